What follows belongs to an exercise in optimizing a design on an open flow for small area, a short achievable clock period and few clock cycles per item; a production flow would make more cautious choices.
At most, simulation tests tie the RTL to the original design; equivalence was not proved.
Runs are listed by start time; runs that overlapped did not see each other's results, and the first one shown may already differ from the original design.
The series may have gaps, and a smaller design here may also do less where the tests do not look.
Only the layout flow was run in run 3; the RTL was not checked for function there.
Power and IR drop assume default switching activity.

==> design.v <==
module replace_last_packet_with_sha
(
    input logic clock,
    input logic reset,
    input logic [511:0] inp_data,
    input logic inp_valid,
    output logic inp_ready,
    input logic [63:0] inp_keep,
    input logic [5:0] inp_id,
    input logic inp_last,
    input logic [511:0] chk_data,
    input logic chk_valid,
    output logic chk_ready,
    input logic [63:0] chk_keep,
    input logic [5:0] chk_id,
    input logic chk_last,
    output logic [511:0] out,
    output logic out_valid,
    input logic out_ready,
    output logic [63:0] out_keep,
    output logic [5:0] out_id,
    output logic out_last
);
localparam [0:0]
    S0 = 1'b0,
    S1 = 1'b1;
reg [0:0] current_state, next_state;
always @(posedge clock)
    begin
        if(reset == 1'b0) 
            begin
                current_state <= S0;
            end
        else
            begin
                current_state <= next_state;
            end
    end
always @(*)
	begin
		next_state = current_state;
        case (current_state)
            S0: begin
                    if (inp_valid && inp_last)
                        next_state = S1;
                end
            S1: begin
                    if (chk_valid && inp_valid)
                        next_state = S0;
                end
        endcase
	end
always @*
    begin
        out = 0;
        out_valid = 0;
        inp_ready = 0;
        chk_ready = 0;
        out_keep = 0;
        out_id = 0;
        out_last = 0;
        case (current_state)
            S0: begin
                    if (inp_valid && !inp_last) 
                        begin
                            inp_ready = 1;
                            out = inp_data;
                            out_valid = inp_valid;
                            out_keep = inp_keep;
                            out_id = inp_id;
                            out_last = 0;  
                        end
                end
            S1: begin
                    if (chk_valid && inp_valid && inp_last) 
                        begin
                            chk_ready = 1;
                            inp_ready = 1;
                            out = chk_data;
                            out_valid = 1;
                            out_keep = chk_keep;
                            out_id = chk_id;
                            out_last = 1;
                        end
                end
        endcase
    end
endmodule
module sha512_signer (
    input  wire         clk,
    input  wire         rst_n,
    input  wire [511:0] s_tdata,
    input  wire [63:0]  s_tkeep,
    input  wire [5:0]   s_tid,
    input  wire         s_tlast,
    input  wire         s_tvalid,
    output wire         s_tready,
    output reg  [511:0] m_tdata,
    output reg  [63:0]  m_tkeep,
    output reg  [5:0]   m_tid,
    output reg          m_tlast,
    output reg          m_tvalid,
    input  wire         m_tready
);
localparam [1:0] ST_ABSORB = 2'd0,
                 ST_ROUND  = 2'd1,
                 ST_ADD    = 2'd2,
                 ST_DONE   = 2'd3;
localparam [63:0] IV0 = 64'h6a09e667f3bcc908, IV1 = 64'hbb67ae8584caa73b,
                  IV2 = 64'h3c6ef372fe94f82b, IV3 = 64'ha54ff53a5f1d36f1,
                  IV4 = 64'h510e527fade682d1, IV5 = 64'h9b05688c2b3e6c1f,
                  IV6 = 64'h1f83d9abfb41bd6b, IV7 = 64'h5be0cd19137e2179;
reg [1:0]  state;
reg        fin;        
reg        half;       
reg [11:0] nbeats;     
reg [6:0]  t;
reg [63:0] w [0:15];
reg [63:0] h0, h1, h2, h3, h4, h5, h6, h7;
reg [63:0] va, vb, vc, vd, ve, vf, vg, vh;
reg [63:0] k;
always @(*) begin
    case (t)
            7'd0: k = 64'h428a2f98d728ae22;
            7'd1: k = 64'h7137449123ef65cd;
            7'd2: k = 64'hb5c0fbcfec4d3b2f;
            7'd3: k = 64'he9b5dba58189dbbc;
            7'd4: k = 64'h3956c25bf348b538;
            7'd5: k = 64'h59f111f1b605d019;
            7'd6: k = 64'h923f82a4af194f9b;
            7'd7: k = 64'hab1c5ed5da6d8118;
            7'd8: k = 64'hd807aa98a3030242;
            7'd9: k = 64'h12835b0145706fbe;
            7'd10: k = 64'h243185be4ee4b28c;
            7'd11: k = 64'h550c7dc3d5ffb4e2;
            7'd12: k = 64'h72be5d74f27b896f;
            7'd13: k = 64'h80deb1fe3b1696b1;
            7'd14: k = 64'h9bdc06a725c71235;
            7'd15: k = 64'hc19bf174cf692694;
            7'd16: k = 64'he49b69c19ef14ad2;
            7'd17: k = 64'hefbe4786384f25e3;
            7'd18: k = 64'h0fc19dc68b8cd5b5;
            7'd19: k = 64'h240ca1cc77ac9c65;
            7'd20: k = 64'h2de92c6f592b0275;
            7'd21: k = 64'h4a7484aa6ea6e483;
            7'd22: k = 64'h5cb0a9dcbd41fbd4;
            7'd23: k = 64'h76f988da831153b5;
            7'd24: k = 64'h983e5152ee66dfab;
            7'd25: k = 64'ha831c66d2db43210;
            7'd26: k = 64'hb00327c898fb213f;
            7'd27: k = 64'hbf597fc7beef0ee4;
            7'd28: k = 64'hc6e00bf33da88fc2;
            7'd29: k = 64'hd5a79147930aa725;
            7'd30: k = 64'h06ca6351e003826f;
            7'd31: k = 64'h142929670a0e6e70;
            7'd32: k = 64'h27b70a8546d22ffc;
            7'd33: k = 64'h2e1b21385c26c926;
            7'd34: k = 64'h4d2c6dfc5ac42aed;
            7'd35: k = 64'h53380d139d95b3df;
            7'd36: k = 64'h650a73548baf63de;
            7'd37: k = 64'h766a0abb3c77b2a8;
            7'd38: k = 64'h81c2c92e47edaee6;
            7'd39: k = 64'h92722c851482353b;
            7'd40: k = 64'ha2bfe8a14cf10364;
            7'd41: k = 64'ha81a664bbc423001;
            7'd42: k = 64'hc24b8b70d0f89791;
            7'd43: k = 64'hc76c51a30654be30;
            7'd44: k = 64'hd192e819d6ef5218;
            7'd45: k = 64'hd69906245565a910;
            7'd46: k = 64'hf40e35855771202a;
            7'd47: k = 64'h106aa07032bbd1b8;
            7'd48: k = 64'h19a4c116b8d2d0c8;
            7'd49: k = 64'h1e376c085141ab53;
            7'd50: k = 64'h2748774cdf8eeb99;
            7'd51: k = 64'h34b0bcb5e19b48a8;
            7'd52: k = 64'h391c0cb3c5c95a63;
            7'd53: k = 64'h4ed8aa4ae3418acb;
            7'd54: k = 64'h5b9cca4f7763e373;
            7'd55: k = 64'h682e6ff3d6b2b8a3;
            7'd56: k = 64'h748f82ee5defb2fc;
            7'd57: k = 64'h78a5636f43172f60;
            7'd58: k = 64'h84c87814a1f0ab72;
            7'd59: k = 64'h8cc702081a6439ec;
            7'd60: k = 64'h90befffa23631e28;
            7'd61: k = 64'ha4506cebde82bde9;
            7'd62: k = 64'hbef9a3f7b2c67915;
            7'd63: k = 64'hc67178f2e372532b;
            7'd64: k = 64'hca273eceea26619c;
            7'd65: k = 64'hd186b8c721c0c207;
            7'd66: k = 64'heada7dd6cde0eb1e;
            7'd67: k = 64'hf57d4f7fee6ed178;
            7'd68: k = 64'h06f067aa72176fba;
            7'd69: k = 64'h0a637dc5a2c898a6;
            7'd70: k = 64'h113f9804bef90dae;
            7'd71: k = 64'h1b710b35131c471b;
            7'd72: k = 64'h28db77f523047d84;
            7'd73: k = 64'h32caab7b40c72493;
            7'd74: k = 64'h3c9ebe0a15c9bebc;
            7'd75: k = 64'h431d67c49c100d4c;
            7'd76: k = 64'h4cc5d4becb3e42b6;
            7'd77: k = 64'h597f299cfc657e2a;
            7'd78: k = 64'h5fcb6fab3ad6faec;
            7'd79: k = 64'h6c44198c4a475817;
            default: k = 64'h0;
    endcase
end
wire [63:0] bsig0 = {va[27:0], va[63:28]} ^ {va[33:0], va[63:34]} ^ {va[38:0], va[63:39]};
wire [63:0] bsig1 = {ve[13:0], ve[63:14]} ^ {ve[17:0], ve[63:18]} ^ {ve[40:0], ve[63:41]};
wire [63:0] ch    = (ve & vf) ^ (~ve & vg);
wire [63:0] maj   = (va & vb) ^ (va & vc) ^ (vb & vc);
wire [63:0] t1    = vh + bsig1 + ch + k + w[0];
wire [63:0] t2    = bsig0 + maj;
wire [63:0] ssig0 = {w[1][0], w[1][63:1]} ^ {w[1][7:0], w[1][63:8]} ^ (w[1] >> 7);
wire [63:0] ssig1 = {w[14][18:0], w[14][63:19]} ^ {w[14][60:0], w[14][63:61]} ^ (w[14] >> 6);
wire [63:0] wnext = ssig1 + w[9] + ssig0 + w[0];
wire out_free = !m_tvalid || m_tready;
wire gate     = out_free && (state == ST_ABSORB || state == ST_DONE);
wire g_valid  = s_tvalid && gate;
wire         rl_inp_ready;
wire         rl_chk_ready;
wire [511:0] rl_out;
wire         rl_out_valid;
wire [63:0]  rl_out_keep;
wire [5:0]   rl_out_id;
wire         rl_out_last;
replace_last_packet_with_sha merge (
    .clock    (clk),
    .reset    (rst_n),
    .inp_data (s_tdata),
    .inp_valid(g_valid),
    .inp_ready(rl_inp_ready),
    .inp_keep (s_tkeep),
    .inp_id   (s_tid),
    .inp_last (s_tlast),
    .chk_data ({h0, h1, h2, h3, h4, h5, h6, h7}),
    .chk_valid(state == ST_DONE),
    .chk_ready(rl_chk_ready),
    .chk_keep (s_tkeep),
    .chk_id   (s_tid),
    .chk_last (1'b1),
    .out      (rl_out),
    .out_valid(rl_out_valid),
    .out_ready(out_free),
    .out_keep (rl_out_keep),
    .out_id   (rl_out_id),
    .out_last (rl_out_last)
);
assign s_tready = rl_inp_ready;
always @(posedge clk) begin
    if (!rst_n) begin
        m_tvalid <= 1'b0;
    end else if (rl_out_valid) begin
        m_tvalid <= 1'b1;
        m_tdata  <= rl_out;
        m_tkeep  <= rl_out_keep;
        m_tid    <= rl_out_id;
        m_tlast  <= rl_out_last;
    end else if (m_tready) begin
        m_tvalid <= 1'b0;
    end
end
wire beat_take = g_valid && !s_tlast && state == ST_ABSORB;
wire last_seen = g_valid &&  s_tlast && state == ST_ABSORB;
integer i;
always @(posedge clk) begin
    if (!rst_n) begin
        state  <= ST_ABSORB;
        fin    <= 1'b0;
        half   <= 1'b0;
        nbeats <= 12'd0;
        h0 <= IV0; h1 <= IV1; h2 <= IV2; h3 <= IV3;
        h4 <= IV4; h5 <= IV5; h6 <= IV6; h7 <= IV7;
    end else begin
        case (state)
        ST_ABSORB: begin
            if (beat_take) begin
                nbeats <= nbeats + 12'd1;
                half   <= !half;
                for (i = 0; i < 8; i = i + 1) begin
                    if (half) w[8 + i] <= s_tdata[(7 - i) * 64 +: 64];
                    else      w[i]     <= s_tdata[(7 - i) * 64 +: 64];
                end
                if (half) begin
                    state <= ST_ROUND;
                    t  <= 7'd0;
                    va <= h0; vb <= h1; vc <= h2; vd <= h3;
                    ve <= h4; vf <= h5; vg <= h6; vh <= h7;
                end
            end else if (last_seen) begin
                for (i = 0; i < 15; i = i + 1) begin
                    if (!half || i >= 8) w[i] <= 64'h0;
                end
                if (half) w[8] <= 64'h8000000000000000;
                else      w[0] <= 64'h8000000000000000;
                w[15] <= {43'h0, nbeats, 9'h0};
                half  <= 1'b0;
                fin   <= 1'b1;
                state <= ST_ROUND;
                t  <= 7'd0;
                va <= h0; vb <= h1; vc <= h2; vd <= h3;
                ve <= h4; vf <= h5; vg <= h6; vh <= h7;
            end
        end
        ST_ROUND: begin
            vh <= vg; vg <= vf; vf <= ve; ve <= vd + t1;
            vd <= vc; vc <= vb; vb <= va; va <= t1 + t2;
            for (i = 0; i < 15; i = i + 1) w[i] <= w[i + 1];
            w[15] <= wnext;
            t <= t + 7'd1;
            if (t == 7'd79) state <= ST_ADD;
        end
        ST_ADD: begin
            h0 <= h0 + va; h1 <= h1 + vb; h2 <= h2 + vc; h3 <= h3 + vd;
            h4 <= h4 + ve; h5 <= h5 + vf; h6 <= h6 + vg; h7 <= h7 + vh;
            state <= fin ? ST_DONE : ST_ABSORB;
        end
        ST_DONE: begin
            if (rl_chk_ready) begin
                state  <= ST_ABSORB;
                fin    <= 1'b0;
                nbeats <= 12'd0;
                h0 <= IV0; h1 <= IV1; h2 <= IV2; h3 <= IV3;
                h4 <= IV4; h5 <= IV5; h6 <= IV6; h7 <= IV7;
            end
        end
        endcase
    end
end
endmodule
==> run.sh <==
#!/bin/bash
# synth_recipe.tcl (not shown) runs the flow's synth.tcl, then flattens the netlist and writes it again
# the make line also repeats each setting of config.mk as NAME=value (left out here)
make -C /OpenROAD-flow-scripts/flow DESIGN_CONFIG=/design/flow/config.mk WORK_HOME=/design/flow/orfs CLKGATE_MAP_FILE= SYNTH_SCRIPT=/design/flow/synth_recipe.tcl finish
==> config.mk <==
export PLATFORM = sky130hd
export DESIGN_NAME = sha512_signer
export DESIGN_NICKNAME = sha512_signer
export VERILOG_FILES = /design/flow/design.v
export SDC_FILE = /design/flow/constraint.sdc
export NUM_CORES = 4
export LEC_CHECK = 0
export CAP_MARGIN = 40
export CORE_MARGIN = 2
export CORE_UTILIZATION = 40
export SLEW_MARGIN = 40
export SYNTH_MEMORY_MAX_BITS = 16384
==> constraint.sdc <==
create_clock -name core_clock -period 11.0 [get_ports {clk}]
set_input_delay 2.2000 -clock core_clock [delete_from_list [all_inputs] [get_ports {clk}]]
set_output_delay 2.2000 -clock core_clock [all_outputs]
set_load 0.01 [all_outputs]
==> results.sh, run 1 <==
export IMPL_yosysWarnings=3
export IMPL_largest_register="w"
export IMPL_die_x_um=650.9
export IMPL_dp_cells=21520
export IMPL_end_kind="flop"
export IMPL_yosysTopAreaCellShare=0.3814
export IMPL_core_area_mm2=0.4166
export IMPL_insertion_delay_ns=0.99
export IMPL_crit_top_cell="fa_1"
export IMPL_synth_top_area_cell="edfxtp_1"
export IMPL_path_class="reg -> reg"
export IMPL_syn_inst=15590
export IMPL_dp_hpwl_mm=687.2
export IMPL_setup_slack_ns=0.5196
export IMPL_synth_top_family_by_area="compound AO/OA/AOI/OAI gates"
export IMPL_fin_worst_skew_ns=0.05537
export IMPL_cts_resized=0
export IMPL_fin_setup_tns_ns=0
export IMPL_top_regs="w: 1024 flops, m_tdata: 512 flops"
export IMPL_die_area_mm2=0.4236
export IMPL_port_buffers=1171
export IMPL_cp_required_ns=11.71
export IMPL_largest_register_ffs=1024
export IMPL_cts_root_buf="clkbuf_16"
export IMPL_critical_path_top_delay_family="simple AND/OR/NAND/NOR gates"
export IMPL_start_util=0.4017
export IMPL_max_freq_mhz=95.42
export IMPL_nets=18130
export IMPL_cpMaxStageDelayCell="edfxtp_1"
export IMPL_cts_setup_buffers=0
export IMPL_synth_fp_nets=17350
export IMPL_synth_edf_count=2126
export IMPL_grtUsageTotal=0.3950
export IMPL_hold_buffers=0
export IMPL_cp_slowest_stage_delay_ns=0.68
export IMPL_grt_first_pass_wirelength_mm=1156
export IMPL_grt_pass1_vias=132600
export IMPL_layout_drive_gt1_share=0.09150
export IMPL_ys_types=102
export IMPL_finalHoldViolations=0
export IMPL_run_status="no timing/DRC/antenna violations"
export IMPL_synthMuxAreaShare=0.03866
export IMPL_pre_cts_ws_ns=0.9546
export IMPL_synth_seq_cells=2720
export IMPL_clk_pin_slew_worst_paths_ns=0.06
export IMPL_fin_crit_ns=10.48
export IMPL_clock_path_buffers=4
export IMPL_syn_avg_cell_area_um2=10.74
export IMPL_async_flop_share=0
export IMPL_min_period_over_period=0.9528
export IMPL_place_congestion=1.094
export IMPL_drt_iter0_markers=20050
export IMPL_min_path_type="reg -> reg"
export IMPL_maxCapViolCount=0
export IMPL_synthFlopType="edfxtp_1"
export IMPL_antenna_found_initial=81
export IMPL_rsz0062_at_grt="no"
export IMPL_critPathArrivalTime_ns=11.19
export IMPL_layout_cells_non_filler=22200
export IMPL_synthToLayoutAreaGrowth_pct=17.44
export IMPL_wire_per_inst_um=39.17
export IMPL_htreeDepth=5
export IMPL_synth_area_mm2=0.1674
export IMPL_critPathLaunchType="flop"
export IMPL_synthXorXnorAreaFrac=0.06288
export IMPL_setup_viol=0
export IMPL_grt_max_degree=192
export IMPL_vias=142300
export IMPL_synth_adder_area_share=0.1077
export IMPL_path_max_fanout=6
export IMPL_rows=237
export IMPL_relSlewSlack=0.2698
export IMPL_drv_slew=0
export IMPL_synth_sequential_area_ratio=0.4525
export IMPL_vias_per_cell=6.410
export IMPL_die_h_um=650.9
export IMPL_timing_worst_slew_pin_value_ns=1.095
export IMPL_cts_buffers=316
export IMPL_cp_num_buf_inv=3
export IMPL_drc=0
export IMPL_yosys_area_share_simple=0.08546
export IMPL_grt_overflow=0
export IMPL_cts_sinks=2720
export IMPL_firstDrtPassIters=6
export IMPL_synth_compound_area_frac=0.2135
export IMPL_synth_area_leaders="edfxtp_1, a22o_1, dfxtp_1"
export IMPL_cts_tree="done"
export IMPL_routed_wl_mm=869.4
export IMPL_drtAntennaViolNets=0
export IMPL_pin_count=1172
logic make-up after synthesis:
family          after synthesis
compound gates             5085
flops                      2720
xor+xnor                   1200
buf+inv                    1744
fa+ha+maj                  1215
simple gates               3045
mux                         577
cells in the mapped netlist (531+ instances only):
master    count
a21o_1      531
a21oi_1    1013
a22o_1     1422
clkbuf_1    929
dfxtp_1     594
edfxtp_1   2126
ha_1        781
inv_1       717
mux2_2      556
nand2_1    1065
nor2_1      655
o21ai_0     803
xnor2_1     789
path summary, 6_finish.rpt:
check,start,cells after the start,slack (ns),to
worst max-delay path,ve[44],33,0.52,va[62]
worst min-delay path,h1[63],2,0.49,h1[63]
worst max register to register,ve[44],33,0.52,va[62]
worst min register to register,h1[63],2,0.49,h1[63]
cell type report:
class	count	area (um2)
multi-input combinational	11120	85710
tap	5497	6878
clock buffer	428	8731
timing repair buffer	1489	14900
antenna	64	160.2
sequential	2720	75730
fill	38760	220100
clock inverter	157	1748
inverter	718	2708
per-layer routing:
metal / vias to the layer above / global-route usage / wire length, um
met5: - / 0.008149 / 787
met3: 1689 / 0.09456 / 86880
met1: 72010 / 0.5075 / 337600
li1: 59990 / - / -
met2: 8545 / 0.5734 / 363500
met4: 34 / 0.3007 / 80580
worst min-delay path, cell delays in order (launching register included):
cell and delay, ns:
dfxtp_1 0.31, inv_1 0.08, a21oi_1 0.06
metrics by stage:
| stage | cell area [um2] | util | hold slack [ns] |
|---|---|---|---|
| 2_1_floorplan | 167500 | - | 0.4477 |
| 3_3_place_gp | 184800 | 0.4435 | 0.4664 |
| 3_5_place_dp | 185300 | 0.4449 | 0.4806 |
| 4_1_cts | 195800 | 0.4700 | 0.4889 |
| 5_1_grt | 196500 | 0.4716 | 0.5129 |
| 6_report | 196600 | 0.4718 | 0.4886 |
placed cells by master, fill, tap and decap left out, types with 180 or more instances in the layout:
| cell | netlist | final |
|---|---|---|
| fa_1 | 391 | 391 |
| nor2b_1 | 198 | 197 |
| nor3_1 | 185 | 180 |
| edfxtp_1 | 2126 | 2126 |
| inv_1 | 717 | 712 |
| o21ai_0 | 803 | 768 |
| xor2_1 | 410 | 405 |
| nand2_1 | 1065 | 1059 |
| nor2_1 | 655 | 647 |
| ha_1 | 781 | 775 |
| a21oi_1 | 1013 | 1009 |
| buf_4 | 3 | 233 |
| nand3_1 | 289 | 288 |
| xnor2_1 | 789 | 767 |
| a22o_1 | 1422 | 1421 |
| mux2_2 | 556 | 554 |
| a21o_1 | 531 | 531 |
| clkdlybuf4s50_1 | 0 | 1169 |
| dfxtp_1 | 594 | 594 |
| clkbuf_16 | 0 | 328 |
Testbench counts, summed over its fixed seeds: cycles 73,266, beats 1,720.
Power of run 1 is not shown: default switching activity piles up to over one toggle a cycle in this logic, so the estimate is an artifact.
==> inputs of run 2 (changes only) <==
==> design.v (replaced) <==
module sha512_signer (
    input  wire         clk,
    input  wire         rst_n,
    input  wire [511:0] s_tdata,
    input  wire [63:0]  s_tkeep,
    input  wire [5:0]   s_tid,
    input  wire         s_tlast,
    input  wire         s_tvalid,
    output wire         s_tready,
    output wire [511:0] m_tdata,
    output wire [63:0]  m_tkeep,
    output wire [5:0]   m_tid,
    output wire         m_tlast,
    output wire         m_tvalid,
    input  wire         m_tready
);
localparam integer R  = 1;           
localparam integer NC = 80 / R;      
localparam integer CW = 7;
localparam [511:0] IV = {64'h6a09e667f3bcc908, 64'hbb67ae8584caa73b,
                         64'h3c6ef372fe94f82b, 64'ha54ff53a5f1d36f1,
                         64'h510e527fade682d1, 64'h9b05688c2b3e6c1f,
                         64'h1f83d9abfb41bd6b, 64'h5be0cd19137e2179};
function [63:0] kconst(input [6:0] n);
    case (n)
    7'd0: kconst = 64'h428a2f98d728ae22; 7'd1: kconst = 64'h7137449123ef65cd;
    7'd2: kconst = 64'hb5c0fbcfec4d3b2f; 7'd3: kconst = 64'he9b5dba58189dbbc;
    7'd4: kconst = 64'h3956c25bf348b538; 7'd5: kconst = 64'h59f111f1b605d019;
    7'd6: kconst = 64'h923f82a4af194f9b; 7'd7: kconst = 64'hab1c5ed5da6d8118;
    7'd8: kconst = 64'hd807aa98a3030242; 7'd9: kconst = 64'h12835b0145706fbe;
    7'd10: kconst = 64'h243185be4ee4b28c; 7'd11: kconst = 64'h550c7dc3d5ffb4e2;
    7'd12: kconst = 64'h72be5d74f27b896f; 7'd13: kconst = 64'h80deb1fe3b1696b1;
    7'd14: kconst = 64'h9bdc06a725c71235; 7'd15: kconst = 64'hc19bf174cf692694;
    7'd16: kconst = 64'he49b69c19ef14ad2; 7'd17: kconst = 64'hefbe4786384f25e3;
    7'd18: kconst = 64'h0fc19dc68b8cd5b5; 7'd19: kconst = 64'h240ca1cc77ac9c65;
    7'd20: kconst = 64'h2de92c6f592b0275; 7'd21: kconst = 64'h4a7484aa6ea6e483;
    7'd22: kconst = 64'h5cb0a9dcbd41fbd4; 7'd23: kconst = 64'h76f988da831153b5;
    7'd24: kconst = 64'h983e5152ee66dfab; 7'd25: kconst = 64'ha831c66d2db43210;
    7'd26: kconst = 64'hb00327c898fb213f; 7'd27: kconst = 64'hbf597fc7beef0ee4;
    7'd28: kconst = 64'hc6e00bf33da88fc2; 7'd29: kconst = 64'hd5a79147930aa725;
    7'd30: kconst = 64'h06ca6351e003826f; 7'd31: kconst = 64'h142929670a0e6e70;
    7'd32: kconst = 64'h27b70a8546d22ffc; 7'd33: kconst = 64'h2e1b21385c26c926;
    7'd34: kconst = 64'h4d2c6dfc5ac42aed; 7'd35: kconst = 64'h53380d139d95b3df;
    7'd36: kconst = 64'h650a73548baf63de; 7'd37: kconst = 64'h766a0abb3c77b2a8;
    7'd38: kconst = 64'h81c2c92e47edaee6; 7'd39: kconst = 64'h92722c851482353b;
    7'd40: kconst = 64'ha2bfe8a14cf10364; 7'd41: kconst = 64'ha81a664bbc423001;
    7'd42: kconst = 64'hc24b8b70d0f89791; 7'd43: kconst = 64'hc76c51a30654be30;
    7'd44: kconst = 64'hd192e819d6ef5218; 7'd45: kconst = 64'hd69906245565a910;
    7'd46: kconst = 64'hf40e35855771202a; 7'd47: kconst = 64'h106aa07032bbd1b8;
    7'd48: kconst = 64'h19a4c116b8d2d0c8; 7'd49: kconst = 64'h1e376c085141ab53;
    7'd50: kconst = 64'h2748774cdf8eeb99; 7'd51: kconst = 64'h34b0bcb5e19b48a8;
    7'd52: kconst = 64'h391c0cb3c5c95a63; 7'd53: kconst = 64'h4ed8aa4ae3418acb;
    7'd54: kconst = 64'h5b9cca4f7763e373; 7'd55: kconst = 64'h682e6ff3d6b2b8a3;
    7'd56: kconst = 64'h748f82ee5defb2fc; 7'd57: kconst = 64'h78a5636f43172f60;
    7'd58: kconst = 64'h84c87814a1f0ab72; 7'd59: kconst = 64'h8cc702081a6439ec;
    7'd60: kconst = 64'h90befffa23631e28; 7'd61: kconst = 64'ha4506cebde82bde9;
    7'd62: kconst = 64'hbef9a3f7b2c67915; 7'd63: kconst = 64'hc67178f2e372532b;
    7'd64: kconst = 64'hca273eceea26619c; 7'd65: kconst = 64'hd186b8c721c0c207;
    7'd66: kconst = 64'heada7dd6cde0eb1e; 7'd67: kconst = 64'hf57d4f7fee6ed178;
    7'd68: kconst = 64'h06f067aa72176fba; 7'd69: kconst = 64'h0a637dc5a2c898a6;
    7'd70: kconst = 64'h113f9804bef90dae; 7'd71: kconst = 64'h1b710b35131c471b;
    7'd72: kconst = 64'h28db77f523047d84; 7'd73: kconst = 64'h32caab7b40c72493;
    7'd74: kconst = 64'h3c9ebe0a15c9bebc; 7'd75: kconst = 64'h431d67c49c100d4c;
    7'd76: kconst = 64'h4cc5d4becb3e42b6; 7'd77: kconst = 64'h597f299cfc657e2a;
    7'd78: kconst = 64'h5fcb6fab3ad6faec; 7'd79: kconst = 64'h6c44198c4a475817;
    default: kconst = 64'h0;
    endcase
endfunction
function [63:0] rotr(input [63:0] x, input integer n);
    rotr = (x >> n) | (x << (64 - n));
endfunction
reg          run;       
reg          add;       
reg          dig;       
reg          fin;       
reg          pad;       
reg          pend;      
reg [CW-1:0] c;         
reg [3:0]    j;         
reg [3:0]    rot;       
reg [11:0]   nbeats;
reg [63:0]   w [0:15];
reg [63:0]   H [0:7];
reg [63:0]   v [0:7];   
wire ld_idle  = !run && !add && !dig;
wire want     = ld_idle || (run && !fin && c >= 7'd65) || (add && !fin);
wire aligned  = (rot == 4'd0) || (ld_idle && j == 4'd0);
wire ins_slot = want && !pend && aligned;
wire beat_end = (j[2:0] == 3'd7);                     
wire dlw      = ins_slot && beat_end;                  
wire can_ins  = ins_slot && s_tvalid;
wire adv      = run && rot == 4'd0 && (!want || can_ins);
wire data_cap = can_ins && !s_tlast && beat_end;
wire blk_full = can_ins && j == 4'd15;
assign m_tvalid = s_tvalid && (dig || pend || (dlw && !s_tlast));
assign s_tready = m_tvalid && m_tready;
assign m_tdata  = dig ? {H[0], H[1], H[2], H[3], H[4], H[5], H[6], H[7]} : s_tdata;
assign m_tkeep  = s_tkeep;
assign m_tid    = s_tid;
assign m_tlast  = s_tlast;
reg [63:0] inw;
always @(*) begin
    if (s_tlast) inw = !pad ? 64'h8000000000000000 : (j == 4'd15) ? {43'h0, nbeats, 9'h0} : 64'h0;
    else         inw = s_tdata[(7 - j[2:0]) * 64 +: 64];
end
function [127:0] csa(input [63:0] x, input [63:0] y, input [63:0] z);
    csa = {((x & y) | (x & z) | (y & z)) << 1, x ^ y ^ z};
endfunction
function [63:0] bsig0(input [63:0] x);
    bsig0 = rotr(x, 28) ^ rotr(x, 34) ^ rotr(x, 39);
endfunction
function [63:0] bsig1(input [63:0] x);
    bsig1 = rotr(x, 14) ^ rotr(x, 18) ^ rotr(x, 41);
endfunction
function [63:0] ssig0(input [63:0] x);
    ssig0 = rotr(x, 1) ^ rotr(x, 8) ^ (x >> 7);
endfunction
function [63:0] ssig1(input [63:0] x);
    ssig1 = rotr(x, 19) ^ rotr(x, 61) ^ (x >> 6);
endfunction
function [63:0] chf(input [63:0] x, input [63:0] y, input [63:0] z);
    chf = (x & y) | (~x & z);
endfunction
function [63:0] majf(input [63:0] x, input [63:0] y, input [63:0] z);
    majf = (x & y) | (x & z) | (y & z);
endfunction
wire [63:0] a0 = v[0], b0 = v[1], c0 = v[2], d0 = v[3];
wire [63:0] e0 = v[4], f0 = v[5], g0 = v[6], h0 = v[7];
wire [63:0] k0 = kconst(c);
wire [127:0] p1  = csa(h0, w[0], k0);
wire [63:0]  s1e = bsig1(e0), ch1 = chf(e0, f0, g0);
wire [63:0]  s0a = bsig0(a0), mj1 = majf(a0, b0, c0);
wire [127:0] x1  = csa(ch1, mj1, s1e);
wire [127:0] y1  = csa(p1[63:0], p1[127:64], s0a);
wire [127:0] z1  = csa(y1[63:0], y1[127:64], x1[63:0]);
wire [127:0] u1  = csa(z1[63:0], z1[127:64], x1[127:64]);
wire [63:0]  a1  = u1[63:0] + u1[127:64];
wire [127:0] q1  = csa(p1[63:0], p1[127:64], d0);
wire [127:0] r1  = csa(q1[63:0], q1[127:64], ch1);
wire [127:0] t1e = csa(r1[63:0], r1[127:64], s1e);
wire [63:0]  e1  = t1e[63:0] + t1e[127:64];
reg [63:0] nv [0:7];
always @(*) begin
    nv[0] = a1; nv[1] = a0; nv[2] = b0; nv[3] = c0;
    nv[4] = e1; nv[5] = e0; nv[6] = f0; nv[7] = g0;
end
wire [127:0] m0a = csa(ssig1(w[14]), w[9], ssig0(w[1]));
wire [127:0] m0b = csa(m0a[63:0], m0a[127:64], w[0]);
wire [63:0]  wn  = m0b[63:0] + m0b[127:64];
wire ff = add || (adv && c >= NC - 3);
reg [63:0] nH [0:7];
integer q, r;
always @(*) begin
    for (q = 0; q < 2; q = q + 1) begin
        for (r = 0; r < 4; r = r + 1) begin
            if (r < R) nH[4 * q + r] = H[4 * q + 4 - R + r] + v[4 * q + r];
            else       nH[4 * q + r] = H[4 * q + r - R];
        end
    end
end
wire dig_out = dig && s_tvalid && m_tready;
integer i;
always @(posedge clk) begin
    for (i = 0; i < 15; i = i + 1) w[i] <= w[i + 1];
    w[15] <= can_ins ? inw : adv ? wn : w[0];
    if (!rst_n) begin
        run <= 1'b0; add <= 1'b0; dig <= 1'b0; fin <= 1'b0; pad <= 1'b0;
        pend <= 1'b0; j <= 4'd0; rot <= 4'd0; nbeats <= 12'd0;
        for (i = 0; i < 8; i = i + 1) begin
            H[i] <= IV[(7 - i) * 64 +: 64];
            v[i] <= IV[(7 - i) * 64 +: 64];
        end
    end else begin
        if (can_ins && ld_idle && j == 4'd0) rot <= 4'd0;
        else if (!can_ins && !adv)          rot <= rot + 4'd1;
        if (can_ins) begin
            j <= j + 4'd1;
            if (s_tlast) pad <= 1'b1;
        end
        if (data_cap) begin
            nbeats <= nbeats + 12'd1;
            if (!m_tready) pend <= 1'b1;
        end
        if (pend && s_tvalid && m_tready) pend <= 1'b0;
        if (adv) begin
            for (i = 0; i < 8; i = i + 1) v[i] <= nv[i];
            c <= c + 1'b1;
            if (c == NC - 1) begin
                run <= 1'b0;
                add <= 1'b1;
            end
        end
        if (ff) begin
            for (i = 0; i < 8; i = i + 1) H[i] <= nH[i];
        end
        if (add) begin
            for (i = 0; i < 8; i = i + 1) v[i] <= nH[i];
            add <= 1'b0;
            if (fin) dig <= 1'b1;
        end
        if (blk_full) begin
            pad <= 1'b0;
            run <= 1'b1;
            fin <= pad || s_tlast;
            c   <= 0;
        end
        if (dig_out) begin
            dig <= 1'b0;
            fin <= 1'b0;
            nbeats <= 12'd0;
            for (i = 0; i < 8; i = i + 1) begin
                H[i] <= IV[(7 - i) * 64 +: 64];
                v[i] <= IV[(7 - i) * 64 +: 64];
            end
        end
    end
end
endmodule
==> run 2 against run 1 <==
Effect of this change: critical path depth down 24; synthesized area shrank 29%; worst setup slack improved by 2.5 ns; critical endpoint is now s_tready; largest cell class unchanged.
==> results.sh, run 2 <==
export IMPL_max_freq_mhz=124.9
export IMPL_rsz0062_at_grt="no"
export IMPL_syn_inst=13460
export IMPL_drc=0
export IMPL_path_max_fanout=18
export IMPL_synthMuxAreaShare=0.08553
export IMPL_synth_seq_cells=2145
export IMPL_cp_slowest_stage_delay_ns=0.59
export IMPL_async_flop_share=0
export IMPL_die_h_um=548.1
export IMPL_final_common_cell="nand2_1"
export IMPL_synth_common_cells="nand2_1, dfxtp_1, a21oi_1"
export IMPL_grt_overflow=0
export IMPL_rows=199
export IMPL_synth_adder_area_share=0.1382
export IMPL_cpMaxStageDelayCell="clkdlybuf4s50_1"
export IMPL_clock_path_buffers=4
export IMPL_synth_top_family_by_area="simple AND/OR/NAND/NOR gates"
export IMPL_final_cell_area_mm2=0.1405
export IMPL_grt_max_degree=178
export IMPL_run_status="no timing/DRC/antenna violations"
export IMPL_critPathArrivalTime_ns=5.81
export IMPL_r2r_start="w[0][1]"
export IMPL_cts_resized=0
export IMPL_core_area_mm2=0.2943
export IMPL_maxCapViolCount=0
export IMPL_cp_num_buf_inv=2
export IMPL_synth_fp_nets=14970
export IMPL_crit_path_cell_trace="clkdlybuf4s50_1, nor2b_1, o21ai_2, a21o_1, nor2_1, nand2_1, nand2_1, and2_1, clkdlybuf4s50_1"
export IMPL_finalHoldViolations=0
export IMPL_critPathLaunchType="input port"
export IMPL_p_total_mw=29.28
export IMPL_drtAntennaViolNets=0
export IMPL_die_area_mm2=0.3004
export IMPL_hold_buffers=0
export IMPL_fin_crit_ns=8.005
export IMPL_layout_drive_gt1_share=0.1027
export IMPL_yosysWarnings=6
export IMPL_synth_area_leaders="dfxtp_1, fa_1, nand2_1"
export IMPL_wire_per_inst_um=33.50
export IMPL_ys_types=97
export IMPL_fin_worst_skew_ns=0.1070
export IMPL_cts_sinks=2145
export IMPL_yosysTopAreaCellShare=0.3614
export IMPL_htreeDepth=4
export IMPL_place_area_mm2=0.1324
export IMPL_dp_hpwl_mm=489.5
export IMPL_syn_avg_cell_area_um2=8.796
export IMPL_synth_edf_count=7
export IMPL_yosys_area_share_simple=0.1463
export IMPL_critical_path_top_delay_family="simple AND/OR/NAND/NOR gates"
export IMPL_cts_setup_buffers=0
export IMPL_insertion_delay_ns=0.94
export IMPL_firstDrtPassIters=6
export IMPL_synth_most_common_cell="nand2_1"
export IMPL_min_path_type="reg -> reg"
export IMPL_clk_pin_slew_worst_paths_ns=0.07
export IMPL_grt_first_pass_wirelength_mm=820.9
export IMPL_pin_count=1172
export IMPL_die_x_um=548.1
export IMPL_cp_startpoint="s_tvalid"
export IMPL_largest_register_ffs=1024
export IMPL_synth_compound_area_frac=0.1431
export IMPL_vias=106700
export IMPL_cp_required_ns=8.80
export IMPL_final_cell_mix="nand2_1, dfxtp_1, a21oi_1"
export IMPL_hold_start="w[15][2]"
export IMPL_antenna_found_initial=99
export IMPL_path_class="in -> out"
export IMPL_top_regs="w: 1024 flops, H: 512 flops, v: 512 flops"
export IMPL_drt_iter0_markers=14010
export IMPL_grt_pass1_vias=98550
export IMPL_synth_sequential_area_ratio=0.3632
export IMPL_largest_register="w"
export IMPL_vias_per_cell=5.876
export IMPL_cts_tree="done"
export IMPL_synth_area_mm2=0.1184
export IMPL_place_congestion=1.059
export IMPL_cts_root_buf="clkbuf_16"
export IMPL_fin_setup_tns_ns=0
export IMPL_port_buffers=1031
export IMPL_start_util=0.4024
export IMPL_drv_slew=0
export IMPL_p_leak_nw=56.30
export IMPL_setup_viol=0
export IMPL_grtUsageTotal=0.3912
export IMPL_nets=15480
export IMPL_synth_top_area_cell="dfxtp_1"
export IMPL_synthXorXnorAreaFrac=0.06656
export IMPL_timing_worst_slew_pin_value_ns=1.041
export IMPL_routed_wl_mm=608.3
export IMPL_min_period_over_period=0.7277
export IMPL_cts_buffers=228
export IMPL_synthFlopType="dfxtp_1"
export IMPL_end_kind="output pin"
export IMPL_power_density_mw_per_mm2=208.4
export IMPL_ir_drop_v=0.0001898
export IMPL_synthToLayoutAreaGrowth_pct=18.65
export IMPL_relSlewSlack=0.2990
run 2: cell types whose count changed after synthesis, moves of 160 or more:
cell and delta:
a21o_1 -332, edfxtp_1 -2119, ha_1 -436, fa_1 +179
nand3_1 +279, nor2b_1 -163, dfxtp_1 +1544, clkbuf_1 -160
xor2_1 -244, nand2_1 +1436, a22o_1 -1421
run 2: report_power, final:
group / switching [mW] / leakage, nW / internal (mW)
sequential: 0.544 / 17.5 / 8.37
clock: 3.45 / 3.84 / 4.72
combinational: 7.55 / 34.9 / 4.65
total: 11.5 / 56.3 / 17.7
run 2: routing by layer:
metal	GRT usage	routed length, um	vias to the layer above
li1	-	-	46600
met1	0.5299	249400	52660
met2	0.5489	245800	6236
met3	0.1082	69060	1183
met4	0.2409	43790	22
met5	0	180	-
run 2: cell families after synthesis:
| logic type | after synthesis |
|---|---|
| AND/OR/NAND/NOR | 4137 |
| AO/OA/AOI/OAI | 2818 |
| flip-flops | 2145 |
| buffers and inverters | 1705 |
| adder cells (fa/ha/maj) | 979 |
| XOR/XNOR | 900 |
| multiplexers | 779 |
run 2: final timing paths:
check        depth (start not counted)  slack, ns        to
max                                  9       2.99  s_tready
min                                  0       0.27  w[14][2]
max reg2reg                         24       3.36  v[4][63]
min reg2reg                          0       0.27  w[14][2]
run 2: through the flow:
stage	hold WS, ns	instances	util	setup WS [ns]
after floorplan	0.3096	13460	-	5.129
after global placement	0.3095	17650	0.4474	2.495
after detailed placement	0.3121	17660	0.4498	3.092
after CTS	0.2536	18070	0.4764	3.141
after global routing	0.2628	18130	0.4772	2.931
final	0.2668	18160	0.4774	2.995
run 2: area by class of cell:
class	instances	area, um2
antenna	84	210.2
clock buffer	309	6555
clock inverter	103	1259
fill	28500	153800
inverter	735	2766
multi-input combinational	9613	69350
sequential	2145	43040
tap	3919	4903
timing repair buffer	1252	12420
run 2: worst reg2reg max path, cell delays in order (launching register included):
cell,delay (ns)
dfxtp_1,0.33
inv_1,0.37
fa_1,0.52
nor2b_1,0.17
nor2_1,0.23
xor2_1,0.25
fa_1,0.47
fa_1,0.52
ha_1,0.19
inv_1,0.07
fa_1,0.43
nand2b_1,0.19
a21oi_1,0.22
o21a_1,0.25
o221ai_1,0.34
a211oi_1,0.68
nor3_2,0.24
o31ai_2,0.43
buf_4,0.24
a311oi_1,0.15
o21ai_1,0.35
a211oi_1,0.13
buf_4,0.15
a211oi_2,0.48
a211oi_1,0.10
Testbench counts for the RTL of run 2, summed over its fixed seeds: cycles 73,074, beats 1,720.
==> inputs of run 3 (changes only) <==
--- a/design.v
+++ b/design.v
@@ -79,6 +79,8 @@
 reg [3:0]    j;         
 reg [3:0]    rot;       
 reg [11:0]   nbeats;
+reg          ok_dat;    
+reg          ok_out;    
 reg [63:0]   w [0:15];
 reg [63:0]   H [0:7];
 reg [63:0]   v [0:7];   
@@ -92,7 +94,7 @@
 wire adv      = run && rot == 4'd0 && (!want || can_ins);
 wire data_cap = can_ins && !s_tlast && beat_end;
 wire blk_full = can_ins && j == 4'd15;
-assign m_tvalid = s_tvalid && (dig || pend || (dlw && !s_tlast));
+assign m_tvalid = s_tvalid && (ok_out || (ok_dat && !s_tlast));
 assign s_tready = m_tvalid && m_tready;
 assign m_tdata  = dig ? {H[0], H[1], H[2], H[3], H[4], H[5], H[6], H[7]} : s_tdata;
 assign m_tkeep  = s_tkeep;
@@ -106,6 +108,27 @@
 function [127:0] csa(input [63:0] x, input [63:0] y, input [63:0] z);
     csa = {((x & y) | (x & z) | (y & z)) << 1, x ^ y ^ z};
 endfunction
+function [63:0] add64(input [63:0] x, input [63:0] y);
+    reg [63:0] g, p, gn, pn;
+    integer l, b;
+    begin
+        g = x & y;
+        p = x ^ y;
+        for (l = 0; l < 6; l = l + 1) begin
+            gn = g;
+            pn = p;
+            for (b = 0; b < 64; b = b + 1) begin
+                if (b & (1 << l)) begin
+                    gn[b] = g[b] | (p[b] & g[((b >> l) << l) - 1]);
+                    pn[b] = p[b] & p[((b >> l) << l) - 1];
+                end
+            end
+            g = gn;
+            p = pn;
+        end
+        add64 = x ^ y ^ {g[62:0], 1'b0};
+    end
+endfunction
 function [63:0] bsig0(input [63:0] x);
     bsig0 = rotr(x, 28) ^ rotr(x, 34) ^ rotr(x, 39);
 endfunction
@@ -126,7 +149,7 @@
 endfunction
 wire [63:0] a0 = v[0], b0 = v[1], c0 = v[2], d0 = v[3];
 wire [63:0] e0 = v[4], f0 = v[5], g0 = v[6], h0 = v[7];
-wire [63:0] k0 = kconst(c);
+reg  [63:0] k0;
 wire [127:0] p1  = csa(h0, w[0], k0);
 wire [63:0]  s1e = bsig1(e0), ch1 = chf(e0, f0, g0);
 wire [63:0]  s0a = bsig0(a0), mj1 = majf(a0, b0, c0);
@@ -134,11 +157,11 @@
 wire [127:0] y1  = csa(p1[63:0], p1[127:64], s0a);
 wire [127:0] z1  = csa(y1[63:0], y1[127:64], x1[63:0]);
 wire [127:0] u1  = csa(z1[63:0], z1[127:64], x1[127:64]);
-wire [63:0]  a1  = u1[63:0] + u1[127:64];
+wire [63:0]  a1  = add64(u1[63:0], u1[127:64]);
 wire [127:0] q1  = csa(p1[63:0], p1[127:64], d0);
 wire [127:0] r1  = csa(q1[63:0], q1[127:64], ch1);
 wire [127:0] t1e = csa(r1[63:0], r1[127:64], s1e);
-wire [63:0]  e1  = t1e[63:0] + t1e[127:64];
+wire [63:0]  e1  = add64(t1e[63:0], t1e[127:64]);
 reg [63:0] nv [0:7];
 always @(*) begin
     nv[0] = a1; nv[1] = a0; nv[2] = b0; nv[3] = c0;
@@ -146,68 +169,93 @@
 end
 wire [127:0] m0a = csa(ssig1(w[14]), w[9], ssig0(w[1]));
 wire [127:0] m0b = csa(m0a[63:0], m0a[127:64], w[0]);
-wire [63:0]  wn  = m0b[63:0] + m0b[127:64];
+wire [63:0]  wn  = add64(m0b[63:0], m0b[127:64]);
 wire ff = add || (adv && c >= NC - 3);
 reg [63:0] nH [0:7];
 integer q, r;
 always @(*) begin
     for (q = 0; q < 2; q = q + 1) begin
         for (r = 0; r < 4; r = r + 1) begin
-            if (r < R) nH[4 * q + r] = H[4 * q + 4 - R + r] + v[4 * q + r];
+            if (r < R) nH[4 * q + r] = add64(H[4 * q + 4 - R + r], v[4 * q + r]);
             else       nH[4 * q + r] = H[4 * q + r - R];
         end
     end
 end
 wire dig_out = dig && s_tvalid && m_tready;
+reg          run_n, add_n, dig_n, fin_n, pad_n, pend_n;
+reg [CW-1:0] c_n;
+reg [3:0]    j_n, rot_n;
+reg [11:0]   nbeats_n;
+always @(*) begin
+    run_n = run; add_n = add; dig_n = dig; fin_n = fin; pad_n = pad;
+    pend_n = pend; c_n = c; j_n = j; rot_n = rot; nbeats_n = nbeats;
+    if (can_ins && ld_idle && j == 4'd0) rot_n = 4'd0;
+    else if (!can_ins && !adv)          rot_n = rot + 4'd1;
+    if (can_ins) begin
+        j_n = j + 4'd1;
+        if (s_tlast) pad_n = 1'b1;
+    end
+    if (data_cap) begin
+        nbeats_n = nbeats + 12'd1;
+        if (!m_tready) pend_n = 1'b1;
+    end
+    if (pend && s_tvalid && m_tready) pend_n = 1'b0;
+    if (adv) begin
+        c_n = c + 1'b1;
+        if (c == NC - 1) begin
+            run_n = 1'b0;
+            add_n = 1'b1;
+        end
+    end
+    if (add) begin
+        add_n = 1'b0;
+        if (fin) dig_n = 1'b1;
+    end
+    if (blk_full) begin
+        pad_n = 1'b0;
+        run_n = 1'b1;
+        fin_n = pad || s_tlast;
+        c_n   = 0;
+    end
+    if (dig_out) begin
+        dig_n = 1'b0;
+        fin_n = 1'b0;
+        nbeats_n = 12'd0;
+    end
+    if (!rst_n) begin
+        run_n = 1'b0; add_n = 1'b0; dig_n = 1'b0; fin_n = 1'b0; pad_n = 1'b0;
+        pend_n = 1'b0; j_n = 4'd0; rot_n = 4'd0; nbeats_n = 12'd0;
+    end
+end
+wire ld_idle_n = !run_n && !add_n && !dig_n;
+wire want_n    = ld_idle_n || (run_n && !fin_n && c_n >= 7'd65) || (add_n && !fin_n);
+wire aligned_n = (rot_n == 4'd0) || (ld_idle_n && j_n == 4'd0);
 integer i;
 always @(posedge clk) begin
     for (i = 0; i < 15; i = i + 1) w[i] <= w[i + 1];
     w[15] <= can_ins ? inw : adv ? wn : w[0];
+    if (adv)           k0 <= kconst(c + 7'd1);
+    else if (blk_full) k0 <= kconst(7'd0);
+    run <= run_n; add <= add_n; dig <= dig_n; fin <= fin_n; pad <= pad_n;
+    pend <= pend_n; c <= c_n; j <= j_n; rot <= rot_n; nbeats <= nbeats_n;
+    ok_dat <= want_n && !pend_n && aligned_n && (j_n[2:0] == 3'd7);
+    ok_out <= dig_n || pend_n;
     if (!rst_n) begin
-        run <= 1'b0; add <= 1'b0; dig <= 1'b0; fin <= 1'b0; pad <= 1'b0;
-        pend <= 1'b0; j <= 4'd0; rot <= 4'd0; nbeats <= 12'd0;
         for (i = 0; i < 8; i = i + 1) begin
             H[i] <= IV[(7 - i) * 64 +: 64];
             v[i] <= IV[(7 - i) * 64 +: 64];
         end
     end else begin
-        if (can_ins && ld_idle && j == 4'd0) rot <= 4'd0;
-        else if (!can_ins && !adv)          rot <= rot + 4'd1;
-        if (can_ins) begin
-            j <= j + 4'd1;
-            if (s_tlast) pad <= 1'b1;
-        end
-        if (data_cap) begin
-            nbeats <= nbeats + 12'd1;
-            if (!m_tready) pend <= 1'b1;
-        end
-        if (pend && s_tvalid && m_tready) pend <= 1'b0;
         if (adv) begin
             for (i = 0; i < 8; i = i + 1) v[i] <= nv[i];
-            c <= c + 1'b1;
-            if (c == NC - 1) begin
-                run <= 1'b0;
-                add <= 1'b1;
-            end
         end
         if (ff) begin
             for (i = 0; i < 8; i = i + 1) H[i] <= nH[i];
         end
         if (add) begin
             for (i = 0; i < 8; i = i + 1) v[i] <= nH[i];
-            add <= 1'b0;
-            if (fin) dig <= 1'b1;
-        end
-        if (blk_full) begin
-            pad <= 1'b0;
-            run <= 1'b1;
-            fin <= pad || s_tlast;
-            c   <= 0;
         end
         if (dig_out) begin
-            dig <= 1'b0;
-            fin <= 1'b0;
-            nbeats <= 12'd0;
             for (i = 0; i < 8; i = i + 1) begin
                 H[i] <= IV[(7 - i) * 64 +: 64];
                 v[i] <= IV[(7 - i) * 64 +: 64];
==> flow/run.sh (new file) <==
#!/bin/bash
# Standard layout with stronger timing repair and faster port buffers.
cp standard.sh standard_sh.log
cp config.mk config_mk.log
export BUFFER_PORTS_ARGS="-buffer_cell sky130_fd_sc_hd__buf_4"
export SETUP_SLACK_MARGIN=6
bash standard.sh > standard.log 2>&1
==> standard.sh (new file) <==
#!/bin/bash
# synth_recipe.tcl (not shown) runs the flow's synth.tcl, then flattens the netlist and writes it again
# the make line also repeats each setting of config.mk as NAME=value (left out here)
make -C /OpenROAD-flow-scripts/flow DESIGN_CONFIG=/design/flow/config.mk WORK_HOME=/design/flow/orfs CLKGATE_MAP_FILE= SYNTH_SCRIPT=/design/flow/synth_recipe.tcl "${@:-finish}"
--- a/config.mk
+++ b/config.mk
@@ -7,6 +7,6 @@
 export LEC_CHECK = 0
 export CAP_MARGIN = 40
 export CORE_MARGIN = 2
-export CORE_UTILIZATION = 40
+export CORE_UTILIZATION = 50
 export SLEW_MARGIN = 40
 export SYNTH_MEMORY_MAX_BITS = 16384
removed: run.sh
==> run 3 against run 2 <==
Effect of this change: worst hold slack lost 0.016 ns; via count fell by 1.0%; clock power decreased by 4.6%; still clean on timing, DRC and antenna; critical path depth is 13 higher; largest power group unchanged.
==> results.sh, run 3 <==
export IMPL_run_status="no timing/DRC/antenna violations"
export IMPL_p_total_mw=29.28
export IMPL_ys_types=93
export IMPL_hold_start="w[12][61]"
export IMPL_cp_required_ns=11.75
export IMPL_rows=176
export IMPL_place_area_mm2=0.1252
export IMPL_cp_startpoint="v[0][52]"
export IMPL_core_area_mm2=0.2297
export IMPL_fillers=18980
export IMPL_synthXorXnorAreaFrac=0.05905
export IMPL_pin_count=1172
export IMPL_r2r_start="v[0][52]"
export IMPL_power_density_mw_per_mm2=211.2
export IMPL_htreeDepth=4
export IMPL_synthFlopType="dfxtp_1"
export IMPL_largest_register="w"
export IMPL_syn_avg_cell_area_um2=9.162
export IMPL_yosysTopAreaCellShare=0.3614
export IMPL_synth_seq_cells=2147
export IMPL_synth_sequential_area_ratio=0.3780
export IMPL_final_cell_area_mm2=0.1386
export IMPL_timing_worst_slew_pin_value_ns=1.004
export IMPL_critPathCapture="v[0][46]"
export IMPL_die_area_mm2=0.2346
export IMPL_min_period_over_period=0.5409
export IMPL_port_buffers=1031
export IMPL_yosys_area_share_simple=0.1375
export IMPL_cts_root_buf="clkbuf_16"
export IMPL_vias_per_cell=6.405
export IMPL_setup_slack_ns=5.050
export IMPL_synthToLayoutAreaGrowth_pct=20.15
export IMPL_p_leak_nw=57.47
export IMPL_synth_top_area_cell="dfxtp_1"
export IMPL_layout_drive_gt1_share=0.2430
export IMPL_synth_most_common_cell="nand2_1"
export IMPL_cpMaxStageDelayCell="fa_1"
export IMPL_cts_sinks=2147
export IMPL_syn_inst=12600
export IMPL_async_flop_share=0
export IMPL_ff_latch_area_mm2=0.04414
export IMPL_final_cell_mix="nand2_1, dfxtp_1, buf_4"
export IMPL_max_freq_mhz=168.1
export IMPL_drt_iter0_markers=15610
export IMPL_critPathLaunchType="flop"
export IMPL_grt_first_pass_wirelength_mm=803.6
export IMPL_nets=14830
export IMPL_fin_worst_skew_ns=0.1124
export IMPL_die_x_um=484.4
export IMPL_insertion_delay_ns=0.95
export IMPL_r2r_worst_path_cells=22
export IMPL_firstDrtPassIters=10
export IMPL_synth_area_mm2=0.1154
export IMPL_largest_register_ffs=1024
export IMPL_hold_buffers=0
export IMPL_start_util=0.5024
export IMPL_cts_tree="done"
export IMPL_synth_fp_nets=14180
export IMPL_reg2reg_to="v[0][46]"
export IMPL_ir_drop_v=0.0002363
export IMPL_drc=0
export IMPL_cp_slowest_stage_delay_ns=0.62
export IMPL_yosysWarnings=6
export IMPL_drv_slew=0
export IMPL_place_congestion=1.112
export IMPL_multi_input_area_mm2=0.06899
export IMPL_clock_path_buffers=3
export IMPL_relSlewSlack=0.3300
export IMPL_wire_per_inst_um=36.27
export IMPL_final_common_cell="nand2_1"
export IMPL_ff2ff_setup_slack_ns=5.05
export IMPL_pre_cts_ws_ns=4.694
export IMPL_grtUsageTotal=0.4916
export IMPL_hold_slack_ns=0.2512
export IMPL_vias=105600
export IMPL_fin_setup_tns_ns=0
export IMPL_synth_edf_count=64
export IMPL_end_kind="flop"
export IMPL_cts_buffers=210
export IMPL_drtAntennaViolNets=0
export IMPL_grt_overflow=0
export IMPL_crit_top_cell="fa_1"
export IMPL_crit_path_cell_trace="xnor2_2, xnor2_2, buf_6, fa_1, fa_1, inv_1, fa_1, inv_1, ha_1, a21o_1, a21o_1, a21oi_2, or2_4, buf_4, a21oi_4, buf_6, o211ai_1, nand2_1, a211oi_1, or3_1, a21oi_1, a211o_1"
export IMPL_clk_pin_slew_worst_paths_ns=0.06
export IMPL_synth_adder_area_share=0.1563
export IMPL_grt_pass1_vias=98280
export IMPL_min_path_type="reg -> reg"
export IMPL_critPathArrivalTime_ns=6.70
export IMPL_setup_viol=0
export IMPL_synth_area_leaders="dfxtp_1, fa_1, nand2_1"
export IMPL_grt_max_degree=189
export IMPL_synth_top_family_by_area="adder cells"
export IMPL_synth_compound_area_frac=0.1251
export IMPL_finalHoldViolations=0
export IMPL_path_class="reg -> reg"
export IMPL_rsz0062_at_grt="yes"
export IMPL_path_max_fanout=7
export IMPL_synth_common_cells="nand2_1, dfxtp_1, a21oi_1"
export IMPL_antenna_found_initial=74
export IMPL_synthMuxAreaShare=0.08819
export IMPL_dp_hpwl_mm=467.8
export IMPL_fin_crit_ns=5.950
export IMPL_maxCapViolCount=0
export IMPL_die_h_um=484.4
export IMPL_routed_wl_mm=598.2
export IMPL_top_regs="w: 1024 flops, H: 512 flops, v: 512 flops"
-- run 3: worst min path at each step --
| stage | depth (start not counted) | to |
|---|---|---|
| floorplan | 0 | w[10][0] |
| global placement | 0 | w[14][50] |
| detailed placement | 0 | w[3][41] |
| CTS | 0 | w[14][41] |
| global route | 0 | w[11][41] |
| finish | 0 | w[11][61] |
-- run 3: area by class of cell --
class / count / area share
Multi-Input combinational cell: 8812 / 0.4976
Sequential cell: 2147 / 0.3184
Timing Repair Buffer: 1371 / 0.08230
Clock buffer: 283 / 0.04307
Tap cell: 3026 / 0.02731
Inverter: 705 / 0.01924
Clock inverter: 105 / 0.01134
Antenna cell: 44 / 0.0007942
-- run 3: metal layers --
| metal | part of all wire | global-route usage | up-vias |
|---|---|---|---|
| li1 | - | - | 43720 |
| met1 | 0.37 | 0.6225 | 51740 |
| met2 | 0.39 | 0.6634 | 8390 |
| met3 | 0.16 | 0.2337 | 1761 |
| met4 | 0.083 | 0.3161 | 28 |
| met5 | 0.00058 | 0.005103 | - |
-- run 3: power breakdown --
part	total, mW	internal [mW]	switching [mW]
clock network	7.80	4.40	3.39
registers	9.10	8.44	0.660
logic	12.4	5.37	7.02
-- run 3: cells by family (layout without fill, tap and decap cells) --
| group | after synthesis | in the layout |
|---|---|---|
| adder cells (fa/ha/maj) | 1061 | 1061 |
| multiplexers | 783 | 783 |
| buffers and inverters | 1638 | 2464 |
| XOR/XNOR | 778 | 778 |
| AND/OR/NAND/NOR | 3801 | 3803 |
| other | 0 | 44 |
| AO/OA/AOI/OAI | 2387 | 2387 |
| flip-flops | 2147 | 2147 |
-- run 3: stage by stage --
step	instances	utilization
2_1_floorplan	12600	-
3_3_place_gp	15880	0.5432
3_5_place_dp	15890	0.5450
4_1_cts	16370	0.5924
5_1_grt	16460	0.6033
6_report	16490	0.6036
-- run 3: worst max-delay path: cells and delay by family (launching register included) --
family | cells | cell delay, ns
flops | 1 | 0.40
xor+xnor | 2 | 0.54
compound gates | 8 | 1.62
simple gates | 3 | 0.61
buf+inv | 5 | 0.64
fa+ha+maj | 4 | 1.94
-- run 3: what timing repair did --
item / 4_1_cts / 5_1_grt
setup endpoints to repair: 604 / 280
cloned: 11 / 2
setup buffers: 88 / 71
gates resized for setup: 676 / 408
pin swaps: 144 / 208
==> inputs of run 4 (changes only) <==
--- a/design.v
+++ b/design.v
@@ -79,8 +79,6 @@
 reg [3:0]    j;         
 reg [3:0]    rot;       
 reg [11:0]   nbeats;
-reg          ok_dat;    
-reg          ok_out;    
 reg [63:0]   w [0:15];
 reg [63:0]   H [0:7];
 reg [63:0]   v [0:7];   
@@ -94,7 +92,7 @@
 wire adv      = run && rot == 4'd0 && (!want || can_ins);
 wire data_cap = can_ins && !s_tlast && beat_end;
 wire blk_full = can_ins && j == 4'd15;
-assign m_tvalid = s_tvalid && (ok_out || (ok_dat && !s_tlast));
+assign m_tvalid = s_tvalid && (dig || pend || (dlw && !s_tlast));
 assign s_tready = m_tvalid && m_tready;
 assign m_tdata  = dig ? {H[0], H[1], H[2], H[3], H[4], H[5], H[6], H[7]} : s_tdata;
 assign m_tkeep  = s_tkeep;
@@ -149,7 +147,7 @@
 endfunction
 wire [63:0] a0 = v[0], b0 = v[1], c0 = v[2], d0 = v[3];
 wire [63:0] e0 = v[4], f0 = v[5], g0 = v[6], h0 = v[7];
-reg  [63:0] k0;
+wire [63:0] k0 = kconst(c);
 wire [127:0] p1  = csa(h0, w[0], k0);
 wire [63:0]  s1e = bsig1(e0), ch1 = chf(e0, f0, g0);
 wire [63:0]  s0a = bsig0(a0), mj1 = majf(a0, b0, c0);
@@ -182,80 +180,55 @@
     end
 end
 wire dig_out = dig && s_tvalid && m_tready;
-reg          run_n, add_n, dig_n, fin_n, pad_n, pend_n;
-reg [CW-1:0] c_n;
-reg [3:0]    j_n, rot_n;
-reg [11:0]   nbeats_n;
-always @(*) begin
-    run_n = run; add_n = add; dig_n = dig; fin_n = fin; pad_n = pad;
-    pend_n = pend; c_n = c; j_n = j; rot_n = rot; nbeats_n = nbeats;
-    if (can_ins && ld_idle && j == 4'd0) rot_n = 4'd0;
-    else if (!can_ins && !adv)          rot_n = rot + 4'd1;
-    if (can_ins) begin
-        j_n = j + 4'd1;
-        if (s_tlast) pad_n = 1'b1;
-    end
-    if (data_cap) begin
-        nbeats_n = nbeats + 12'd1;
-        if (!m_tready) pend_n = 1'b1;
-    end
-    if (pend && s_tvalid && m_tready) pend_n = 1'b0;
-    if (adv) begin
-        c_n = c + 1'b1;
-        if (c == NC - 1) begin
-            run_n = 1'b0;
-            add_n = 1'b1;
-        end
-    end
-    if (add) begin
-        add_n = 1'b0;
-        if (fin) dig_n = 1'b1;
-    end
-    if (blk_full) begin
-        pad_n = 1'b0;
-        run_n = 1'b1;
-        fin_n = pad || s_tlast;
-        c_n   = 0;
-    end
-    if (dig_out) begin
-        dig_n = 1'b0;
-        fin_n = 1'b0;
-        nbeats_n = 12'd0;
-    end
-    if (!rst_n) begin
-        run_n = 1'b0; add_n = 1'b0; dig_n = 1'b0; fin_n = 1'b0; pad_n = 1'b0;
-        pend_n = 1'b0; j_n = 4'd0; rot_n = 4'd0; nbeats_n = 12'd0;
-    end
-end
-wire ld_idle_n = !run_n && !add_n && !dig_n;
-wire want_n    = ld_idle_n || (run_n && !fin_n && c_n >= 7'd65) || (add_n && !fin_n);
-wire aligned_n = (rot_n == 4'd0) || (ld_idle_n && j_n == 4'd0);
 integer i;
 always @(posedge clk) begin
     for (i = 0; i < 15; i = i + 1) w[i] <= w[i + 1];
     w[15] <= can_ins ? inw : adv ? wn : w[0];
-    if (adv)           k0 <= kconst(c + 7'd1);
-    else if (blk_full) k0 <= kconst(7'd0);
-    run <= run_n; add <= add_n; dig <= dig_n; fin <= fin_n; pad <= pad_n;
-    pend <= pend_n; c <= c_n; j <= j_n; rot <= rot_n; nbeats <= nbeats_n;
-    ok_dat <= want_n && !pend_n && aligned_n && (j_n[2:0] == 3'd7);
-    ok_out <= dig_n || pend_n;
     if (!rst_n) begin
+        run <= 1'b0; add <= 1'b0; dig <= 1'b0; fin <= 1'b0; pad <= 1'b0;
+        pend <= 1'b0; j <= 4'd0; rot <= 4'd0; nbeats <= 12'd0;
         for (i = 0; i < 8; i = i + 1) begin
             H[i] <= IV[(7 - i) * 64 +: 64];
             v[i] <= IV[(7 - i) * 64 +: 64];
         end
     end else begin
+        if (can_ins && ld_idle && j == 4'd0) rot <= 4'd0;
+        else if (!can_ins && !adv)          rot <= rot + 4'd1;
+        if (can_ins) begin
+            j <= j + 4'd1;
+            if (s_tlast) pad <= 1'b1;
+        end
+        if (data_cap) begin
+            nbeats <= nbeats + 12'd1;
+            if (!m_tready) pend <= 1'b1;
+        end
+        if (pend && s_tvalid && m_tready) pend <= 1'b0;
         if (adv) begin
             for (i = 0; i < 8; i = i + 1) v[i] <= nv[i];
+            c <= c + 1'b1;
+            if (c == NC - 1) begin
+                run <= 1'b0;
+                add <= 1'b1;
+            end
         end
         if (ff) begin
             for (i = 0; i < 8; i = i + 1) H[i] <= nH[i];
         end
         if (add) begin
             for (i = 0; i < 8; i = i + 1) v[i] <= nH[i];
+            add <= 1'b0;
+            if (fin) dig <= 1'b1;
+        end
+        if (blk_full) begin
+            pad <= 1'b0;
+            run <= 1'b1;
+            fin <= pad || s_tlast;
+            c   <= 0;
         end
         if (dig_out) begin
+            dig <= 1'b0;
+            fin <= 1'b0;
+            nbeats <= 12'd0;
             for (i = 0; i < 8; i = i + 1) begin
                 H[i] <= IV[(7 - i) * 64 +: 64];
                 v[i] <= IV[(7 - i) * 64 +: 64];
==> run.sh (new file) <==
#!/bin/bash
# synth_recipe.tcl (not shown) runs the flow's synth.tcl, then flattens the netlist and writes it again
# the make line also repeats each setting of config.mk as NAME=value (left out here)
make -C /OpenROAD-flow-scripts/flow DESIGN_CONFIG=/design/flow/config.mk WORK_HOME=/design/flow/orfs CLKGATE_MAP_FILE= SYNTH_SCRIPT=/design/flow/synth_recipe.tcl finish
--- a/config.mk
+++ b/config.mk
@@ -8,5 +8,6 @@
 export CAP_MARGIN = 40
 export CORE_MARGIN = 2
 export CORE_UTILIZATION = 50
+export SETUP_SLACK_MARGIN = 5
 export SLEW_MARGIN = 40
 export SYNTH_MEMORY_MAX_BITS = 16384
removed: flow/run.sh
removed: standard.sh
==> run 4 against run 3 <==
Effect of this change: final area fell by 2.1%; clock power increased by 4.2%; largest power group unchanged; still clean on timing, DRC and antenna; worst hold slack better by 0.024 ns.
==> results.sh, run 4 <==
export IMPL_p_total_mw=28.12
export IMPL_synth_sequential_area_ratio=0.3787
export IMPL_pin_count=1172
export IMPL_clk_pin_slew_worst_paths_ns=0.07
export IMPL_synth_seq_cells=2145
export IMPL_final_common_cell="nand2_1"
export IMPL_core_area_mm2=0.2253
export IMPL_timing_worst_slew_pin_value_ns=1.017
export IMPL_synth_area_mm2=0.1136
export IMPL_final_cell_area_mm2=0.1357
export IMPL_fin_crit_ns=6.159
export IMPL_synthFlopType="dfxtp_1"
export IMPL_insertion_delay_ns=0.96
export IMPL_grtUsageTotal=0.4830
export IMPL_path_max_fanout=7
export IMPL_p_comb_frac=0.391
export IMPL_synth_common_cells="nand2_1, dfxtp_1, a21oi_1"
export IMPL_ys_types=98
export IMPL_cp_required_ns=11.70
export IMPL_fin_setup_tns_ns=0
export IMPL_synth_top_area_cell="dfxtp_1"
export IMPL_place_area_mm2=0.1259
export IMPL_p_switching_mw=10.71
export IMPL_switching_share=0.3807
export IMPL_vias_per_cell=6.321
export IMPL_ir_drop_v=0.0002009
export IMPL_rows=174
export IMPL_run_status="no timing/DRC/antenna violations"
export IMPL_cts_buffers=217
export IMPL_min_period_over_period=0.5599
export IMPL_hold_buffers=0
export IMPL_intPower_mw=17.42
export IMPL_p_seq_frac=0.320
export IMPL_fillers=19090
export IMPL_top_regs="w: 1024 flops, H: 512 flops, v: 512 flops"
export IMPL_syn_inst=12400
export IMPL_drv_slew=0
export IMPL_grt_pass1_vias=94600
export IMPL_maxCapViolCount=0
export IMPL_final_cell_mix="nand2_1, dfxtp_1, clkdlybuf4s50_1"
export IMPL_multi_input_area_mm2=0.06581
export IMPL_rsz0062_at_grt="yes"
export IMPL_top_layer="met5"
export IMPL_antenna_found_initial=92
export IMPL_critPathArrivalTime_ns=6.86
export IMPL_htreeDepth=4
export IMPL_drtAntennaViolNets=0
export IMPL_grt_max_degree=187
export IMPL_dp_hpwl_mm=453.8
export IMPL_hold_slack_ns=0.2757
export IMPL_die_x_um=480.6
export IMPL_finalHoldViolations=0
export IMPL_wire_per_inst_um=35.54
export IMPL_port_buffers=1031
export IMPL_cts_root_buf="clkbuf_16"
export IMPL_yosysTopAreaCellShare=0.3769
export IMPL_cts_tree="done"
export IMPL_wl_met3_mm=90.36
export IMPL_wl_met1_mm=215.3
export IMPL_synth_fp_nets=13960
export IMPL_synth_area_leaders="dfxtp_1, fa_1, nand2_1"
export IMPL_start_util=0.5040
export IMPL_pwr_share_clk=0.289
export IMPL_synthToLayoutAreaGrowth_pct=19.50
export IMPL_setup_viol=0
export IMPL_relSlewSlack=0.3028
export IMPL_grt_overflow=0
export IMPL_die_area_mm2=0.2310
export IMPL_end_kind="flop"
export IMPL_grt_first_pass_wirelength_mm=773.5
export IMPL_layout_drive_gt1_share=0.1287
export IMPL_finish_utilization=0.6023
export IMPL_drt_iter0_markers=16130
export IMPL_syn_avg_cell_area_um2=9.162
export IMPL_async_flop_share=0
export IMPL_place_congestion=1.106
export IMPL_layout_cells_non_filler=16150
export IMPL_cts_sinks=2145
export IMPL_synth_most_common_cell="nand2_1"
export IMPL_dr_wl_met2_mm=221.1
export IMPL_critPathLaunchType="flop"
export IMPL_die_h_um=480.6
export IMPL_largest_register_ffs=1024
export IMPL_min_path_type="reg -> reg"
export IMPL_path_class="reg -> reg"
export IMPL_fin_worst_skew_ns=0.1090
export IMPL_setup_slack_ns=4.841
export IMPL_synth_edf_count=7
export IMPL_nets=14500
export IMPL_yosysWarnings=6
export IMPL_dp_cells=15670
export IMPL_drc=0
export IMPL_largest_register="w"
export IMPL_firstDrtPassIters=8
export IMPL_pre_cts_ws_ns=3.473
export IMPL_vias=102100
export IMPL_ff_latch_area_mm2=0.04324
export IMPL_p_leak_nw=54.56
export IMPL_max_freq_mhz=162.4
export IMPL_routed_wl_mm=574.2
export IMPL_power_density_mw_per_mm2=207.2
export IMPL_clock_path_buffers=3
-- run 4: cell types whose count changed in the layout (fill, tap and decap cells not counted), sizes merged, moves of 21 or more --
cell,delta
a211oi,-30
buf,-1174
clkdlybuf4s50,+1020
dfxtp,+55
edfxtp,-57
fa,-21
inv,-30
o221ai,-24
o22ai,-29
or3,-26
xnor2,+42
-- run 4: cell families after synthesis --
logic type	count (synthesis)	share of synthesized area
simple gates	3746	0.1377
compound gates	2288	0.1206
flops	2145	0.3787
mux	779	0.08914
xor+xnor	819	0.06316
fa+ha+maj	1040	0.1551
buf+inv	1578	0.05555
-- run 4: final timing paths --
kind	end	startpoint	slack [ns]	cells after the start
setup reg to reg	v[0][53]	v[0][48]	4.84	22
setup / recovery	v[0][53]	v[0][48]	4.84	22
hold reg to reg	w[7][32]	w[8][32]	0.28	0
hold / removal	w[7][32]	w[8][32]	0.28	0
-- run 4: per-layer routing --
layer  track usage  vias up
met5       0.01160        -
met4        0.3192       54
met3        0.2141     1596
met2        0.6422     7920
met1        0.6258    49910
li1              -    42630
-- run 4: cell type report --
type,instances,share of cell area
clock buffer,278,0.04392
sequential,2145,0.3186
antenna,49,0.0009036
tap,2992,0.02759
clock inverter,119,0.01385
inverter,672,0.01868
timing repair buffer,1227,0.09151
multi-input combinational,8672,0.4849
-- run 4: power groups by stage --
stage / registers (mW) / logic [mW] / clock network (mW)
floorplan: 8.78 / 6.64 / 0
global placement: 9.11 / 9.98 / 0
detailed placement: 9.13 / 10.1 / 0
CTS: 8.97 / 10.4 / 8.11
global route: 9.00 / 11.6 / 8.42
finish: 9.00 / 11.0 / 8.13
-- run 4: what timing repair did --
item,4_1_cts,5_1_grt
resized for setup,274,107
buffers inserted,28,3
endpoints found under the setup margin,495,189
gates cloned,3,1
pin swaps,37,15
-- run 4: critical path, cell delays in order (launching register included) --
cell	delay, ns
dfxtp_2	0.52
xnor2_2	0.15
xnor2_4	0.42
fa_1	0.49
inv_1	0.08
fa_1	0.42
inv_1	0.08
fa_1	0.43
ha_1	0.36
a21oi_2	0.23
o21ai_1	0.16
a22oi_2	0.30
a21oi_2	0.12
o41ai_4	0.39
buf_4	0.20
nand4b_1	0.16
a221o_1	0.36
a221o_1	0.33
buf_6	0.13
xnor2_2	0.14
nor2_1	0.07
a211oi_2	0.30
a211oi_2	0.06
Testbench counts for the RTL of run 4, summed over its fixed seeds: cycles 73,074, beats 1,720.
==> inputs of run 5 (changes only) <==
--- a/design.v
+++ b/design.v
@@ -79,6 +79,8 @@
 reg [3:0]    j;         
 reg [3:0]    rot;       
 reg [11:0]   nbeats;
+reg          ok_dat;    
+reg          ok_out;    
 reg [63:0]   w [0:15];
 reg [63:0]   H [0:7];
 reg [63:0]   v [0:7];   
@@ -92,7 +94,7 @@
 wire adv      = run && rot == 4'd0 && (!want || can_ins);
 wire data_cap = can_ins && !s_tlast && beat_end;
 wire blk_full = can_ins && j == 4'd15;
-assign m_tvalid = s_tvalid && (dig || pend || (dlw && !s_tlast));
+assign m_tvalid = s_tvalid && (ok_out || (ok_dat && !s_tlast));
 assign s_tready = m_tvalid && m_tready;
 assign m_tdata  = dig ? {H[0], H[1], H[2], H[3], H[4], H[5], H[6], H[7]} : s_tdata;
 assign m_tkeep  = s_tkeep;
@@ -127,6 +129,39 @@
         add64 = x ^ y ^ {g[62:0], 1'b0};
     end
 endfunction
+function [63:0] add64f(input [63:0] x, input [63:0] y);
+    reg [63:0] g, p, gn, pn;
+    integer l, b, k, base, blk;
+    begin
+        g = x & y;
+        p = x ^ y;
+        for (l = 0; l < 3; l = l + 1) begin
+            gn = g;
+            pn = p;
+            blk = 1 << (2 * l);
+            for (b = 0; b < 64; b = b + 1) begin
+                k = (b >> (2 * l)) & 3;
+                base = (b >> (2 * l + 2)) << (2 * l + 2);
+                if (k >= 1) begin
+                    gn[b] = g[b] | (p[b] & g[base + k * blk - 1]);
+                    pn[b] = p[b] & p[base + k * blk - 1];
+                end
+                if (k >= 2) begin
+                    gn[b] = gn[b] | (p[b] & p[base + k * blk - 1] & g[base + (k - 1) * blk - 1]);
+                    pn[b] = pn[b] & p[base + (k - 1) * blk - 1];
+                end
+                if (k >= 3) begin
+                    gn[b] = gn[b] | (p[b] & p[base + k * blk - 1] & p[base + (k - 1) * blk - 1]
+                                     & g[base + (k - 2) * blk - 1]);
+                    pn[b] = pn[b] & p[base + (k - 2) * blk - 1];
+                end
+            end
+            g = gn;
+            p = pn;
+        end
+        add64f = x ^ y ^ {g[62:0], 1'b0};
+    end
+endfunction
 function [63:0] bsig0(input [63:0] x);
     bsig0 = rotr(x, 28) ^ rotr(x, 34) ^ rotr(x, 39);
 endfunction
@@ -147,7 +182,7 @@
 endfunction
 wire [63:0] a0 = v[0], b0 = v[1], c0 = v[2], d0 = v[3];
 wire [63:0] e0 = v[4], f0 = v[5], g0 = v[6], h0 = v[7];
-wire [63:0] k0 = kconst(c);
+reg  [63:0] k0;
 wire [127:0] p1  = csa(h0, w[0], k0);
 wire [63:0]  s1e = bsig1(e0), ch1 = chf(e0, f0, g0);
 wire [63:0]  s0a = bsig0(a0), mj1 = majf(a0, b0, c0);
@@ -155,11 +190,11 @@
 wire [127:0] y1  = csa(p1[63:0], p1[127:64], s0a);
 wire [127:0] z1  = csa(y1[63:0], y1[127:64], x1[63:0]);
 wire [127:0] u1  = csa(z1[63:0], z1[127:64], x1[127:64]);
-wire [63:0]  a1  = add64(u1[63:0], u1[127:64]);
+wire [63:0]  a1  = add64f(u1[63:0], u1[127:64]);
 wire [127:0] q1  = csa(p1[63:0], p1[127:64], d0);
 wire [127:0] r1  = csa(q1[63:0], q1[127:64], ch1);
 wire [127:0] t1e = csa(r1[63:0], r1[127:64], s1e);
-wire [63:0]  e1  = add64(t1e[63:0], t1e[127:64]);
+wire [63:0]  e1  = add64f(t1e[63:0], t1e[127:64]);
 reg [63:0] nv [0:7];
 always @(*) begin
     nv[0] = a1; nv[1] = a0; nv[2] = b0; nv[3] = c0;
@@ -180,60 +215,72 @@
     end
 end
 wire dig_out = dig && s_tvalid && m_tready;
+reg          run_n, add_n, dig_n, fin_n, pad_n, pend_n;
+reg [CW-1:0] c_n;
+reg [3:0]    j_n, rot_n;
+reg [11:0]   nbeats_n;
+always @(*) begin
+    run_n = run; add_n = add; dig_n = dig; fin_n = fin; pad_n = pad;
+    pend_n = pend; c_n = c; j_n = j; rot_n = rot; nbeats_n = nbeats;
+    if (can_ins && ld_idle && j == 4'd0) rot_n = 4'd0;
+    else if (!can_ins && !adv)          rot_n = rot + 4'd1;
+    if (can_ins) begin
+        j_n = j + 4'd1;
+        if (s_tlast) pad_n = 1'b1;
+    end
+    if (data_cap) begin
+        nbeats_n = nbeats + 12'd1;
+        if (!m_tready) pend_n = 1'b1;
+    end
+    if (pend && s_tvalid && m_tready) pend_n = 1'b0;
+    if (adv) begin
+        c_n = c + 1'b1;
+        if (c == NC - 1) begin
+            run_n = 1'b0;
+            add_n = 1'b1;
+        end
+    end
+    if (add) begin
+        add_n = 1'b0;
+        if (fin) dig_n = 1'b1;
+    end
+    if (blk_full) begin
+        pad_n = 1'b0;
+        run_n = 1'b1;
+        fin_n = pad || s_tlast;
+        c_n   = 0;
+    end
+    if (dig_out) begin
+        dig_n = 1'b0;
+        fin_n = 1'b0;
+        nbeats_n = 12'd0;
+    end
+    if (!rst_n) begin
+        run_n = 1'b0; add_n = 1'b0; dig_n = 1'b0; fin_n = 1'b0; pad_n = 1'b0;
+        pend_n = 1'b0; j_n = 4'd0; rot_n = 4'd0; nbeats_n = 12'd0;
+    end
+end
+wire ld_idle_n = !run_n && !add_n && !dig_n;
+wire want_n    = ld_idle_n || (run_n && !fin_n && c_n >= 7'd65) || (add_n && !fin_n);
+wire aligned_n = (rot_n == 4'd0) || (ld_idle_n && j_n == 4'd0);
 integer i;
 always @(posedge clk) begin
     for (i = 0; i < 15; i = i + 1) w[i] <= w[i + 1];
     w[15] <= can_ins ? inw : adv ? wn : w[0];
-    if (!rst_n) begin
-        run <= 1'b0; add <= 1'b0; dig <= 1'b0; fin <= 1'b0; pad <= 1'b0;
-        pend <= 1'b0; j <= 4'd0; rot <= 4'd0; nbeats <= 12'd0;
-        for (i = 0; i < 8; i = i + 1) begin
-            H[i] <= IV[(7 - i) * 64 +: 64];
-            v[i] <= IV[(7 - i) * 64 +: 64];
-        end
-    end else begin
-        if (can_ins && ld_idle && j == 4'd0) rot <= 4'd0;
-        else if (!can_ins && !adv)          rot <= rot + 4'd1;
-        if (can_ins) begin
-            j <= j + 4'd1;
-            if (s_tlast) pad <= 1'b1;
-        end
-        if (data_cap) begin
-            nbeats <= nbeats + 12'd1;
-            if (!m_tready) pend <= 1'b1;
-        end
-        if (pend && s_tvalid && m_tready) pend <= 1'b0;
-        if (adv) begin
-            for (i = 0; i < 8; i = i + 1) v[i] <= nv[i];
-            c <= c + 1'b1;
-            if (c == NC - 1) begin
-                run <= 1'b0;
-                add <= 1'b1;
-            end
-        end
-        if (ff) begin
-            for (i = 0; i < 8; i = i + 1) H[i] <= nH[i];
-        end
-        if (add) begin
-            for (i = 0; i < 8; i = i + 1) v[i] <= nH[i];
-            add <= 1'b0;
-            if (fin) dig <= 1'b1;
-        end
-        if (blk_full) begin
-            pad <= 1'b0;
-            run <= 1'b1;
-            fin <= pad || s_tlast;
-            c   <= 0;
-        end
-        if (dig_out) begin
-            dig <= 1'b0;
-            fin <= 1'b0;
-            nbeats <= 12'd0;
-            for (i = 0; i < 8; i = i + 1) begin
-                H[i] <= IV[(7 - i) * 64 +: 64];
-                v[i] <= IV[(7 - i) * 64 +: 64];
-            end
-        end
+    if (adv)           k0 <= kconst(c + 7'd1);
+    else if (blk_full) k0 <= kconst(7'd0);
+    run <= run_n; add <= add_n; dig <= dig_n; fin <= fin_n; pad <= pad_n;
+    pend <= pend_n; c <= c_n; j <= j_n; rot <= rot_n; nbeats <= nbeats_n;
+    ok_dat <= want_n && !pend_n && aligned_n && (j_n[2:0] == 3'd7);
+    ok_out <= dig_n || pend_n;
+    for (i = 0; i < 8; i = i + 1) begin
+        if (adv && rst_n)             v[i] <= nv[i];
+        else if (!rst_n || dig_out)   v[i] <= IV[(7 - i) * 64 +: 64];
+        else if (add)                 v[i] <= nH[i];
+    end
+    for (i = 0; i < 8; i = i + 1) begin
+        if (!rst_n || dig_out)        H[i] <= IV[(7 - i) * 64 +: 64];
+        else if (ff)                  H[i] <= nH[i];
     end
 end
 endmodule
==> flow/run.sh (new file) <==
#!/bin/bash
# The standard layout, with small fast port buffers and timing repair
# aimed below the clock period (the constraints are unchanged).
export BUFFER_PORTS_ARGS="-buffer_cell sky130_fd_sc_hd__buf_2"
export SETUP_SLACK_MARGIN=6
bash standard.sh > standard.log 2>&1
==> standard.sh (new file) <==
#!/bin/bash
# synth_recipe.tcl (not shown) runs the flow's synth.tcl, then flattens the netlist and writes it again
# the make line also repeats each setting of config.mk as NAME=value (left out here)
make -C /OpenROAD-flow-scripts/flow DESIGN_CONFIG=/design/flow/config.mk WORK_HOME=/design/flow/orfs CLKGATE_MAP_FILE= SYNTH_SCRIPT=/design/flow/synth_recipe.tcl "${@:-finish}"
--- a/config.mk
+++ b/config.mk
@@ -7,7 +7,6 @@
 export LEC_CHECK = 0
 export CAP_MARGIN = 40
 export CORE_MARGIN = 2
-export CORE_UTILIZATION = 50
-export SETUP_SLACK_MARGIN = 5
+export CORE_UTILIZATION = 55
 export SLEW_MARGIN = 40
 export SYNTH_MEMORY_MAX_BITS = 16384
removed: run.sh
==> run 5 against run 4 <==
Effect of this change: still clean; final area down 0.10%; synthesized cell count is 17% lower; worst hold slack got worse by 0.014 ns; synthesized area is 1.4% lower; die area fell by 10%; register-to-register slack improved by 0.25 ns; via count shrank 5.4%; clock power fell by 3.3%; largest power group unchanged; highest routed layer unchanged.
==> results.sh, run 5 <==
export IMPL_run_status="no timing/DRC/antenna violations"
export IMPL_path_max_fanout=4
export IMPL_intPower_mw=24.16
export IMPL_min_delay_worst_endpoint="w[6][23]"
export IMPL_cts_tree="done"
export IMPL_drt_iter0_markers=15220
export IMPL_path_class="reg -> reg"
export IMPL_grtUsageTotal=0.5264
export IMPL_routed_wl_mm=564.1
export IMPL_r2r_start="v[0][48]"
export IMPL_final_cell_mix="dfxtp_1, nand2_1, buf_2"
export IMPL_die_area_mm2=0.2073
export IMPL_ff2ff_setup_slack_ns=5.09
export IMPL_end_kind="flop"
export IMPL_yosysTopAreaCellShare=0.2807
export IMPL_cp_slowest_stage_delay_ns=0.58
export IMPL_hold_start="w[7][23]"
export IMPL_fin_worst_skew_ns=0.09465
export IMPL_ff_latch_area_mm2=0.04906
export IMPL_crit_path_cell_trace="buf_4, xnor2_2, xnor2_1, buf_6, fa_1, fa_1, inv_1, fa_1, inv_1, ha_1, and3_2, and4_1, a32o_2, o21ai_4, buf_12, buf_6, a211oi_2, a211o_1, a21o_1, buf_4, xnor2_2, o22ai_1"
export IMPL_largest_register="w"
export IMPL_grt_pass1_vias=92410
export IMPL_p_comb_frac=0.599
export IMPL_setup_viol=0
export IMPL_clk_pin_slew_worst_paths_ns=0.07
export IMPL_insertion_delay_ns=0.94
export IMPL_drc=0
export IMPL_maxCapViolCount=0
export IMPL_layout_drive_gt1_share=0.2979
export IMPL_dp_cells=13420
export IMPL_multi_input_area_mm2=0.06329
export IMPL_htreeDepth=4
export IMPL_synth_edf_count=576
export IMPL_max_freq_mhz=169.2
export IMPL_p_switching_mw=19.33
export IMPL_min_path_type="reg -> reg"
export IMPL_r2r_worst_path_cells=22
export IMPL_critical_path_top_delay_family="adder cells"
export IMPL_die_h_um=455.3
export IMPL_pin_count=1172
export IMPL_synth_top_area_cell="dfxtp_1"
export IMPL_cpMaxStageDelayCell="fa_1"
export IMPL_grt_first_pass_wirelength_mm=750.2
export IMPL_critPathLaunchType="flop"
export IMPL_grt_overflow=0
export IMPL_cts_sinks=2147
export IMPL_cp_required_ns=11.66
export IMPL_synth_fp_nets=11870
export IMPL_synth_sequential_area_ratio=0.4351
export IMPL_port_buffers=1031
export IMPL_clock_path_buffers=3
export IMPL_layout_cells_non_filler=14260
export IMPL_hold_path_depth=0
export IMPL_yosysWarnings=6
export IMPL_critPathArrivalTime_ns=6.57
export IMPL_core_area_mm2=0.2023
export IMPL_firstDrtPassIters=9
export IMPL_final_common_cell="dfxtp_1"
export IMPL_power_density_mw_per_mm2=320.8
export IMPL_synthFlopType="dfxtp_1"
export IMPL_largest_register_ffs=1024
export IMPL_grt_max_degree=181
export IMPL_synthToLayoutAreaGrowth_pct=21.01
export IMPL_syn_inst=10290
export IMPL_synth_area_mm2=0.1120
export IMPL_wire_per_inst_um=39.56
export IMPL_relSlewSlack=0.2452
export IMPL_reg2reg_to="v[0][49]"
export IMPL_synth_most_common_cell="dfxtp_1"
export IMPL_start_util=0.5537
export IMPL_rows=165
export IMPL_fillers=14160
export IMPL_hold_buffers=0
export IMPL_finalHoldViolations=0
export IMPL_pwr_share_clk=0.181
export IMPL_cts_buffers=207
export IMPL_timing_worst_slew_pin_value_ns=1.124
export IMPL_antenna_found_initial=76
export IMPL_vias_per_cell=6.776
export IMPL_die_x_um=455.3
export IMPL_fin_setup_tns_ns=0
export IMPL_rsz0062_at_grt="yes"
export IMPL_vias=96600
export IMPL_drtAntennaViolNets=0
export IMPL_ir_drop_v=0.0004797
export IMPL_cts_root_buf="clkbuf_16"
export IMPL_synth_seq_cells=2147
export IMPL_nets=12920
export IMPL_top_regs="w: 1024 flops, H: 512 flops, v: 512 flops"
export IMPL_place_congestion=1.108
export IMPL_dp_hpwl_mm=423.5
export IMPL_p_seq_frac=0.220
export IMPL_switching_share=0.4444
export IMPL_p_leak_nw=54.02
export IMPL_fin_crit_ns=5.909
export IMPL_synth_common_cells="dfxtp_1, nand2_1, fa_1"
export IMPL_cp_num_buf_inv=7
export IMPL_synth_area_leaders="dfxtp_1, edfxtp_1, fa_1"
export IMPL_crit_top_cell="fa_1"
export IMPL_min_period_over_period=0.5372
export IMPL_finish_utilization=0.6701
export IMPL_p_total_mw=43.49
export IMPL_drv_slew=0
export IMPL_syn_avg_cell_area_um2=10.88
export IMPL_ys_types=92
export IMPL_async_flop_share=0
==> run 5: repair_timing <==
action,CTS,global route
setup buffers,302,75
setup endpoints to repair,849,487
gates resized for setup,663,331
gates cloned,1,2
pin swaps,271,185
==> run 5: worst reg2reg max path, delay by kind of cell (launching register included) <==
family	cells	cell delay [ns]
adder cells (fa/ha/maj)	4	2.02
AO/OA/AOI/OAI	6	1.12
buffers and inverters	7	0.98
XOR/XNOR	3	0.63
AND/OR/NAND/NOR	2	0.45
flip-flops	1	0.40
==> run 5: how the worst max path moves through the flow <==
stage / startpoint / endpoint / slack, ns / cells past startpoint
after floorplan: s_tvalid / v[0][0] / 4.20 / 5
after global placement: v[0][45] / v[0][63] / 4.23 / 19
after detailed placement: v[0][44] / v[0][63] / 4.16 / 19
after CTS: v[0][41] / v[0][22] / 5.26 / 23
after global routing: v[0][53] / v[0][38] / 4.97 / 23
final: v[0][48] / v[0][49] / 5.09 / 22
==> run 5: power by group through the flow <==
stage	Combinational (mW)	Sequential, mW	Clock [mW]
3_5_place_dp	17.8	9.69	0
3_3_place_gp	17.3	9.67	0
4_1_cts	22.0	9.50	7.77
6_report	26.1	9.57	7.86
5_1_grt	26.9	9.57	8.10
2_1_floorplan	11.9	9.22	0
==> run 5: routing by layer <==
layer | track usage | share of wire | vias up | routed length (um)
met4 | 0.3991 | 0.097 | 44 | 54540
met3 | 0.2579 | 0.16 | 2096 | 92550
met2 | 0.7116 | 0.40 | 8578 | 223500
li1 | - | - | 38250 | -
met5 | 0.02780 | 0.0012 | - | 672
met1 | 0.6380 | 0.34 | 47640 | 192800
==> run 5: layout make-up <==
cell class / instances / area share
multi-input combinational: 6948 / 0.4669
timing repair buffer: 1588 / 0.07751
clock inverter: 115 / 0.01155
sequential: 2147 / 0.3619
tap: 2672 / 0.02466
clock buffer: 281 / 0.04411
inverter: 444 / 0.01229
antenna: 62 / 0.001144
==> run 5: per-stage QoR <==
step | worst slack [ns] | hold WS [ns] | area (um2)
floorplan | 4.204 | 0.3096 | 112300
global placement | 4.229 | 0.3098 | 119300
detailed placement | 4.161 | 0.3121 | 119800
CTS | 5.264 | 0.2506 | 133000
global route | 4.972 | 0.2634 | 135500
finish | 5.091 | 0.2615 | 135600
==> run 5: logic make-up (layout without fill, tap and decap cells) <==
| logic type | count (synthesis) | count (layout) | synth area share |
|---|---|---|---|
| AO/OA/AOI/OAI | 2093 | 2093 | 0.1257 |
| XOR/XNOR | 785 | 785 | 0.06137 |
| adder cells (fa/ha/maj) | 1057 | 1057 | 0.1602 |
| buffers and inverters | 1199 | 2428 | 0.04257 |
| flip-flops | 2147 | 2147 | 0.4351 |
| multiplexers | 779 | 779 | 0.09036 |
| other | 0 | 62 | 0 |
| AND/OR/NAND/NOR | 2233 | 2234 | 0.08466 |
Testbench counts for the RTL of run 5, summed over its fixed seeds: cycles 73,074, beats 1,720.
==> inputs of run 6 (changes only) <==
--- a/design.v
+++ b/design.v
@@ -14,8 +14,6 @@
     output wire         m_tvalid,
     input  wire         m_tready
 );
-localparam integer R  = 1;           
-localparam integer NC = 80 / R;      
 localparam integer CW = 7;
 localparam [511:0] IV = {64'h6a09e667f3bcc908, 64'hbb67ae8584caa73b,
                          64'h3c6ef372fe94f82b, 64'ha54ff53a5f1d36f1,
@@ -70,7 +68,6 @@
     rotr = (x >> n) | (x << (64 - n));
 endfunction
 reg          run;       
-reg          add;       
 reg          dig;       
 reg          fin;       
 reg          pad;       
@@ -81,11 +78,14 @@
 reg [11:0]   nbeats;
 reg          ok_dat;    
 reg          ok_out;    
+reg          lastc;     
 reg [63:0]   w [0:15];
 reg [63:0]   H [0:7];
 reg [63:0]   v [0:7];   
-wire ld_idle  = !run && !add && !dig;
-wire want     = ld_idle || (run && !fin && c >= 7'd65) || (add && !fin);
+reg [63:0]   kr;        
+reg [63:0]   qr;        
+wire ld_idle  = !run && !dig;
+wire want     = ld_idle || (run && !fin && c >= 7'd66);
 wire aligned  = (rot == 4'd0) || (ld_idle && j == 4'd0);
 wire ins_slot = want && !pend && aligned;
 wire beat_end = (j[2:0] == 3'd7);                     
@@ -95,7 +95,7 @@
 wire data_cap = can_ins && !s_tlast && beat_end;
 wire blk_full = can_ins && j == 4'd15;
 assign m_tvalid = s_tvalid && (ok_out || (ok_dat && !s_tlast));
-assign s_tready = m_tvalid && m_tready;
+assign s_tready = m_tready && (ok_out || (ok_dat && !s_tlast));
 assign m_tdata  = dig ? {H[0], H[1], H[2], H[3], H[4], H[5], H[6], H[7]} : s_tdata;
 assign m_tkeep  = s_tkeep;
 assign m_tid    = s_tid;
@@ -180,47 +180,42 @@
 function [63:0] majf(input [63:0] x, input [63:0] y, input [63:0] z);
     majf = (x & y) | (x & z) | (y & z);
 endfunction
-wire [63:0] a0 = v[0], b0 = v[1], c0 = v[2], d0 = v[3];
-wire [63:0] e0 = v[4], f0 = v[5], g0 = v[6], h0 = v[7];
-reg  [63:0] k0;
-wire [127:0] p1  = csa(h0, w[0], k0);
-wire [63:0]  s1e = bsig1(e0), ch1 = chf(e0, f0, g0);
-wire [63:0]  s0a = bsig0(a0), mj1 = majf(a0, b0, c0);
-wire [127:0] x1  = csa(ch1, mj1, s1e);
-wire [127:0] y1  = csa(p1[63:0], p1[127:64], s0a);
-wire [127:0] z1  = csa(y1[63:0], y1[127:64], x1[63:0]);
-wire [127:0] u1  = csa(z1[63:0], z1[127:64], x1[127:64]);
-wire [63:0]  a1  = add64f(u1[63:0], u1[127:64]);
-wire [127:0] q1  = csa(p1[63:0], p1[127:64], d0);
-wire [127:0] r1  = csa(q1[63:0], q1[127:64], ch1);
-wire [127:0] t1e = csa(r1[63:0], r1[127:64], s1e);
+wire [63:0]  ea = v[4], eb = v[5], ec = v[6];
+wire [63:0]  s1e = bsig1(ea), ch1 = chf(ea, eb, ec);
+wire [127:0] t1e = csa(qr, ch1, s1e);
 wire [63:0]  e1  = add64f(t1e[63:0], t1e[127:64]);
-reg [63:0] nv [0:7];
-always @(*) begin
-    nv[0] = a1; nv[1] = a0; nv[2] = b0; nv[3] = c0;
-    nv[4] = e1; nv[5] = e0; nv[6] = f0; nv[7] = g0;
-end
+wire [63:0]  hq  = lastc ? H[7] : run ? v[6] : IV[63:0];
+wire [63:0]  dq  = lastc ? H[2] : run ? v[1] : IV[319:256];
+wire [127:0] qa  = csa(hq, w[1], (run && !lastc) ? kr : kconst(7'd0));
+wire [127:0] qb  = csa(qa[63:0], qa[127:64], dq);
+wire [63:0]  qn  = add64f(qb[63:0], qb[127:64]);
+wire [63:0]  aa = v[0], ab = v[1], ac = v[2], ad = v[3];
+wire [127:0] x1  = csa(ea, ~ad, majf(aa, ab, ac));
+wire [127:0] y1  = csa(x1[63:0], x1[127:64] | 64'd1, bsig0(aa));
+wire [63:0]  a1  = add64f(y1[63:0], y1[127:64]);
 wire [127:0] m0a = csa(ssig1(w[14]), w[9], ssig0(w[1]));
 wire [127:0] m0b = csa(m0a[63:0], m0a[127:64], w[0]);
 wire [63:0]  wn  = add64(m0b[63:0], m0b[127:64]);
-wire ff = add || (adv && c >= NC - 3);
+wire e_step  = c <= 7'd79;                            
+wire a_step  = c <= 7'd80;                            
+wire last    = c == 7'd81;
+wire ff_e    = c >= 7'd77 && c <= 7'd80;
+wire ff_a    = c >= 7'd78;
 reg [63:0] nH [0:7];
 integer q, r;
 always @(*) begin
     for (q = 0; q < 2; q = q + 1) begin
-        for (r = 0; r < 4; r = r + 1) begin
-            if (r < R) nH[4 * q + r] = add64(H[4 * q + 4 - R + r], v[4 * q + r]);
-            else       nH[4 * q + r] = H[4 * q + r - R];
-        end
+        nH[4 * q] = add64(H[4 * q + 3], v[4 * q]);
+        for (r = 1; r < 4; r = r + 1) nH[4 * q + r] = H[4 * q + r - 1];
     end
 end
 wire dig_out = dig && s_tvalid && m_tready;
-reg          run_n, add_n, dig_n, fin_n, pad_n, pend_n;
+reg          run_n, dig_n, fin_n, pad_n, pend_n;
 reg [CW-1:0] c_n;
 reg [3:0]    j_n, rot_n;
 reg [11:0]   nbeats_n;
 always @(*) begin
-    run_n = run; add_n = add; dig_n = dig; fin_n = fin; pad_n = pad;
+    run_n = run; dig_n = dig; fin_n = fin; pad_n = pad;
     pend_n = pend; c_n = c; j_n = j; rot_n = rot; nbeats_n = nbeats;
     if (can_ins && ld_idle && j == 4'd0) rot_n = 4'd0;
     else if (!can_ins && !adv)          rot_n = rot + 4'd1;
@@ -235,14 +230,10 @@
     if (pend && s_tvalid && m_tready) pend_n = 1'b0;
     if (adv) begin
         c_n = c + 1'b1;
-        if (c == NC - 1) begin
+        if (last) begin
             run_n = 1'b0;
-            add_n = 1'b1;
+            if (fin) dig_n = 1'b1;
         end
-    end
-    if (add) begin
-        add_n = 1'b0;
-        if (fin) dig_n = 1'b1;
     end
     if (blk_full) begin
         pad_n = 1'b0;
@@ -256,31 +247,38 @@
         nbeats_n = 12'd0;
     end
     if (!rst_n) begin
-        run_n = 1'b0; add_n = 1'b0; dig_n = 1'b0; fin_n = 1'b0; pad_n = 1'b0;
+        run_n = 1'b0; dig_n = 1'b0; fin_n = 1'b0; pad_n = 1'b0;
         pend_n = 1'b0; j_n = 4'd0; rot_n = 4'd0; nbeats_n = 12'd0;
     end
 end
-wire ld_idle_n = !run_n && !add_n && !dig_n;
-wire want_n    = ld_idle_n || (run_n && !fin_n && c_n >= 7'd65) || (add_n && !fin_n);
+wire ld_idle_n = !run_n && !dig_n;
+wire want_n    = ld_idle_n || (run_n && !fin_n && c_n >= 7'd66);
 wire aligned_n = (rot_n == 4'd0) || (ld_idle_n && j_n == 4'd0);
 integer i;
 always @(posedge clk) begin
     for (i = 0; i < 15; i = i + 1) w[i] <= w[i + 1];
     w[15] <= can_ins ? inw : adv ? wn : w[0];
-    if (adv)           k0 <= kconst(c + 7'd1);
-    else if (blk_full) k0 <= kconst(7'd0);
-    run <= run_n; add <= add_n; dig <= dig_n; fin <= fin_n; pad <= pad_n;
+    if (adv)             kr <= kconst(c + 7'd2);
+    if (blk_full)        kr <= kconst(7'd1);
+    if (adv || blk_full) qr <= qn;
+    run <= run_n; dig <= dig_n; fin <= fin_n; pad <= pad_n;
     pend <= pend_n; c <= c_n; j <= j_n; rot <= rot_n; nbeats <= nbeats_n;
     ok_dat <= want_n && !pend_n && aligned_n && (j_n[2:0] == 3'd7);
     ok_out <= dig_n || pend_n;
+    lastc  <= run_n && c_n == 7'd81;
+    for (i = 0; i < 4; i = i + 1) begin
+        if (adv && rst_n && a_step)       v[i] <= (i > 0) ? v[i - 1] : (c == 7'd0) ? H[0] : a1;
+        else if (!rst_n || dig_out)       v[i] <= (i < 3) ? IV[(6 - i) * 64 +: 64] : 64'h0;
+        else if (adv && last)             v[i] <= (i < 3) ? nH[i + 1] : v[i];
+    end
+    for (i = 4; i < 8; i = i + 1) begin
+        if (adv && rst_n && e_step)       v[i] <= (i == 4) ? e1 : v[i - 1];
+        else if (!rst_n || dig_out)       v[i] <= IV[(7 - i) * 64 +: 64];
+        else if (adv && last)             v[i] <= H[i];
+    end
     for (i = 0; i < 8; i = i + 1) begin
-        if (adv && rst_n)             v[i] <= nv[i];
-        else if (!rst_n || dig_out)   v[i] <= IV[(7 - i) * 64 +: 64];
-        else if (add)                 v[i] <= nH[i];
-    end
-    for (i = 0; i < 8; i = i + 1) begin
-        if (!rst_n || dig_out)        H[i] <= IV[(7 - i) * 64 +: 64];
-        else if (ff)                  H[i] <= nH[i];
+        if (!rst_n || dig_out)            H[i] <= IV[(7 - i) * 64 +: 64];
+        else if (adv && (i < 4 ? ff_a : ff_e)) H[i] <= nH[i];
     end
 end
 endmodule
==> run 6 against run 5 <==
Effect of this change: highest routed layer unchanged; wire length grew 16%; fmax grew 2.7%; critical path type unchanged; worst hold slack lost 0.020 ns; still clean.
==> results.sh, run 6 <==
export IMPL_grt_pass1_vias=100800
export IMPL_path_class="reg -> reg"
export IMPL_ys_types=82
export IMPL_vias_per_cell=7.033
export IMPL_layout_cells_non_filler=15600
export IMPL_htreeDepth=4
export IMPL_finalHoldViolations=0
export IMPL_drv_slew=0
export IMPL_final_common_cell="dfxtp_1"
export IMPL_maxCapViolCount=0
export IMPL_wire_per_inst_um=41.90
export IMPL_critPathArrivalTime_ns=6.55
export IMPL_routed_wl_mm=653.6
export IMPL_yosysTopAreaCellShare=0.2887
export IMPL_cts_buffers=212
export IMPL_power_density_mw_per_mm2=200.5
export IMPL_fin_worst_skew_ns=0.1387
export IMPL_core_area_mm2=0.2048
export IMPL_fin_crit_ns=5.752
export IMPL_hold_slack_ns=0.2413
export IMPL_die_x_um=458.0
export IMPL_fin_setup_tns_ns=0
export IMPL_synth_edf_count=512
export IMPL_yosysWarnings=5
export IMPL_start_util=0.5536
export IMPL_setup_viol=0
export IMPL_fillers=14920
export IMPL_die_area_mm2=0.2098
export IMPL_rows=166
export IMPL_synth_common_cells="dfxtp_1, nand2_1, a21oi_1"
export IMPL_grt_max_degree=188
export IMPL_vias=109700
export IMPL_nets=13890
export IMPL_die_h_um=458.0
export IMPL_largest_register="w"
export IMPL_dp_cells=14570
export IMPL_synth_area_leaders="dfxtp_1, edfxtp_1, fa_1"
export IMPL_cts_tree="done"
export IMPL_drt_iter0_markers=19790
export IMPL_path_max_fanout=6
export IMPL_finish_utilization=0.6653
export IMPL_syn_avg_cell_area_um2=9.864
export IMPL_firstDrtPassIters=12
export IMPL_clock_path_buffers=3
export IMPL_run_status="no timing/DRC/antenna violations"
export IMPL_end_kind="flop"
export IMPL_largest_register_ffs=1024
export IMPL_rsz0062_at_grt="yes"
export IMPL_pin_count=1172
export IMPL_synth_area_mm2=0.1134
export IMPL_synth_seq_cells=2147
export IMPL_top_regs="w: 1024 flops, H: 512 flops, v: 448 flops"
export IMPL_relSlewSlack=0.2310
export IMPL_async_flop_share=0
export IMPL_min_path_type="reg -> reg"
export IMPL_cts_root_buf="clkbuf_16"
export IMPL_synth_fp_nets=12950
export IMPL_critPathLaunchType="flop"
export IMPL_ir_drop_v=0.0002383
export IMPL_port_buffers=1031
export IMPL_timing_worst_slew_pin_value_ns=1.153
export IMPL_grt_overflow=0
export IMPL_synth_sequential_area_ratio=0.4243
export IMPL_layout_drive_gt1_share=0.2470
export IMPL_synth_most_common_cell="dfxtp_1"
export IMPL_grtUsageTotal=0.5931
export IMPL_synthToLayoutAreaGrowth_pct=20.19
export IMPL_max_freq_mhz=173.9
export IMPL_p_leak_nw=55.35
export IMPL_drc=0
export IMPL_insertion_delay_ns=0.98
export IMPL_cts_sinks=2147
export IMPL_place_congestion=1.186
export IMPL_antenna_found_initial=153
export IMPL_syn_inst=11490
export IMPL_synthFlopType="dfxtp_1"
export IMPL_synth_top_area_cell="dfxtp_1"
export IMPL_final_cell_mix="dfxtp_1, nand2_1, buf_2"
export IMPL_drtAntennaViolNets=0
export IMPL_cp_required_ns=11.80
export IMPL_clk_pin_slew_worst_paths_ns=0.07
export IMPL_min_period_over_period=0.5229
export IMPL_dp_hpwl_mm=471.8
export IMPL_grt_first_pass_wirelength_mm=851.6
[run 6: changes by cell type after synthesis, sizes merged, moves of 167 or more]
cell	previous run	this run
nor2	346	660
o22a	217	1
inv	441	636
fa	651	464
nand2	1268	1454
a22o	174	7
[run 6: per-layer routing]
| metal | up-vias | global-route usage | wire length, um | part of all wire |
|---|---|---|---|---|
| met1 | 52250 | 0.6362 | 199000 | 0.30 |
| met2 | 11530 | 0.7992 | 251500 | 0.38 |
| met4 | 46 | 0.6149 | 91000 | 0.14 |
| met3 | 4032 | 0.3120 | 109900 | 0.17 |
| li1 | 41830 | - | - | - |
| met5 | - | 0.07646 | 2170 | 0.0033 |
[run 6: logic make-up (layout without fill, tap and decap cells)]
| logic type | count (synthesis) | in the layout | synth area share |
|---|---|---|---|
| flip-flops | 2147 | 2147 | 0.4243 |
| AND/OR/NAND/NOR | 3238 | 3244 | 0.1262 |
| adder cells (fa/ha/maj) | 914 | 914 | 0.1305 |
| buffers and inverters | 1471 | 2596 | 0.05105 |
| XOR/XNOR | 840 | 840 | 0.06489 |
| multiplexers | 778 | 778 | 0.08863 |
| AO/OA/AOI/OAI | 2105 | 2105 | 0.1144 |
| other | 0 | 285 | 0 |
[run 6: path summary, 6_finish.rpt]
path	from	to	slack, ns	cells after the start
max	run	qr[63]	5.25	20
min	w[8][7]	w[7][7]	0.24	0
max reg2reg	run	qr[63]	5.25	20
min reg2reg	w[8][7]	w[7][7]	0.24	0
[run 6: layout make-up]
class,count,area (um2),share of cell area
Antenna cell,285,713.2,0.005234
Clock buffer,290,6198,0.04549
Clock inverter,112,1370,0.01005
Inverter,640,2459,0.01804
Multi-Input combinational cell,7881,62630,0.4597
Sequential cell,2147,48340,0.3548
Tap cell,2688,3363,0.02468
Timing Repair Buffer,1554,11180,0.08206
[run 6: critical path, cell delays in order (launching register included)]
cell	delay, ns
dfxtp_4	0.46
buf_16	0.17
buf_16	0.15
and3_4	0.19
a21oi_4	0.04
fa_1	0.56
inv_2	0.05
fa_1	0.56
ha_4	0.22
a21o_1	0.20
a311o_1	0.37
a221oi_2	0.28
a21boi_2	0.15
o41a_1	0.36
a221o_1	0.34
a21oi_4	0.22
o21ai_4	0.08
a41o_1	0.25
o41a_1	0.36
or4_1	0.48
nand3_1	0.10
[run 6: power by group]
| part | switching, mW | internal (mW) | total [mW] | leakage, nW |
|---|---|---|---|---|
| sequential | 0.707 | 8.77 | 9.47 | 18.0 |
| combinational | 5.89 | 4.01 | 9.91 | 33.6 |
| clock | 3.60 | 4.34 | 7.95 | 3.70 |
[run 6: repair_timing]
action	4_1_cts	5_1_grt
setup endpoints to repair	837	598
hold buffers	0	0
gates cloned	19	3
pin swaps	120	136
resized for setup	592	337
setup buffers	208	105
[run 6: stage by stage]
stage | area, um2 | setup WS (ns) | total power, mW
2_1_floorplan | 113800 | 5.692 | 14.14
3_3_place_gp | 120400 | 3.907 | 16.37
3_5_place_dp | 120700 | 4.112 | 16.75
4_1_cts | 133100 | 5.354 | 25.26
5_1_grt | 136100 | 5.284 | 27.60
6_report | 136300 | 5.248 | 27.33
Testbench counts for the RTL of run 6, summed over its fixed seeds: cycles 73,956, beats 1,720.
==> inputs of run 7 (changes only) <==
--- a/design.v
+++ b/design.v
@@ -195,7 +195,7 @@
 wire [63:0]  a1  = add64f(y1[63:0], y1[127:64]);
 wire [127:0] m0a = csa(ssig1(w[14]), w[9], ssig0(w[1]));
 wire [127:0] m0b = csa(m0a[63:0], m0a[127:64], w[0]);
-wire [63:0]  wn  = add64(m0b[63:0], m0b[127:64]);
+wire [63:0]  wn  = add64f(m0b[63:0], m0b[127:64]);
 wire e_step  = c <= 7'd79;                            
 wire a_step  = c <= 7'd80;                            
 wire last    = c == 7'd81;
==> run 7 against run 6 <==
Effect of this change: the layout now fails its checks (max-capacitance violations, max-slew violations); core utilization shrank 0.14 points; clock skew up 0.027 ns; wire length decreased by 3.2%; via count shrank 2.3%; die area fell by 0.27%; largest cell class unchanged; non-clock buffer count is 25 lower.
==> results.sh, run 7 <==
export IMPL_switching_share=0.3770
export IMPL_pin_count=1172
export IMPL_synthFlopType="dfxtp_1"
export IMPL_setup_slack_ns=5.237
export IMPL_layout_cells_non_filler=15310
export IMPL_synthToLayoutAreaGrowth_pct=20.02
export IMPL_dr_wl_met2_mm=239.8
export IMPL_antenna_found_initial=137
export IMPL_htreeDepth=4
export IMPL_critPathArrivalTime_ns=6.54
export IMPL_top_regs="w: 1024 flops, H: 512 flops, v: 448 flops"
export IMPL_cts_sinks=2147
export IMPL_r2r_worst_path_cells=18
export IMPL_nets=13680
export IMPL_rows=166
export IMPL_yosysTopAreaCellShare=0.2895
export IMPL_hold_start="w[11][11]"
export IMPL_timing_worst_slew_pin_value_ns=1.953
export IMPL_fin_worst_skew_ns=0.1657
export IMPL_insertion_delay_ns=0.99
export IMPL_start_util=0.5532
export IMPL_path_class="reg -> reg"
export IMPL_pwr_share_clk=0.287
export IMPL_pre_cts_ws_ns=4.650
export IMPL_async_flop_share=0
export IMPL_critPathLaunchType="flop"
export IMPL_p_comb_frac=0.372
export IMPL_firstDrtPassIters=9
export IMPL_drtAntennaViolNets=0
export IMPL_synth_common_cells="dfxtp_1, nand2_1, a21oi_1"
export IMPL_dp_hpwl_mm=454.4
export IMPL_p_switching_mw=10.43
export IMPL_min_period_over_period=0.5239
export IMPL_largest_register_ffs=1024
export IMPL_synth_area_mm2=0.1131
export IMPL_port_buffers=1031
export IMPL_die_x_um=457.4
export IMPL_final_common_cell="dfxtp_1"
export IMPL_synth_edf_count=512
export IMPL_place_congestion=1.164
export IMPL_grt_overflow=0
export IMPL_dp_cells=14430
export IMPL_intPower_mw=17.24
export IMPL_place_area_mm2=0.1209
export IMPL_hold_path_depth=0
export IMPL_synth_most_common_cell="dfxtp_1"
export IMPL_rsz0062_at_grt="yes"
export IMPL_p_leak_nw=55.12
export IMPL_path_max_fanout=5
export IMPL_clk_pin_slew_worst_paths_ns=0.07
export IMPL_cts_buffers=211
export IMPL_die_h_um=457.4
export IMPL_grt_first_pass_wirelength_mm=823.4
export IMPL_final_cell_mix="dfxtp_1, nand2_1, buf_2"
export IMPL_wire_per_inst_um=41.32
export IMPL_synth_sequential_area_ratio=0.4255
export IMPL_syn_inst=11300
export IMPL_synth_area_leaders="dfxtp_1, edfxtp_1, fa_1"
export IMPL_p_seq_frac=0.341
export IMPL_grtUsageTotal=0.5741
export IMPL_die_area_mm2=0.2092
export IMPL_cts_root_buf="clkbuf_16"
export IMPL_setup_viol=0
export IMPL_ir_drop_v=0.0002532
export IMPL_synth_fp_nets=12750
export IMPL_largest_register="w"
export IMPL_end_kind="flop"
export IMPL_synth_top_area_cell="dfxtp_1"
export IMPL_finish_utilization=0.6639
export IMPL_syn_avg_cell_area_um2=10.01
export IMPL_layout_drive_gt1_share=0.2474
export IMPL_so_violations="max-capacitance violations, max-slew violations"
export IMPL_fin_crit_ns=5.763
export IMPL_yosysWarnings=5
export IMPL_fillers=15160
export IMPL_grt_max_degree=182
export IMPL_min_path_type="reg -> reg"
export IMPL_wl_met3_mm=111.4
export IMPL_vias_per_cell=7.000
export IMPL_top_layer="met5"
export IMPL_vias=107200
export IMPL_max_freq_mhz=173.5
export IMPL_drt_iter0_markers=19660
export IMPL_power_density_mw_per_mm2=204.0
export IMPL_fin_setup_tns_ns=0
export IMPL_finalHoldViolations=0
export IMPL_cp_required_ns=11.77
export IMPL_ys_types=100
export IMPL_wl_met1_mm=204.5
export IMPL_clock_path_buffers=3
export IMPL_drc=0
export IMPL_maxCapViolCount=2
export IMPL_min_delay_worst_endpoint="w[10][11]"
export IMPL_p_total_mw=27.68
export IMPL_routed_wl_mm=632.6
export IMPL_cts_tree="done"
export IMPL_synth_seq_cells=2147
export IMPL_core_area_mm2=0.2044
export IMPL_final_cell_area_mm2=0.1357
export IMPL_r2r_start="w[14][18]"
export IMPL_relSlewSlack=-0.3396
export IMPL_ff2ff_setup_slack_ns=5.24
export IMPL_grt_pass1_vias=98560
export IMPL_reg2reg_to="w[15][39]"
export IMPL_drv_slew=4
export IMPL_run_status="failed layout checks"
export IMPL_hold_slack_ns=0.2365
==> run 7: changes by cell type in the layout (fill, tap and decap cells not counted), moves of 34 or more <==
cell     before   now
nand2_1    1441  1311
diode_2     285   213
and2_1      102    34
nor2_1      630   563
and3_1       49   109
a31oi_1      93    42
a22o_1        7    51
o22a_1        1    45
nand3_1     393   350
nor3_1      242   203
a21oi_1     674   711
xnor2_1     515   480
dfxtp_1    1535  1569
==> run 7: layout make-up <==
class / instances / area [um2] / share of cell area
clock buffers: 304 / 6267 / 0.04619
well taps: 2688 / 3363 / 0.02479
multi-input cells: 7678 / 62550 / 0.4609
flip-flops and latches: 2147 / 48220 / 0.3554
inverters: 658 / 2525 / 0.01861
diodes: 213 / 533.0 / 0.003928
clock inverters: 95 / 1261 / 0.009294
repair buffers: 1529 / 10970 / 0.08087
==> run 7: critical path: stages (launching register included) <==
cell and delay (ns):
dfxtp_2 0.55, xnor2_1 0.14, xnor2_1 0.73, fa_1 0.58
fa_1 0.48, ha_1 0.39, a21oi_1 0.17, o21ai_0 0.09
a21o_1 0.23, a221oi_4 0.42, a211oi_4 0.13, buf_12 0.16
o21ai_4 0.27, o21ai_4 0.13, a21o_1 0.27, a21o_1 0.26
a21oi_2 0.20, xor2_1 0.27, o21ai_0 0.18
==> run 7: how the worst max path moves through the flow <==
stage	startpoint	to	slack, ns	depth (start not counted)
after floorplan	s_tvalid	v[4][0]	5.70	5
after global placement	v[4][58]	v[4][42]	4.03	16
after detailed placement	run	qr[63]	4.65	18
after CTS	w[14][8]	w[15][63]	5.85	20
after global routing	w[1][43]	w[15][46]	5.21	17
final	w[14][18]	w[15][39]	5.24	18
==> run 7: cells by family (layout without fill, tap and decap cells) <==
family,Yosys count,after routing,synth area share
other,0,213,0
xor gates and xnor gates,839,839,0.06499
and+or+nand+nor,2945,2948,0.1159
AOI/OAI and AO/OA,2203,2203,0.1228
buffers and inverters,1475,2586,0.05166
adders and majority gates,910,910,0.1304
muxes,778,778,0.08885
DFF,2147,2147,0.4255
==> run 7: per-layer routing <==
| metal | vias to the layer above | track usage |
|---|---|---|
| met2 | 11080 | 0.7531 |
| met3 | 3183 | 0.3080 |
| met4 | 68 | 0.5233 |
| met5 | - | 0.05235 |
| met1 | 51660 | 0.6600 |
| li1 | 41200 | - |
==> run 7: what timing repair did <==
item                                    4_1_cts  5_1_grt
hold buffers                                  0        0
setup buffers                               130      116
pin swaps                                    85      159
endpoints found under the setup margin      709      234
resized for setup                           509      354
gates cloned                                 20        3
==> run 7: power groups by stage <==
stage / clock network [mW] / registers (mW) / logic [mW]
after floorplan: 0 / 9.15 / 5.30
after global placement: 0 / 9.47 / 7.21
after detailed placement: 0 / 9.50 / 7.57
after CTS: 7.77 / 9.35 / 8.67
after global routing: 8.12 / 9.42 / 10.5
final: 7.94 / 9.45 / 10.3
Testbench counts for the RTL of run 7, summed over its fixed seeds: cycles 73,956, beats 1,720.
==> inputs of run 8 (changes only) <==
--- a/design.v
+++ b/design.v
@@ -184,18 +184,18 @@
 wire [63:0]  s1e = bsig1(ea), ch1 = chf(ea, eb, ec);
 wire [127:0] t1e = csa(qr, ch1, s1e);
 wire [63:0]  e1  = add64f(t1e[63:0], t1e[127:64]);
-wire [63:0]  hq  = lastc ? H[7] : run ? v[6] : IV[63:0];
-wire [63:0]  dq  = lastc ? H[2] : run ? v[1] : IV[319:256];
+wire [63:0]  hq  = !run ? v[7] : lastc ? H[7] : v[6];
+wire [63:0]  dq  = !run ? v[2] : lastc ? H[2] : v[1];
 wire [127:0] qa  = csa(hq, w[1], (run && !lastc) ? kr : kconst(7'd0));
 wire [127:0] qb  = csa(qa[63:0], qa[127:64], dq);
 wire [63:0]  qn  = add64f(qb[63:0], qb[127:64]);
 wire [63:0]  aa = v[0], ab = v[1], ac = v[2], ad = v[3];
-wire [127:0] x1  = csa(ea, ~ad, majf(aa, ab, ac));
-wire [127:0] y1  = csa(x1[63:0], x1[127:64] | 64'd1, bsig0(aa));
+wire [127:0] x1  = csa(ea, ~ad, bsig0(aa));
+wire [127:0] y1  = csa(x1[63:0], x1[127:64] | 64'd1, majf(aa, ab, ac));
 wire [63:0]  a1  = add64f(y1[63:0], y1[127:64]);
 wire [127:0] m0a = csa(ssig1(w[14]), w[9], ssig0(w[1]));
 wire [127:0] m0b = csa(m0a[63:0], m0a[127:64], w[0]);
-wire [63:0]  wn  = add64f(m0b[63:0], m0b[127:64]);
+wire [63:0]  wn  = add64(m0b[63:0], m0b[127:64]);
 wire e_step  = c <= 7'd79;                            
 wire a_step  = c <= 7'd80;                            
 wire last    = c == 7'd81;
==> run 8 against run 7 <==
Effect of this change: now clean on timing, DRC and antenna; core utilization fell by 0.32 points; sequential power grew 2.9%; via count is 1.3% higher; worst hold slack better by 0.0092 ns; worst setup slack improved by 0.35 ns; final cell count is 5.6% higher; global-route usage is 1.9 points lower; critical path depth decreased by 1; synthesized area is 3.9% higher; non-clock buffer count grew 34; clock skew is 0.049 ns lower; flip-flop and latch count increased by 64; largest cell class unchanged.
==> results.sh, run 8 <==
export IMPL_crit_top_cell="a21o_1"
export IMPL_min_path_type="reg -> reg"
export IMPL_r2r_start="w[14][3]"
export IMPL_synth_common_cells="dfxtp_1, nand2_1, nor2_1"
export IMPL_cpMaxStageDelayCell="fa_1"
export IMPL_rsz0062_at_grt="yes"
export IMPL_top_regs="w: 1024 flops, H: 512 flops, v: 512 flops"
export IMPL_p_seq_frac=0.345
export IMPL_routed_wl_mm=629.7
export IMPL_setup_viol=0
export IMPL_end_kind="flop"
export IMPL_pin_count=1172
export IMPL_htreeDepth=4
export IMPL_cp_num_buf_inv=0
export IMPL_clk_pin_slew_worst_paths_ns=0.09
export IMPL_nets=14400
export IMPL_drc=0
export IMPL_max_freq_mhz=184.7
export IMPL_core_area_mm2=0.2123
export IMPL_syn_inst=12010
export IMPL_hold_path_depth=0
export IMPL_synth_top_area_cell="dfxtp_1"
export IMPL_finish_utilization=0.6607
export IMPL_synth_seq_cells=2211
export IMPL_firstDrtPassIters=14
export IMPL_finalHoldViolations=0
export IMPL_synthToLayoutAreaGrowth_pct=19.38
export IMPL_dp_cells=15200
export IMPL_fin_setup_tns_ns=0
export IMPL_synth_top_family_by_area="simple AND/OR/NAND/NOR gates"
export IMPL_die_h_um=466.2
export IMPL_hold_buffers=0
export IMPL_final_cell_mix="dfxtp_1, nand2_1, buf_2"
export IMPL_hold_start="w[3][7]"
export IMPL_critPathLaunchType="flop"
export IMPL_p_leak_nw=57.14
export IMPL_largest_register="w"
export IMPL_drtAntennaViolNets=0
export IMPL_min_period_over_period=0.4922
export IMPL_final_common_cell="dfxtp_1"
export IMPL_insertion_delay_ns=0.95
export IMPL_cts_buffers=216
export IMPL_final_cell_area_mm2=0.1403
export IMPL_largest_register_ffs=1024
export IMPL_synth_adder_area_share=0.1228
export IMPL_p_switching_mw=10.49
export IMPL_critical_path_top_delay_family="compound AO/OA/AOI/OAI gates"
export IMPL_intPower_mw=17.69
export IMPL_port_buffers=1031
export IMPL_path_max_fanout=3
export IMPL_synth_most_common_cell="dfxtp_1"
export IMPL_min_delay_worst_endpoint="w[2][7]"
export IMPL_async_flop_share=0
export IMPL_p_comb_frac=0.362
export IMPL_clock_path_buffers=3
export IMPL_synth_sequential_area_ratio=0.4258
export IMPL_layout_cells_non_filler=16170
export IMPL_synthFlopType="dfxtp_1"
export IMPL_maxCapViolCount=0
export IMPL_grt_first_pass_wirelength_mm=830.5
export IMPL_grtUsageTotal=0.5551
export IMPL_switching_share=0.3724
export IMPL_reg2reg_to="w[15][63]"
export IMPL_dp_hpwl_mm=456.5
export IMPL_synth_edf_count=576
export IMPL_timing_worst_slew_pin_value_ns=1.090
export IMPL_synth_area_mm2=0.1175
export IMPL_cts_sinks=2211
export IMPL_synthXorXnorAreaFrac=0.06344
export IMPL_yosysWarnings=5
export IMPL_antenna_found_initial=111
export IMPL_wire_per_inst_um=38.95
export IMPL_grt_max_degree=171
export IMPL_synthMuxAreaShare=0.09681
export IMPL_r2r_worst_path_cells=17
export IMPL_vias_per_cell=6.718
export IMPL_run_status="no timing/DRC/antenna violations"
export IMPL_start_util=0.5534
export IMPL_drt_iter0_markers=17380
export IMPL_fillers=16060
export IMPL_syn_avg_cell_area_um2=9.780
export IMPL_relSlewSlack=0.2658
export IMPL_critPathArrivalTime_ns=6.17
export IMPL_cts_tree="done"
export IMPL_pwr_share_clk=0.293
export IMPL_ff2ff_setup_slack_ns=5.59
export IMPL_ys_types=97
export IMPL_fin_crit_ns=5.414
export IMPL_cts_root_buf="clkbuf_16"
export IMPL_die_area_mm2=0.2173
export IMPL_synth_fp_nets=13470
export IMPL_fin_worst_skew_ns=0.1167
export IMPL_yosysTopAreaCellShare=0.2786
export IMPL_place_congestion=1.099
export IMPL_cp_slowest_stage_delay_ns=0.64
export IMPL_drv_slew=0
export IMPL_die_x_um=466.2
export IMPL_grt_overflow=0
export IMPL_crit_path_cell_trace="xnor2_4, xnor2_4, fa_1, fa_2, ha_2, a21o_1, a21o_1, a21o_1, a21o_1, a2111oi_2, a2bb2oi_2, o21ai_2, a31o_2, o31a_1, a21oi_1, xnor2_1, o221ai_1"
export IMPL_ir_drop_v=0.0002124
export IMPL_synth_compound_area_frac=0.1093
export IMPL_rows=169
export IMPL_power_density_mw_per_mm2=200.9
export IMPL_grt_pass1_vias=100800
export IMPL_layout_drive_gt1_share=0.2410
export IMPL_yosys_area_share_simple=0.1308
export IMPL_path_class="reg -> reg"
export IMPL_vias=108600
export IMPL_place_area_mm2=0.1249
export IMPL_synth_area_leaders="dfxtp_1, edfxtp_1, fa_1"
export IMPL_cp_required_ns=11.76
-- run 8: layout make-up --
cell class	count	area, um2	share of cell area
diodes	216	540.5	0.003853
clock buffers	294	6138	0.04376
clock inverters	111	1658	0.01182
inverters	670	2595	0.01850
multi-input cells	8281	64720	0.4614
flip-flops and latches	2211	50220	0.3580
well taps	2821	3530	0.02516
repair buffers	1563	10870	0.07750
-- run 8: routing by layer --
metal | GRT usage | share of wire
met2 | 0.7458 | 0.39
met1 | 0.6328 | 0.32
met5 | 0.08959 | 0.0039
met4 | 0.4869 | 0.12
met3 | 0.2892 | 0.17
-- run 8: repair_timing --
item | 4_1_cts | 5_1_grt
buffers inserted | 204 | 111
resized for setup | 446 | 350
gates cloned | 16 | 5
pin swaps | 80 | 157
endpoints found under the setup margin | 995 | 364
-- run 8: kinds of logic (layout without fill, tap and decap cells) --
group           after synthesis  count (layout)
buf+inv                    1526            2638
mux                         908             908
other cells                   0             216
fa+ha+maj                   877             877
flops                      2211            2211
simple gates               3557            3559
compound gates             2084            2086
xor+xnor                    851             851
-- run 8: through the flow --
stage | hold slack (ns) | setup slack, ns | power, mW
final | 0.2457 | 5.586 | 28.18
after global routing | 0.2456 | 5.600 | 28.69
after CTS | 0.2290 | 5.873 | 26.48
after detailed placement | 0.3121 | 4.473 | 17.63
after global placement | 0.3096 | 4.652 | 17.27
after floorplan | 0.3096 | 5.355 | 14.99
-- run 8: power by group through the flow --
stage / registers, mW / clock network, mW / logic, mW
final: 9.72 / 8.26 / 10.2
after global routing: 9.71 / 8.46 / 10.5
after CTS: 9.64 / 8.11 / 8.73
after detailed placement: 9.78 / 0 / 7.85
after global placement: 9.75 / 0 / 7.51
after floorplan: 9.44 / 0 / 5.55
-- run 8: how the worst max path moves through the flow --
stage                     startpoint         to  cells past startpoint
final                       w[14][3]  w[15][63]                     17
after global routing        v[0][13]   v[0][58]                     19
after CTS                   v[0][54]   v[0][58]                     19
after detailed placement    s_tvalid    v[6][3]                      9
after global placement      s_tvalid    v[5][0]                      8
after floorplan                rst_n    v[4][0]                      5
Testbench counts for the RTL of run 8, summed over its fixed seeds: cycles 73,956, beats 1,720.

==> port drivers added, routing unchanged <==
The results above use ideal ports. As a check the final layouts listed here were re-extracted and re-timed, cells and wires unchanged. Step 1, drivers: a clkbuf_16 drives clk and a buf_2 each remaining input, both assumed. Step 2 moves the port delays by t, midway between the first and last clock arrival at a register: inputs arrive t later, outputs are due t later. That takes back most of the time a late clock gives input paths. Three values: ideal ports, drivers, drivers and shift; two values: the first two.
run | t (ns) | slack for setup (ns) | worst register clock-pin slew, ns
run 1 | 1.087 | 0.520 / 0.520 / 0.520 | 0.09 / 0.09
run 2 | 0.989 | 2.995 / 2.675 / 2.510 | 0.08 / 0.08
run 3 | 0.996 | 5.050 / 5.050 / 5.039 | 0.07 / 0.07
run 4 | 1.017 | 4.841 / 4.743 / 3.726 | 0.08 / 0.08
run 5 | 1.010 | 5.091 / 5.091 / 5.091 | 0.08 / 0.08
run 6 | 1.029 | 5.248 / 5.248 / 4.931 | 0.08 / 0.08
run 7 | 1.016 | 5.237 / 5.237 / 4.933 | 0.09 / 0.09
run 8 | 1.010 | 5.586 / 5.586 / 5.151 | 0.09 / 0.09
The setup slack of run 4, which loses most, moves by -0.098 ns with the drivers and by -1.115 ns with both steps.
